Context: an optimization exercise on an open-source flow, tuned for small area. The choices shown serve that exercise and are no tape-out recipe.
Where RTL was checked, it was by simulation tests only, not by an equivalence proof against the original.
Order is by start time. A run may have started before the one above it ended, and the first run may already hold edits.
The series may have gaps, and a smaller design here may also do less where the tests do not look.
Only the layout flow was run in run 1; the RTL was not checked for function there.
Power figures rest on the tool's default switching activity, not on a simulated workload.

### flow/run.sh
#!/bin/bash
# synth_recipe.tcl (not shown) runs the flow's synth.tcl, then flattens the netlist and writes it again
# the make line also repeats each setting of config.mk as NAME=value (left out here)
make -C /OpenROAD-flow-scripts/flow DESIGN_CONFIG=/design/flow/config.mk WORK_HOME=/design/flow/orfs CLKGATE_MAP_FILE= SYNTH_SCRIPT=/design/flow/synth_recipe.tcl finish
### flow/config.mk
export PLATFORM = sky130hd
export DESIGN_NAME = lx32_system
export DESIGN_NICKNAME = lx32_system
export VERILOG_FILES = /design/flow/design.v
export SDC_FILE = /design/flow/constraint.sdc
export NUM_CORES = 4
export LEC_CHECK = 0
export ABC_CLOCK_PERIOD_IN_PS = 11500
export CAP_MARGIN = 20
export CORE_MARGIN = 2
export CORE_UTILIZATION = 30
export PLACE_DENSITY = 0.4
export SETUP_SLACK_MARGIN = 0.2
export SLEW_MARGIN = 20
### flow/constraint.sdc
create_clock -name core_clock -period 13.0 [get_ports {clk}]
set_input_delay 2.6000 -clock core_clock [delete_from_list [all_inputs] [get_ports {clk}]]
set_output_delay 2.6000 -clock core_clock [all_outputs]
set_load 0.01 [all_outputs]
### flow/design.v
`timescale 1ns / 1ps
package lx32_arch_pkg;
  parameter int XLEN = 32;
  parameter int REG_COUNT = 32;
  localparam int REG_ADDR_WIDTH = $clog2(REG_COUNT);
  parameter int PC_WIDTH = 32;
  typedef logic [XLEN-1:0] instr_t;
  typedef logic [XLEN-1:0] data_t;
  typedef logic [REG_ADDR_WIDTH-1:0] reg_idx_t;
  typedef logic [PC_WIDTH-1:0] addr_t;
  typedef addr_t pc_t;
endpackage
`timescale 1ns / 1ps
package lx32_isa_pkg;
  typedef enum logic [6:0] {
    OP_LUI       = 7'b0110111,
    OP_AUIPC     = 7'b0010111,
    OP_JAL       = 7'b1101111,
    OP_JALR      = 7'b1100111,
    OP_BRANCH    = 7'b1100011,
    OP_LOAD      = 7'b0000011,
    OP_STORE     = 7'b0100011,
    OP_OP_IMM    = 7'b0010011,  
    OP_OP        = 7'b0110011,  
    OP_INVALID   = 7'b0000000
  } opcode_t;
endpackage
`timescale 1ns / 1ps
package lx32_alu_pkg;
  typedef enum logic [3:0] {
    ALU_ADD   = 4'd0,   
    ALU_SUB   = 4'd1,   
    ALU_SLL   = 4'd2,   
    ALU_SRL   = 4'd3,   
    ALU_SRA   = 4'd4,   
    ALU_SLT   = 4'd5,   
    ALU_SLTU  = 4'd6,   
    ALU_XOR   = 4'd7,
    ALU_OR    = 4'd8,
    ALU_AND   = 4'd9
  } alu_op_e;
endpackage
`timescale 1ns / 1ps
package lx32_branch_pkg;
  typedef enum logic [2:0] {
    BR_EQ   = 3'd0,   
    BR_NE   = 3'd1,   
    BR_LT   = 3'd2,   
    BR_GE   = 3'd3,   
    BR_LTU  = 3'd4,   
    BR_GEU  = 3'd5    
  } branch_op_e;
endpackage
`timescale 1ns / 1ps
package lx32_decode_pkg;
  localparam int INSTR_WIDTH = 32;
  localparam int SIGN_BIT    = INSTR_WIDTH - 1;
  localparam int I_IMM_BITS = 12;
  localparam int S_IMM_BITS = 12;
  localparam int B_IMM_BITS = 13; 
  localparam int U_IMM_BITS = 20;
  localparam int J_IMM_BITS = 21; 
  localparam int U_LOW_BITS = INSTR_WIDTH - U_IMM_BITS;
  function automatic logic [lx32_arch_pkg::XLEN-1:0] get_i_imm(lx32_arch_pkg::instr_t instr);
    get_i_imm = {
      {(lx32_arch_pkg::XLEN - I_IMM_BITS){instr[SIGN_BIT]}},
      instr[31:20]
    };
  endfunction
  function automatic logic [lx32_arch_pkg::XLEN-1:0] get_s_imm(lx32_arch_pkg::instr_t instr);
    get_s_imm = {
      {(lx32_arch_pkg::XLEN - S_IMM_BITS){instr[SIGN_BIT]}},
      instr[31:25],
      instr[11:7]
    };
  endfunction
  function automatic logic [lx32_arch_pkg::XLEN-1:0] get_b_imm(lx32_arch_pkg::instr_t instr);
    get_b_imm = {
      {(lx32_arch_pkg::XLEN - B_IMM_BITS){instr[SIGN_BIT]}},
      instr[31],
      instr[7],
      instr[30:25],
      instr[11:8],
      1'b0
    };
  endfunction
  /*verilator lint_off UNUSEDSIGNAL*/
  function automatic logic [lx32_arch_pkg::XLEN-1:0] get_u_imm(lx32_arch_pkg::instr_t instr);
    get_u_imm = {
      instr[31:12],
      {U_LOW_BITS{1'b0}}
    };
  endfunction
  /*verilator lint_on UNUSEDSIGNAL*/
  function automatic logic [lx32_arch_pkg::XLEN-1:0] get_j_imm(lx32_arch_pkg::instr_t instr);
    get_j_imm = {
      {(lx32_arch_pkg::XLEN - J_IMM_BITS){instr[SIGN_BIT]}},
      instr[31],
      instr[19:12],
      instr[20],
      instr[30:21],
      1'b0
    };
  endfunction
endpackage
module reg_generic #(
  parameter int WIDTH = 8
) (
  input  logic                   clk,
  input  logic                   rst,
  input  logic                   en,
  input  logic [WIDTH-1:0]       data_in,
  output logic [WIDTH-1:0]       data_out
);
  always_ff @(posedge clk or posedge rst) begin
    if (rst)
      data_out <= '0;
    else if (en)
      data_out <= data_in;
  end
endmodule
module register_file (
  input  logic        clk,
  input  logic        rst,
  input  logic [4:0]  addr_rs1,
  input  logic [4:0]  addr_rs2,
  input  logic [4:0]  addr_rd,
  input  logic [31:0] data_rd,
  input  logic        we,
  output logic [31:0] data_rs1,
  output logic [31:0] data_rs2
);
  logic [31:0] regs_out [31:0];
  assign regs_out[0] = 32'h0;
  /*verilator lint_off UNUSEDSIGNAL*/
  logic [31:0] write_en;
  /*verilator lint_on UNUSEDSIGNAL*/
  assign write_en = (we && (addr_rd != 5'd0)) ? (32'b1 << addr_rd) : 32'b0;
  genvar i;
  generate
    for (i = 1; i < 32; i++) begin : gen_registers
      reg_generic #(
        .WIDTH(32)
      ) reg_inst (
        .clk      (clk),
        .rst      (rst),
        .en       (write_en[i]),
        .data_in  (data_rd),
        .data_out (regs_out[i])
      );
    end
  endgenerate
  assign data_rs1 = regs_out[addr_rs1];
  assign data_rs2 = regs_out[addr_rs2];
endmodule
module alu #(
  parameter int WIDTH = 32
) (
  input  logic [WIDTH-1:0]              src_a,
  input  logic [WIDTH-1:0]              src_b,
  input  lx32_alu_pkg::alu_op_e         alu_control,
  output logic [WIDTH-1:0]              alu_result
);
  localparam int SHAMT_WIDTH = $clog2(WIDTH);
  logic [SHAMT_WIDTH-1:0] shamt;
  assign shamt = src_b[SHAMT_WIDTH-1:0];
  always_comb begin
    alu_result = '0;
    unique case (alu_control)
      lx32_alu_pkg::ALU_ADD  : alu_result = src_a + src_b;
      lx32_alu_pkg::ALU_SUB  : alu_result = src_a - src_b;
      lx32_alu_pkg::ALU_SLL  : alu_result = src_a << shamt;
      lx32_alu_pkg::ALU_SRL  : alu_result = src_a >> shamt;
      lx32_alu_pkg::ALU_SRA  : alu_result = $signed(src_a) >>> shamt;
      lx32_alu_pkg::ALU_SLT  : alu_result = {
                              {(WIDTH-1){1'b0}},
                              ($signed(src_a) < $signed(src_b))
                            };
      lx32_alu_pkg::ALU_SLTU : alu_result = {
                              {(WIDTH-1){1'b0}},
                              (src_a < src_b)
                            };
      lx32_alu_pkg::ALU_XOR  : alu_result = src_a ^ src_b;
      lx32_alu_pkg::ALU_OR   : alu_result = src_a | src_b;
      lx32_alu_pkg::ALU_AND  : alu_result = src_a & src_b;
    endcase
  end
endmodule
module branch_unit #(
  parameter int WIDTH = 32
) (
  input  logic [WIDTH-1:0]                src_a,
  input  logic [WIDTH-1:0]                src_b,
  input  logic                            is_branch,
  input  lx32_branch_pkg::branch_op_e     branch_op,
  output logic                            branch_taken
);
  logic compare_result;
  always_comb begin
    compare_result = 1'b0;
    case (branch_op)
      lx32_branch_pkg::BR_EQ  : compare_result = (src_a == src_b);
      lx32_branch_pkg::BR_NE  : compare_result = (src_a != src_b);
      lx32_branch_pkg::BR_LT  : compare_result = ($signed(src_a) <  $signed(src_b));
      lx32_branch_pkg::BR_GE  : compare_result = ($signed(src_a) >= $signed(src_b));
      lx32_branch_pkg::BR_LTU : compare_result = ($unsigned(src_a) <  $unsigned(src_b));
      lx32_branch_pkg::BR_GEU : compare_result = ($unsigned(src_a) >= $unsigned(src_b));
      default: compare_result = 1'b0;
    endcase
  end
  assign branch_taken = is_branch & compare_result;
endmodule
module control_unit (
    input lx32_isa_pkg::opcode_t       opcode,
    input logic                  [2:0] funct3,
    input logic                        funct7_5,
    output logic                              reg_write,
    output logic                              alu_src,
    output logic                              mem_write,
    output logic                        [1:0] result_src,
    output logic                              branch,
    output logic                              jump,
    output logic                              jalr,
    output logic                              src_a_pc,
    output lx32_branch_pkg::branch_op_e       branch_op,
    output lx32_alu_pkg::alu_op_e alu_control
);
  typedef enum logic [1:0] {
    ALU_MAIN_ADD  = 2'b00,   
    ALU_MAIN_SUB  = 2'b01,   
    ALU_MAIN_FUNC = 2'b10,   
    ALU_MAIN_RSVD = 2'b11    
  } alu_main_e;
  alu_main_e alu_op_main;
  always_comb begin
    reg_write   = 1'b0;
    alu_src     = 1'b0;
    mem_write   = 1'b0;
    result_src  = 2'b00;
    branch      = 1'b0;
    jump        = 1'b0;
    jalr        = 1'b0;
    src_a_pc    = 1'b0;
    branch_op   = lx32_branch_pkg::BR_EQ;
    alu_op_main = ALU_MAIN_ADD;
    case (opcode)
      lx32_isa_pkg::OP_LOAD: begin
        reg_write  = 1'b1;
        alu_src    = 1'b1;
        result_src = 2'b01;
      end
      lx32_isa_pkg::OP_STORE: begin
        alu_src   = 1'b1;
        mem_write = 1'b1;
      end
      lx32_isa_pkg::OP_LUI: begin
        reg_write  = 1'b1;
        alu_src    = 1'b1;
        result_src = 2'b11;  
      end
      lx32_isa_pkg::OP_AUIPC: begin
        reg_write   = 1'b1;
        alu_src     = 1'b1;
        src_a_pc    = 1'b1;
        alu_op_main = ALU_MAIN_ADD;
      end
      lx32_isa_pkg::OP_JAL: begin
        reg_write  = 1'b1;
        result_src = 2'b10;  
        jump       = 1'b1;
      end
      lx32_isa_pkg::OP_JALR: begin
        reg_write  = 1'b1;
        result_src = 2'b10;  
        jump       = 1'b1;
        jalr       = 1'b1;
        alu_src    = 1'b1;
      end
      lx32_isa_pkg::OP_OP: begin
        reg_write   = 1'b1;
        alu_op_main = ALU_MAIN_FUNC;
      end
      lx32_isa_pkg::OP_OP_IMM: begin
        reg_write   = 1'b1;
        alu_src     = 1'b1;
        alu_op_main = ALU_MAIN_FUNC;
      end
      lx32_isa_pkg::OP_BRANCH: begin
        branch      = 1'b1;
        alu_op_main = ALU_MAIN_SUB;
        case (funct3)
          3'b000:  branch_op = lx32_branch_pkg::BR_EQ;
          3'b001:  branch_op = lx32_branch_pkg::BR_NE;
          3'b100:  branch_op = lx32_branch_pkg::BR_LT;
          3'b101:  branch_op = lx32_branch_pkg::BR_GE;
          3'b110:  branch_op = lx32_branch_pkg::BR_LTU;
          3'b111:  branch_op = lx32_branch_pkg::BR_GEU;
          default: branch_op = lx32_branch_pkg::BR_EQ;
        endcase
      end
      default: ;
    endcase
  end
  always_comb begin
    alu_control = lx32_alu_pkg::ALU_ADD;
    case (alu_op_main)
      ALU_MAIN_ADD: alu_control = lx32_alu_pkg::ALU_ADD;
      ALU_MAIN_SUB: alu_control = lx32_alu_pkg::ALU_SUB;
      ALU_MAIN_FUNC: begin
        case (funct3)
          3'b000: alu_control = (opcode == lx32_isa_pkg::OP_OP && funct7_5) ? lx32_alu_pkg::ALU_SUB : lx32_alu_pkg::ALU_ADD;
          3'b001: alu_control = lx32_alu_pkg::ALU_SLL;
          3'b010: alu_control = lx32_alu_pkg::ALU_SLT;
          3'b011: alu_control = lx32_alu_pkg::ALU_SLTU;
          3'b100: alu_control = lx32_alu_pkg::ALU_XOR;
          3'b101: alu_control = funct7_5 ? lx32_alu_pkg::ALU_SRA : lx32_alu_pkg::ALU_SRL;
          3'b110: alu_control = lx32_alu_pkg::ALU_OR;
          3'b111: alu_control = lx32_alu_pkg::ALU_AND;
          default: alu_control = lx32_alu_pkg::ALU_ADD;
        endcase
      end
      default: alu_control = lx32_alu_pkg::ALU_ADD;
    endcase
  end
endmodule
module imm_gen (
  input  logic [31:0] instr,
  output logic [31:0] imm
);
  lx32_isa_pkg::opcode_t opcode;
  assign opcode = lx32_isa_pkg::opcode_t'(instr[6:0]);
  always_comb begin
    imm = 32'b0;
    case (opcode)
      lx32_isa_pkg::OP_OP_IMM,
      lx32_isa_pkg::OP_LOAD,
      lx32_isa_pkg::OP_JALR: begin
        imm = lx32_decode_pkg::get_i_imm(instr);
      end
      lx32_isa_pkg::OP_STORE: begin
        imm = lx32_decode_pkg::get_s_imm(instr);
      end
      lx32_isa_pkg::OP_BRANCH: begin
        imm = lx32_decode_pkg::get_b_imm(instr);
      end
      lx32_isa_pkg::OP_LUI,
      lx32_isa_pkg::OP_AUIPC: begin
        imm = lx32_decode_pkg::get_u_imm(instr);
      end
      lx32_isa_pkg::OP_JAL: begin
        imm = lx32_decode_pkg::get_j_imm(instr);
      end
      default: begin
        imm = 32'b0;
      end
    endcase
  end
endmodule
module lsu (
  input  logic [31:0] alu_result,    
  input  logic [31:0] write_data,    
  input  logic        mem_write,     
  output logic [31:0] mem_addr,      
  output logic [31:0] mem_wdata,     
  output logic        mem_we         
);
  assign mem_addr  = alu_result;
  assign mem_wdata = write_data;
  assign mem_we    = mem_write;
endmodule
module lx32_system (
  input  logic        clk,
  input  logic        rst,
  output logic [31:0] pc_out,
  input  logic [31:0] instr,
  output logic [31:0] mem_addr,
  output logic [31:0] mem_wdata,
  input  logic [31:0] mem_rdata,
  output logic        mem_we
);
  logic [31:0] pc, next_pc;
  logic [31:0] rs1_data, rs2_data, imm_ext;
  logic [31:0] alu_a, alu_b, alu_res, rd_data;
  logic        reg_write, alu_src, mem_write;
  logic        branch_en, branch_taken, jump, jalr, src_a_pc;
  logic [1:0]  result_src;
  lx32_alu_pkg::alu_op_e     alu_control;
  lx32_branch_pkg::branch_op_e  branch_op_ctrl;  
  /*verilator lint_off SYNCASYNCNET*/
  always_ff @(posedge clk or posedge rst) begin
    if (rst) pc <= 32'h0;
    else     pc <= next_pc;
  end
  /*verilator lint_on SYNCASYNCNET*/
  assign pc_out  = pc;
  assign next_pc = jump
                 ? (jalr ? ((rs1_data + imm_ext) & 32'hFFFF_FFFE) : (pc + imm_ext))
                 : ((branch_en && branch_taken) ? (pc + imm_ext) : (pc + 4));
  control_unit ctrl (
    .opcode      (lx32_isa_pkg::opcode_t'(instr[6:0])),
    .funct3      (instr[14:12]),
    .funct7_5    (instr[30]),
    .reg_write   (reg_write),
    .alu_src     (alu_src),
    .mem_write   (mem_write),
    .result_src  (result_src),
    .branch      (branch_en),
    .jump        (jump),
    .jalr        (jalr),
    .src_a_pc    (src_a_pc),
    .branch_op   (branch_op_ctrl),  
    .alu_control (alu_control)
  );
  register_file rf (
    .clk      (clk),
    .rst      (rst),
    .addr_rs1 (instr[19:15]),
    .addr_rs2 (instr[24:20]),
    .addr_rd  (instr[11:7]),
    .data_rd  (rd_data),
    .we       (reg_write),
    .data_rs1 (rs1_data),
    .data_rs2 (rs2_data)
  );
  imm_gen igen (
    .instr (instr),
    .imm   (imm_ext)
  );
  assign alu_a = src_a_pc ? pc : rs1_data;
  assign alu_b = alu_src ? imm_ext : rs2_data;
  alu core_alu (
    .src_a       (alu_a),
    .src_b       (alu_b),
    .alu_control (alu_control),
    .alu_result  (alu_res)
  );
  branch_unit core_branch_unit (
    .src_a        (rs1_data),        
    .src_b        (rs2_data),        
    .is_branch    (branch_en),
    .branch_op    (branch_op_ctrl),  
    .branch_taken (branch_taken)
  );
  lsu core_lsu (
    .alu_result (alu_res),
    .write_data (rs2_data),
    .mem_write  (mem_write),
    .mem_addr   (mem_addr),
    .mem_wdata  (mem_wdata),
    .mem_we     (mem_we)
  );
  always_comb begin
    case (result_src)
      2'b01:   rd_data = mem_rdata;  
      2'b10:   rd_data = pc + 32'd4;  
      2'b11:   rd_data = imm_ext;     
      default: rd_data = alu_res;    
    endcase
  end
endmodule
==> results of run 1 <==
==> worst max-delay path, stage by stage <==
cell and delay, ns:
sky130_fd_sc_hd__buf_2 0.38, sky130_fd_sc_hd__or3b_2 0.62, sky130_fd_sc_hd__nor2_4 0.81, sky130_fd_sc_hd__a22oi_1 0.22, sky130_fd_sc_hd__and4_1 0.25, sky130_fd_sc_hd__o2111ai_1 0.08, sky130_fd_sc_hd__or3_1 0.44, sky130_fd_sc_hd__a21oi_1 0.21
sky130_fd_sc_hd__ha_1 0.55, sky130_fd_sc_hd__and4_1 0.30, sky130_fd_sc_hd__o211ai_1 0.11, sky130_fd_sc_hd__a31oi_1 0.30, sky130_fd_sc_hd__buf_4 0.19, sky130_fd_sc_hd__o21ba_2 0.21, sky130_fd_sc_hd__o211ai_1 0.23, sky130_fd_sc_hd__a211oi_1 0.35
sky130_fd_sc_hd__nor2_1 0.15, sky130_fd_sc_hd__o21a_1 0.21, sky130_fd_sc_hd__o21ai_0 0.18, sky130_fd_sc_hd__mux2_2 0.37, sky130_fd_sc_hd__a2111o_1 0.44, sky130_fd_sc_hd__or2_2 0.33, sky130_fd_sc_hd__clkdlybuf4s50_1 0.50
==> per-layer routing <==
| layer | vias up | track usage, % | routed length, µm |
|---|---|---|---|
| li1 | 30731 | - | - |
| met1 | 37417 | 52.0 | 192000 |
| met2 | 5068 | 60.4 | 205000 |
| met3 | 1324 | 9.98 | 45200 |
| met4 | 12 | 25.8 | 36600 |
| met5 | - | 0 | 80 |
==> area by class of cell <==
class	instances	area (µm²)	share of cell area (%)
Sequential cell	1024	25600	32.2
Inverter	168	637	0.799
Tap cell	2992	3740	4.70
Multi-Input combinational cell	6324	39800	49.9
Clock buffer	188	3790	4.76
Antenna cell	23	57.6	0.0722
Clock inverter	46	671	0.842
Timing Repair Buffer	631	5380	6.76
==> synth_stat cells, types with 102 or more instances <==
| cell | number | area share [%] |
|---|---|---|
| sky130_fd_sc_hd__nand2_1 | 1219 | 6.7 |
| sky130_fd_sc_hd__dfrtp_1 | 1024 | 38 |
| sky130_fd_sc_hd__o21ai_0 | 877 | 6.5 |
| sky130_fd_sc_hd__clkbuf_1 | 639 | 3.5 |
| sky130_fd_sc_hd__a22oi_1 | 541 | 6.0 |
| sky130_fd_sc_hd__nor2_1 | 515 | 2.8 |
| sky130_fd_sc_hd__and3_1 | 387 | 3.6 |
| sky130_fd_sc_hd__a21oi_1 | 306 | 2.3 |
| sky130_fd_sc_hd__nand3_1 | 300 | 2.2 |
| sky130_fd_sc_hd__ha_1 | 193 | 3.6 |
| sky130_fd_sc_hd__inv_1 | 152 | 0.84 |
| sky130_fd_sc_hd__nand4_1 | 131 | 1.2 |
| sky130_fd_sc_hd__o211ai_1 | 105 | 1.2 |
| sky130_fd_sc_hd__nor3_1 | 102 | 0.75 |
==> worst max path at each step <==
stage | startpoint | cells past startpoint | end
after floorplan | rst | 1 | pc[0]
after global placement | instr[19] | 24 | mem_addr[31]
after detailed placement | instr[19] | 24 | mem_addr[31]
after CTS | instr[17] | 24 | mem_addr[31]
after global routing | instr[20] | 24 | mem_addr[31]
final | instr[22] | 23 | mem_addr[31]
==> power groups by stage <==
stage,clock [mW],combinational (mW),sequential (mW)
CTS,3.93,1.31,3.43
floorplan,0,0.658,3.42
detailed placement,0,1.30,3.49
global placement,0,1.30,3.49
finish,3.88,1.35,3.44
global route,4.05,1.40,3.44
==> cells by family (layout without fill, tap and decap cells) <==
kind of cell,count (synthesis),after routing,share of synthesized area (%)
multiplexers,185,185,3.19
XOR/XNOR,102,102,1.31
AO/OA/AOI/OAI,2786,2786,27.2
adder cells (fa/ha/maj),197,197,3.67
flip-flops,1024,1024,37.7
buffers and inverters,928,1033,5.40
other,0,23,0
AND/OR/NAND/NOR,3053,3054,21.5
==> repair_timing <==
item                                    in CTS  in global routing
pin swaps                                    0                  1
cloned                                       0                  1
endpoints found under the setup margin       5                 11
buffers inserted                             0                  6
resized for setup                            3                 16
==> sequential cells by signal, indices dropped and copies added (netlist names) <==
signal / count
rf.gen_registers.reg_inst.data_out: 992
pc: 32
==> per-stage QoR <==
| step | instances | worst slack [ns] | hold slack [ns] |
|---|---|---|---|
| after CTS | 11366 | 0.222 | 0.499 |
| final | 11396 | 0.293 | 0.500 |
| after floorplan | 8275 | -3.71 | 0.455 |
| after global routing | 11376 | 0.210 | 0.528 |
| after global placement | 11129 | -0.0940 | 0.478 |
| after detailed placement | 11132 | 0.0237 | 0.486 |
==> reports/summary.md, run 1 <==
The final layout contains routed wiring with a total length of 479000 µm. VDD sags by at most 156 µV. Count of nets left with antenna violations after detail routing: 0. The share of the clock period used by the worst path is 97.7%, and the final count of hold timing violations is 0.

Once the floorplan was initialized, standard cells occupied 30.2% of the core. Counting I/O delays and the setup requirement, the final critical path takes 12.71 ns. For the final-report setup violation count, the log shows 0. The run gives 0 as the total count of max-transition violations in the final report.

The worst clock skew is 0.0305 ns. The power per unit of standard cell area is 109 nW/µm², and the clock-pin slew on the worst setup and hold paths is 0.06 ns. In the layout the commonest cells are sky130_fd_sc_hd__nand2_1 (1186), sky130_fd_sc_hd__dfrtp_1 (1024), sky130_fd_sc_hd__o21ai_0 (869). For the net total in the final layout, the log shows 8543.

The timing-limited maximum frequency is 78.7 MHz, and the number of flops mapped to enable cells by yosys is 0. The path with the worst hold slack has its endpoint at rf.gen_registers[15].reg_inst.data_out[19]. The layout cell share with drive strength beyond 1 works out to 12.6%.

The relative contribution of sequential cells to total power was 39.7%; the Yosys warning count was 9. Leaving out fill and tap cells, the most frequent cell in the layout is sky130_fd_sc_hd__nand2_1. The measured slew at the worst slew-check pin is 1.25 ns, and the total cell area at the placement stage is 75000 µm². Measured against its own limit, the worst slew margin works out to 16.6%. Setup repair after global routing left no endpoint under its margin. Routability-driven placement finished with a final weighted congestion of 1.05. The quantity of hold-fixing buffers added after cts is 0. The power spent charging and discharging nets was 2.73 mW; the number of DRC violations after detailed routing was 0.

The most used flip-flop cell after synthesis is sky130_fd_sc_hd__dfrtp_1. The synthesized netlist occupies a cell area of 68000 µm². For the number of global-route vias before repair, the log shows 69819. The startpoint of the worst register-to-register path is rf.gen_registers[8].reg_inst.data_out[31]. The detailed router finished its first iteration with 10457 violations. The maximum root-to-sink buffer count is 3. The number of primary I/O pins is 163, and the cell area after layout is 79700 µm². The run gives 174 as the placement row count.

The worst setup path is launched from an input port. The sequential element share of the synthesized area is 37.7%, and the number of distinct library cell variants in the gate-level netlist after synthesis is 99. The run gives 4 as the H-tree depth.

The clock latency on the worst-skew pair is 0.83 ns, and the average cell area after synthesis is 8.22 µm². Layout filler cell count: 23440. The flop-to-flop setup slack was 5.26 ns.

In this run the horizontal extent of the chip is 480 µm. The critical path is of the in -> out type. Entering global routing, the biggest net connects 172 pins. The pre-antenna-repair detailed-routing pass consisted of 8 iterations.

The endpoint required time on the critical path is 10.40 ns, and the leakage dissipation is 35.5 nW. Switching share of power: 31.5%. In this run, synthesis produced a sequential element count of 1024. Input and output buffers added on the ports amount to 162. The hold path depth is 2, and the core area is 225000 µm².

The number of cell instances on the worst register-to-register path was 20. The cell count after synthesis came out at 8275. The first global-routing pass estimated 640000 µm of wire.

Relative to the synthesized area, the layout overhead comes to 17.2%. The tightest min-delay check is of the reg -> reg type. STA classifies the critical path endpoint as an output port.

The combinational power share was 15.5%; the height of the die was 480 µm. In this run, the clock network consumes 44.7% of the power. Total vias in the final route: 74552. Startpoint of the most critical hold path: rf.gen_registers[15].reg_inst.data_out[19]. After detailed routing, the average wire length per cell comes to 42.0 µm. The internal power of the cells totals 5.94 mW. Global routing used 40.4% of the available tracks.

The tools report the total power draw as 8.67 mW. The floorplan step defined a die boundary enclosing 230000 µm². The logs give 0 ns for the setup TNS and 35.4% for the utilization of the core after routing.

The max capacitance violation total came out at 0. After detailed routing, the number of vias per cell comes to 6.54. The CTS buffer count was 131; the async set or reset register ratio after synthesis was 100%. Global routing finished with a remaining overflow of 0. Number of clock sinks: 1024. TritonCTS built the clock tree.

STA puts the critical path data arrival time at 10.11 ns. The tools report the post-DP HPWL as 346000 µm. The initial antenna violation count was 40; the highest net fanout along the worst path was 23.

The reg-to-reg critical path endpoint was pc[30]. The tools report the cell chosen for the clock root as sky130_fd_sc_hd__clkbuf_16. The flow ran to the end and the layout has no timing, DRC or antenna violations.
==> inputs of run 2 (changes only) <==
==> flow/design.v (replaced) <==
module c_nand2 (input logic a, b, output logic y); assign y = ~(a & b); endmodule
module c_nand3 (input logic a, b, c, output logic y); assign y = ~(a & b & c); endmodule
module c_nand4 (input logic a, b, c, d, output logic y); assign y = ~(a & b & c & d); endmodule
module c_and4 (input logic a, b, c, d, output logic y); assign y = a & b & c & d; endmodule
module c_or3 (input logic a, b, c, output logic y); assign y = a | b | c; endmodule
module c_o21ai (input logic a1, a2, b1, output logic y); assign y = ~((a1 | a2) & b1); endmodule
module c_o22ai (input logic a1, a2, b1, b2, output logic y);
  assign y = ~((a1 | a2) & (b1 | b2));
endmodule
module c_a222oi (input logic a1, a2, b1, b2, c1, c2, output logic y);
  assign y = ~((a1 & a2) | (b1 & b2) | (c1 & c2));
endmodule
module rf_wbit (input logic q, we_n, wd_n, output logic d);
  logic h;
  c_nand2 u_h (.a(q), .b(we_n), .y(h));
  c_o21ai u_d (.a1(we_n), .a2(wd_n), .b1(h), .y(d));
endmodule
module rf_rbit (input logic [31:1] s, input logic [31:1] q, output logic y);
  logic [10:0] t;
  genvar k;
  generate
    for (k = 0; k < 10; k++) begin : g_t
      c_a222oi u (.a1(s[3*k+1]), .a2(q[3*k+1]), .b1(s[3*k+2]), .b2(q[3*k+2]),
                  .c1(s[3*k+3]), .c2(q[3*k+3]), .y(t[k]));
    end
  endgenerate
  c_nand2 u31 (.a(s[31]), .b(q[31]), .y(t[10]));
  logic p0, p1, p2;
  c_nand4 n0 (.a(t[0]), .b(t[1]), .c(t[2]), .d(t[3]), .y(p0));
  c_nand4 n1 (.a(t[4]), .b(t[5]), .c(t[6]), .d(t[7]), .y(p1));
  c_nand3 n2 (.a(t[8]), .b(t[9]), .c(t[10]), .y(p2));
  c_or3 o (.a(p0), .b(p1), .c(p2), .y(y));
endmodule
module rf_rbit_x (input logic [32:1] s, input logic [32:1] q, output logic y);
  logic [11:0] t;
  genvar k;
  generate
    for (k = 0; k < 10; k++) begin : g_t
      c_a222oi u (.a1(s[3*k+1]), .a2(q[3*k+1]), .b1(s[3*k+2]), .b2(q[3*k+2]),
                  .c1(s[3*k+3]), .c2(q[3*k+3]), .y(t[k]));
    end
  endgenerate
  c_nand2 u31 (.a(s[31]), .b(q[31]), .y(t[10]));
  c_nand2 u32 (.a(s[32]), .b(q[32]), .y(t[11]));
  logic p0, p1, p2;
  c_nand4 n0 (.a(t[0]), .b(t[1]), .c(t[2]), .d(t[3]), .y(p0));
  c_nand4 n1 (.a(t[4]), .b(t[5]), .c(t[6]), .d(t[7]), .y(p1));
  c_nand4 n2 (.a(t[8]), .b(t[9]), .c(t[10]), .d(t[11]), .y(p2));
  c_or3 o (.a(p0), .b(p1), .c(p2), .y(y));
endmodule
module add_sk #(parameter int W = 32) (
  input  logic [W-1:0] a, b,
  input  logic         ci,
  output logic [W-1:0] s, g, p,
  output logic         co
);
  logic [W-1:0] G [0:6];
  logic [W-1:0] P [0:6];
  always_comb begin
    g = a & b;
    p = a ^ b;
    G[0] = g; P[0] = p;
    G[0][0] = g[0] | (p[0] & ci);
    for (int l = 0; l < 6; l++) begin
      G[l+1] = G[l]; P[l+1] = P[l];
      for (int i = 0; i < W; i++) begin
        if (((i >> l) & 1) && (((i >> l) << l) - 1) < W) begin
          G[l+1][i] = G[l][i] | (P[l][i] & G[l][((i >> l) << l) - 1]);
          P[l+1][i] = P[l][i] & P[l][((i >> l) << l) - 1];
        end
      end
    end
  end
  assign s  = p ^ {G[6][W-2:0], ci};
  assign co = G[6][W-1];
endmodule
module inc #(parameter int W = 8) (input logic [W-1:0] a, output logic [W-1:0] s, output logic co);
  logic [W:0] c;
  assign c[0] = 1'b1;
  genvar i;
  generate
    for (i = 0; i < W; i++) begin : g_i
      assign s[i]   = a[i] ^ c[i];
      assign c[i+1] = a[i] & c[i];
    end
  endgenerate
  assign co = c[W];
endmodule
module dec #(parameter int W = 8) (input logic [W-1:0] a, output logic [W-1:0] s);
  logic [W:0] b;
  assign b[0] = 1'b1;
  genvar i;
  generate
    for (i = 0; i < W; i++) begin : g_i
      assign s[i]   = a[i] ^ b[i];
      assign b[i+1] = ~a[i] & b[i];
    end
  endgenerate
endmodule
module add_rc #(parameter int W = 8) (input logic [W-1:0] a, b, output logic [W-1:0] s, output logic co);
  logic [W:0] c;
  assign c[0] = 1'b0;
  genvar i;
  generate
    for (i = 0; i < W; i++) begin : g_i
      assign s[i]   = a[i] ^ b[i] ^ c[i];
      assign c[i+1] = (a[i] & b[i]) | (c[i] & (a[i] ^ b[i]));
    end
  endgenerate
  assign co = c[W];
endmodule
module shifter (
  input  logic [31:0] a,
  input  logic [4:0]  sh,
  input  logic        left,
  input  logic        fill,
  output logic [31:0] y
);
  logic [31:0] x [0:5];
  logic [4:0]  sh_n;
  logic        left_n, fill_n;
  assign sh_n   = ~sh;
  assign left_n = ~left;
  assign fill_n = ~fill;
  genvar i, k;
  generate
    for (i = 0; i < 32; i++) begin : g_rev
      c_o22ai u (.a1(left_n), .a2(a[31-i]), .b1(left), .b2(a[i]), .y(x[0][i]));
    end
    for (k = 0; k < 5; k++) begin : g_st
      for (i = 0; i < 32; i++) begin : g_b
        if (i + (1 << k) < 32) begin : g_in
          c_o22ai u (.a1(sh[k]), .a2(x[k][i]), .b1(sh_n[k]), .b2(x[k][i + (1 << k)]), .y(x[k+1][i]));
        end else begin : g_fill
          c_o22ai u (.a1(sh[k]), .a2(x[k][i]), .b1(sh_n[k]), .b2((k % 2 == 0) ? fill_n : fill), .y(x[k+1][i]));
        end
      end
    end
  endgenerate
  assign y = x[5];
endmodule
module lx32_system (
  input  logic        clk,
  input  logic        rst,
  output logic [31:0] pc_out,
  input  logic [31:0] instr,
  output logic [31:0] mem_addr,
  output logic [31:0] mem_wdata,
  input  logic [31:0] mem_rdata,
  output logic        mem_we
);
  logic [6:0] op;
  logic [4:0] rd, ra1, ra2;
  logic [2:0] f3;
  assign op  = instr[6:0];
  assign rd  = instr[11:7];
  assign f3  = instr[14:12];
  assign ra1 = instr[19:15];
  assign ra2 = instr[24:20];
  logic is_lui, is_auipc, is_jal, is_jalr, is_br, is_ld, is_st, is_opi, is_op, alu_op;
  assign is_lui   = (op == 7'b0110111);
  assign is_auipc = (op == 7'b0010111);
  assign is_jal   = (op == 7'b1101111);
  assign is_jalr  = (op == 7'b1100111);
  assign is_br    = (op == 7'b1100011);
  assign is_ld    = (op == 7'b0000011);
  assign is_st    = (op == 7'b0100011);
  assign is_opi   = (op == 7'b0010011);
  assign is_op    = (op == 7'b0110011);
  assign alu_op   = is_op | is_opi;
  logic is_u, sgn;
  logic [31:0] imm_a;
  assign is_u  = is_lui | is_auipc;
  assign sgn   = instr[31];
  assign imm_a[0]     = is_st ? instr[7] : ((is_u | is_jal) ? 1'b0 : instr[20]);
  assign imm_a[4:1]   = is_st ? instr[11:8] : (is_u ? 4'b0 : instr[24:21]);
  assign imm_a[10:5]  = is_u ? 6'b0 : instr[30:25];
  assign imm_a[11]    = is_u ? 1'b0 : (is_jal ? instr[20] : sgn);
  assign imm_a[19:12] = (is_u | is_jal) ? instr[19:12] : {8{sgn}};
  assign imm_a[31:20] = is_u ? instr[31:20] : {12{sgn}};
  logic [12:1] imm_b;
  assign imm_b = {instr[31], instr[7], instr[30:25], instr[11:8]};
  logic [31:1] pc;
  logic [31:1] next_pc;
  always_ff @(posedge clk or posedge rst) begin
    if (rst) pc <= '0;
    else     pc <= next_pc;
  end
  assign pc_out = {pc, 1'b0};
  logic [31:0] rf [1:31];
  logic [31:0] rf_d [1:31];
  logic [31:1] valid;
  logic [31:0] wd_n;
  logic        reg_write;
  logic [31:1] we_n;
  genvar gi, gb;
  generate
    for (gi = 1; gi < 32; gi++) begin : g_rf
      assign we_n[gi] = ~(reg_write & (rd == gi));
      for (gb = 0; gb < 32; gb++) begin : g_b
        rf_wbit u_w (.q(rf[gi][gb]), .we_n(we_n[gi]), .wd_n(wd_n[gb]), .d(rf_d[gi][gb]));
      end
      always_ff @(posedge clk) rf[gi] <= rf_d[gi];
      always_ff @(posedge clk or posedge rst) begin
        if (rst) valid[gi] <= 1'b0;
        else if (!we_n[gi]) valid[gi] <= 1'b1;
      end
    end
  endgenerate
  logic        a_pc;
  logic [32:1] s1;
  logic [31:1] s2;
  assign a_pc = is_auipc | is_jal;
  always_comb begin
    for (int i = 1; i < 32; i++) begin
      s1[i] = valid[i] & (ra1 == i) & ~(is_lui | a_pc);
      s2[i] = valid[i] & (ra2 == i);
    end
    s1[32] = a_pc;
  end
  logic [31:0] rs1, rs2;
  generate
    for (gb = 0; gb < 32; gb++) begin : g_rd
      logic [32:1] qc;
      for (gi = 1; gi < 32; gi++) begin : g_q
        assign qc[gi] = rf[gi][gb];
      end
      if (gb == 0) begin : g_pc0
        assign qc[32] = 1'b0;
        rf_rbit u_r1 (.s(s1[31:1]), .q(qc[31:1]), .y(rs1[gb]));
      end else begin : g_pcn
        assign qc[32] = pc[gb];
        rf_rbit_x u_r1 (.s(s1), .q(qc), .y(rs1[gb]));
      end
      rf_rbit u_r2 (.s(s2), .q(qc[31:1]), .y(rs2[gb]));
    end
  endgenerate
  logic        use_rs2, sub;
  logic [31:0] b, bx, sum, g, p;
  logic        cout;
  assign use_rs2 = is_op | is_br;
  assign sub     = is_br | (alu_op & (f3[2:1] == 2'b01)) | (is_op & (f3 == 3'b000) & instr[30]);
  assign b       = use_rs2 ? rs2 : imm_a;
  assign bx      = b ^ {32{sub}};
  add_sk #(.W(32)) u_add (.a(rs1), .b(bx), .ci(sub), .s(sum), .g(g), .p(p), .co(cout));
  logic lt_u, lt_s, eq;
  assign lt_u = ~cout;
  assign lt_s = p[31] ? lt_u : rs1[31];   
  assign eq   = &p;                       
  logic [31:0] sh;
  shifter u_sh (.a(rs1), .sh(b[4:0]), .left(~f3[2]), .fill(f3[2] & instr[30] & rs1[31]), .y(sh));
  logic [12:1] pc4_lo, bt_lo;
  logic [31:13] pc_hi, inc_hi, dec_hi;
  logic        c_lo, c_bt;
  assign pc_hi = pc[31:13];
  inc #(.W(11)) u_inc_lo (.a(pc[12:2]), .s(pc4_lo[12:2]), .co(c_lo));
  assign pc4_lo[1] = pc[1];
  inc #(.W(19)) u_inc_hi (.a(pc_hi), .s(inc_hi), .co());
  dec #(.W(19)) u_dec_hi (.a(pc_hi), .s(dec_hi));
  add_rc #(.W(12)) u_bt (.a(pc[12:1]), .b(imm_b), .s(bt_lo), .co(c_bt));
  logic cond, taken;
  assign cond  = f3[2] ? (f3[1] ? lt_u : lt_s) : eq;
  assign taken = cond ^ (f3[0] & (f3[2] | ~f3[1]));
  logic to_alu, to_bt, to_seq;
  assign to_alu = is_jalr | is_jal;
  assign to_bt  = is_br & taken;
  assign to_seq = ~to_alu & ~to_bt;
  logic hi_inc, hi_dec, hi_same;
  assign hi_inc  = (to_bt & c_bt & ~sgn) | (to_seq & c_lo);
  assign hi_dec  = to_bt & ~c_bt & sgn;
  assign hi_same = ~to_alu & ~hi_inc & ~hi_dec;
  always_comb begin
    next_pc[12:1]  = ({12{to_alu}} & sum[12:1]) | ({12{to_bt}} & bt_lo) | ({12{to_seq}} & pc4_lo);
    next_pc[31:13] = ({19{to_alu}} & sum[31:13]) | ({19{hi_inc}} & inc_hi)
                   | ({19{hi_dec}} & dec_hi) | ({19{hi_same}} & pc_hi);
  end
  logic sel_add, sel_p, sel_g, sel_sr, sel_sl, sel_lt, sel_ld, sel_link;
  assign reg_write = is_lui | is_auipc | is_jal | is_jalr | is_ld | alu_op;
  assign sel_add  = (alu_op & (f3 == 3'b000)) | is_lui | is_auipc;
  assign sel_p    = alu_op & (f3 == 3'b100 || f3 == 3'b110);
  assign sel_g    = alu_op & (f3 == 3'b111 || f3 == 3'b110);
  assign sel_sr   = alu_op & (f3 == 3'b101);
  assign sel_sl   = alu_op & (f3 == 3'b001);
  assign sel_lt   = alu_op & (f3[2:1] == 2'b01);
  assign sel_ld   = is_ld;
  assign sel_link = is_jal | is_jalr;
  logic sel_link_inc, sel_link_pc;
  assign sel_link_inc = sel_link & c_lo;
  assign sel_link_pc  = sel_link & ~c_lo;
  logic lt;
  assign lt = f3[0] ? lt_u : lt_s;
  generate
    for (gb = 0; gb < 32; gb++) begin : g_wd
      logic t1, t2, t3, t4;
      c_a222oi u_t1 (.a1(sel_add), .a2(sum[gb]), .b1(sel_p), .b2(p[gb]), .c1(sel_g), .c2(g[gb]), .y(t1));
      c_a222oi u_t2 (.a1(sel_sr), .a2(sh[gb]), .b1(sel_sl), .b2(sh[31-gb]), .c1(sel_ld), .c2(mem_rdata[gb]), .y(t2));
      if (gb == 0) begin : g_b0
        c_nand2 u_t3 (.a(sel_lt), .b(lt), .y(t3));
        assign t4 = 1'b1;
      end else if (gb < 13) begin : g_blo
        c_nand2 u_t3 (.a(sel_link), .b(pc4_lo[gb]), .y(t3));
        assign t4 = 1'b1;
      end else begin : g_bhi
        c_nand2 u_t3 (.a(sel_link_inc), .b(inc_hi[gb]), .y(t3));
        c_nand2 u_t4 (.a(sel_link_pc), .b(pc_hi[gb]), .y(t4));
      end
      c_and4 u_o (.a(t1), .b(t2), .c(t3), .d(t4), .y(wd_n[gb]));
    end
  endgenerate
  assign mem_addr  = sum;
  assign mem_wdata = rs2;
  assign mem_we    = is_st;
endmodule
==> flow/flow/run.sh (new file) <==
#!/bin/bash
# The standard layout (standard.sh: standard synthesis, then ORFS to
# finish), with one change: the port buffers are sky130_fd_sc_hd__buf_1
# instead of the flow's default pick. make's full output goes to
# standard_flow.log here; ORFS's own per-step logs are under orfs/logs/.
set -uo pipefail
export BUFFER_PORTS_ARGS="-buffer_cell sky130_fd_sc_hd__buf_1"
bash standard.sh > standard_flow.log 2>&1
==> flow/standard.sh (new file) <==
#!/bin/bash
# synth_recipe.tcl (not shown) runs the flow's synth.tcl, then flattens the netlist and writes it again
# the make line also repeats each setting of config.mk as NAME=value (left out here)
make -C /OpenROAD-flow-scripts/flow DESIGN_CONFIG=/design/flow/config.mk WORK_HOME=/design/flow/orfs CLKGATE_MAP_FILE= SYNTH_SCRIPT=/design/flow/synth_recipe.tcl "${@:-finish}"
--- a/flow/config.mk
+++ b/flow/config.mk
@@ -7,8 +7,11 @@
 export LEC_CHECK = 0
 export ABC_CLOCK_PERIOD_IN_PS = 11500
-export CAP_MARGIN = 20
+export CAP_MARGIN = 0
 export CORE_MARGIN = 2
-export CORE_UTILIZATION = 30
-export PLACE_DENSITY = 0.4
+export CORE_UTILIZATION = 50
+export CTS_CLUSTER_DIAMETER = 80
+export CTS_CLUSTER_SIZE = 30
+export PLACE_DENSITY = 0.55
 export SETUP_SLACK_MARGIN = 0.2
-export SLEW_MARGIN = 20
+export SLEW_MARGIN = 0
+export SYNTH_HIERARCHICAL = 1
removed: flow/run.sh
==> reports/summary.md, run 2 <==
The tools report the critical path arrival as 9.06 ns. Global placer's final weighted congestion: 1.06. The tools report the area of the mapped netlist as 46600 µm².

The category of the critical setup timing path was in -> out. The wire-length estimate of the detail-placed layout is 143000 µm. The cell sitting at the root of the clock tree is a sky130_fd_sc_hd__clkbuf_16.

The run gives 95600 µm² as the overall die area. Initial antenna violation count: 24. In this run the horizontal extent of the chip is 309 µm. Counting every instance in the synthesized netlist gives 5217.

The logs give 6.06 mW for the total power draw and 0 for the post-cts resize count. For the maximum root-to-sink buffer count, the log shows 3. Summed over all cells, the static leakage comes to 17.4 nW.

After synthesis, the cell types taking the most area are sky130_fd_sc_hd__dfxtp_1 (43%), sky130_fd_sc_hd__a222oi_1 (15%), sky130_fd_sc_hd__o21ai_1 (11%). The largest total area in the synthesized netlist belongs to sky130_fd_sc_hd__dfxtp_1. Final count of hold timing violations: 0. Once the floorplan was initialized, standard cells occupied 50.7% of the core.

The count of nets left with antenna violations after detail routing is 0. The logs give 1054 for the number of clock sinks and 66 for the largest net degree at the start of global routing. After detailed routing, the number of remaining DRC violations is 0.

The total of buffers placed on input and output ports came out at 161. Between clock sinks in the finished design, the worst skew comes to 0.0460 ns. VDD sags by at most 139 µV. 163 I/O pins were placed. The power per unit of standard cell area is 119 nW/µm², and the highest net fanout along the worst path is 32. Area fraction of the dominant cell type after synthesis: 42.6%. The number of flops mapped to enable cells by yosys is 0. STA classifies the critical path startpoint as an input port. Max-cap violations in this run came to 0.

Global routing used 43.6% of the available tracks. The post-detailed-route wirelength per cell works out to 32.1 µm. The run gives 0 as the count of buffers added by post-CTS timing repair for setup.

The register with the most flip-flops in the layout has 992 of them. The flip-flop cell with the highest count after synthesis was sky130_fd_sc_hd__dfxtp_1. The first routing iteration left 10773 violations.

The internal power is 4.32 mW. In this run the worst hold path is classified as reg -> reg. The worst path needs 11.66 ns of the cycle, external delays included. In the final design database the tool counted 5637 nets.

For the detailed-routing iteration count for the pre-antenna-repair pass, the log shows 15. Sequential cells account for 58.1% of the total power. Data on the critical path is required at its endpoint by 10.40 ns. The tools report the setup slack of the critical path after layout as 1.34 ns. The commonest non-fill, non-tap cell in the layout was sky130_fd_sc_hd__nand2_1. The logs give 77 for the number of distinct library cell variants in the gate-level netlist after synthesis and 91900 µm² for the core area. For the quantity of hold-fixing buffers added after cts, the log shows 0.

Of the available clock period, the critical path in the final layout requires 89.7%. The tools report the H-tree depth as 2. The total count of max-transition violations in the final report was 0. Setup repair after global routing left no endpoint under its margin.

Area added between synthesis and finish: 9.60%. Dividing the detail-routed via count by the number of cells gives 7.20. The run gives 0 as the final-report setup violation count. The library cells used most frequently in the layout, excluding fill and tap cells, are sky130_fd_sc_hd__nand2_1 (1173), sky130_fd_sc_hd__o21ai_1 (994), sky130_fd_sc_hd__dfxtp_1 (992). The timing-limited maximum frequency came out at 85.8 MHz. The tools report the power spent charging and discharging nets as 1.74 mW. For the total wire length, the log shows 217000 µm. The async set or reset register ratio after synthesis came out at 5.88%. rf holds more flip-flops than any other register.

Once placement finished, the instance area stood at 49500 µm². The setup TNS is 0 ns. The capturing element type of the critical path is an output port. The part of the power in the clock network was 31.4%; the layout cell share with drive strength beyond 1 was 5.74%.

The global-route wire length before repair is 306000 µm, and the Yosys warning count is 15. The flow ran to the end and the layout has no timing, DRC or antenna violations. At the later pin of the worst-skew pair, clock insertion delay measures 0.72 ns.

TritonCTS built the clock tree. After synthesis, the most frequently instantiated cells are sky130_fd_sc_hd__nand2_1 (1202), sky130_fd_sc_hd__o21ai_1 (994), sky130_fd_sc_hd__dfxtp_1 (992), sky130_fd_sc_hd__a222oi_1 (704), sky130_fd_sc_hd__o22ai_1 (192). By instance count, the leading cell after synthesis is sky130_fd_sc_hd__nand2_1. Total vias in the final route: 48665. The switching share of power is 28.7%. In this run, the combinational gates consume 10.5% of the power.

The CTS buffer count is 46, and the post-placement worst setup slack is 1.66 ns. The initialized floorplan defines 111 standard-cell rows. Summing the sequential cell areas from Yosys gives 46.0% of the chip area. Measured against its own limit, the worst slew margin works out to 16.8%.

In the final layout, the registers with the most flip-flops are rf (992), pc (31), valid (31). For the cell area after layout, the log shows 51100 µm². Global routing finished with a remaining overflow of 0. The number of global-route vias before repair was 42507. At the pin with the least slew margin, the transition time is 1.24 ns.

The height of the die is 309 µm. Clock-pin slew was measured on the worst setup and hold paths at 0.11 ns. The number of flip-flops and latches in the synthesized netlist is 1054. Each instance of the synthesized netlist takes up on average 8.93 µm².
[run 2: kinds of logic after synthesis]
family | Yosys count | synth area share [%]
adder cells (fa/ha/maj) | 95 | 2.83
flip-flops | 1054 | 46.0
multiplexers | 5 | 0.107
AND/OR/NAND/NOR | 1754 | 16.9
AO/OA/AOI/OAI | 2084 | 31.5
XOR/XNOR | 52 | 0.978
other | 2 | 0.0161
buffers and inverters | 171 | 1.74
[run 2: layout make-up]
| cell class | count | area [µm²] |
|---|---|---|
| well taps | 1243 | 1560 |
| diodes | 12 | 30.0 |
| clock inverters | 19 | 254 |
| clock buffers | 59 | 1270 |
| flip-flops and latches | 1054 | 21400 |
| repair buffers | 272 | 1440 |
| inverters | 98 | 368 |
| multi-input cells | 4004 | 24700 |
| fillers | 8883 | 40900 |
[run 2: through the flow]
step	cells	util [%]	hold slack [ns]
2_1_floorplan	5229	-	0.440
3_3_place_gp	6671	53.8	0.458
3_5_place_dp	6671	53.8	0.462
4_1_cts	6749	55.5	0.480
5_1_grt	6753	55.5	0.496
6_report	6761	55.5	0.482
[run 2: power by group through the flow]
stage                     Sequential [mW]  Combinational (mW)  Clock, mW
final                                3.52               0.637       1.90
after detailed placement             3.58               0.611          0
after CTS                            3.50               0.614       1.91
after floorplan                      3.50               0.441          0
after global routing                 3.53               0.690       2.03
after global placement               3.57               0.603          0
[run 2: per-layer routing]
layer | vias up | global-route usage (%) | routed length, µm
li1 | 21526 | - | -
met1 | 22909 | 57.6 | 81600
met2 | 3596 | 62.3 | 88400
met3 | 618 | 14.1 | 32500
met4 | 16 | 25.0 | 14600
met5 | - | 0 | 102
[run 2: modules after synthesis, one instance, submodules excluded, a selection]
module       cells  flip-flops and latches  copies in the design  area, µm²
c_or3            1                       0                    64       6.26
c_o21ai          1                       0                   992       5.00
c_nand2          1                       0                  1138       3.75
c_nand4          1                       0                   159       6.26
shifter          7                       0                     1       26.3
c_nand3          1                       0                    33       5.00
c_o22ai          1                       0                   192       6.26
c_and4           1                       0                    32       8.76
lx32_system   1599                    1054                     1      24800
c_a222oi         1                       0                   704       10.0
[run 2: worst max-delay path: stages]
cell and delay (ns):
sky130_fd_sc_hd__buf_1 0.34, sky130_fd_sc_hd__and2b_1 0.28, sky130_fd_sc_hd__nand4_1 0.16, sky130_fd_sc_hd__clkinv_1 0.17, sky130_fd_sc_hd__nand2_1 0.19, sky130_fd_sc_hd__nand2_1 0.30
sky130_fd_sc_hd__nor4_1 0.48, sky130_fd_sc_hd__and3_2 1.00, sky130_fd_sc_hd__a222oi_1 0.28, sky130_fd_sc_hd__nand4_1 0.23, sky130_fd_sc_hd__or3_1 0.28, sky130_fd_sc_hd__inv_1 0.10
sky130_fd_sc_hd__fa_1 0.43, sky130_fd_sc_hd__inv_1 0.08, sky130_fd_sc_hd__fa_1 0.21, sky130_fd_sc_hd__a211o_1 0.17, sky130_fd_sc_hd__nand3_1 0.15, sky130_fd_sc_hd__a31oi_2 0.36
sky130_fd_sc_hd__o21ai_2 0.15, sky130_fd_sc_hd__a21boi_2 0.22, sky130_fd_sc_hd__nor2_1 0.10, sky130_fd_sc_hd__o311ai_1 0.51, sky130_fd_sc_hd__buf_1 0.22
[run 2: worst paths after layout]
kind	from	to	slack, ns	depth (start not counted)
max	instr[4]	mem_addr[23]	1.34	23
min	rf[8][28]	rf[8][28]	0.48	2
max reg2reg	valid[30]	pc[16]	4.82	24
min reg2reg	rf[8][28]	rf[8][28]	0.48	2
max in group asynchronous	rst	valid[8]	10.08	3
min in group asynchronous	rst	pc[31]	1.77	2
==> inputs of run 3 (changes only) <==
==> flow/run.sh (new file) <==
#!/bin/bash
# synth_recipe.tcl (not shown) runs the flow's synth.tcl, then flattens the netlist and writes it again
# the make line also repeats each setting of config.mk as NAME=value (left out here)
make -C /OpenROAD-flow-scripts/flow DESIGN_CONFIG=/design/flow/config.mk WORK_HOME=/design/flow/orfs CLKGATE_MAP_FILE= SYNTH_SCRIPT=/design/flow/synth_recipe.tcl finish
--- a/flow/config.mk
+++ b/flow/config.mk
@@ -11,5 +11,5 @@
 export CORE_UTILIZATION = 50
 export CTS_CLUSTER_DIAMETER = 80
-export CTS_CLUSTER_SIZE = 30
+export CTS_CLUSTER_SIZE = 25
 export PLACE_DENSITY = 0.55
 export SETUP_SLACK_MARGIN = 0.2
removed: flow/flow/run.sh
removed: flow/standard.sh
==> reports/summary.md, run 3 <==
After layout, the worst path uses 98.6% of the clock period. The largest register by flop count was rf. The run finished with no timing, DRC or antenna violations. The clock latency on the worst-skew pair was 0.73 ns. The run gives 32 as the initial antenna violation count.

Startpoint of the most critical hold path: rf[29][26]. In the final layout, the registers with the most flip-flops are rf (992), pc (31), valid (31). The post-DP HPWL came out at 148000 µm. Clock-pin slew on the worst setup and hold paths: 0.10 ns. The run gives 46.0% as the sequential element share of the synthesized area. For the max capacitance violation total, the log shows 0. The most numerous cell on the critical path is sky130_fd_sc_hd__nand4_1.

Counting instances in the post-synthesis netlist gives the leading cell types as sky130_fd_sc_hd__nand2_1 (1202), sky130_fd_sc_hd__o21ai_1 (994), sky130_fd_sc_hd__dfxtp_1 (992), sky130_fd_sc_hd__a222oi_1 (704), sky130_fd_sc_hd__o22ai_1 (192). The quantity of hold-fixing buffers added after cts came out at 0. After detailed routing, the number of vias per cell comes to 7.32.

The library cell used most frequently in the layout, excluding fill and tap cells, is sky130_fd_sc_hd__nand2_1. The tools report the source of the critical timing path as instr[5]. The tools report the leakage dissipation as 18.0 nW.

Post-CTS timing repair inserted 0 buffers for setup. In this run the horizontal extent of the chip is 309 µm. The final count of hold timing violations is 0, and the power per unit of standard cell area is 117 nW/µm². The H-tree was split into 2 levels. Buffers placed on the I/O ports in this run total 161.

The number of DRC violations after detailed routing was 0; the largest net degree at the start of global routing was 66. For the total count of max-transition violations in the final report, the log shows 0. The longest clock path from root to sink contains 3 buffers. The cell chosen for the clock root was sky130_fd_sc_hd__clkbuf_16. Most frequently used cell type in the post-synthesis netlist: sky130_fd_sc_hd__nand2_1. The core area is 91900 µm².

Clock tree synthesis inserted a total of 51 buffers. sky130_fd_sc_hd__dfxtp_1 takes more of the synthesized area than any other cell. In this run, synthesis produced a sequential element count of 1054. Endpoint of the most critical setup path: mem_addr[23]. The number of clock sinks is 1054. The cell at the slowest stage of the critical path was sky130_fd_sc_hd__a222oi_1.

Sorting the synthesized cells by area gives the leading types as sky130_fd_sc_hd__dfxtp_1 (43%), sky130_fd_sc_hd__a222oi_1 (15%), sky130_fd_sc_hd__o21ai_1 (11%). The top cell type by area accounts for 42.6% of the synthesized area. The die covers 95600 µm². The run gives 43460 as the number of global-route vias before repair.

In this run the mean area of a mapped cell was 8.93 µm². In the layout the commonest cells are sky130_fd_sc_hd__nand2_1 (1173), sky130_fd_sc_hd__o21ai_1 (994), sky130_fd_sc_hd__dfxtp_1 (992). The timing-limited maximum frequency was 78.0 MHz; the post-detailed-route wirelength per cell was 32.6 µm. The placement row count came out at 111. Clock skew on the completed layout was measured at 0.0502 ns.

After layout, the minimum clock period comes to 12.82 ns. The tools report the reg-to-reg critical path endpoint as pc[16]. Counting every instance in the synthesized netlist gives 5217.

The post-cts resize count is 0. Measured against its own limit, the worst slew margin works out to 17.0%. The global placer's final weighted congestion came out at 1.06. For the number of distinct library cell variants in the gate-level netlist after synthesis, the log shows 77.

The synthesized netlist occupies a cell area of 46600 µm². The logs give 312000 µm for the global-route wire length before repair and 5683 for the net total in the final layout. TritonCTS built the clock tree. STA classifies the critical path startpoint as an input port. The measured slew at the worst slew-check pin was 1.24 ns; the highest net fanout along the worst path was 9.

Setup violations remaining at the end of the flow were counted as 0. Startpoint of the worst register-to-register path: valid[6]. Setup repair after global routing left no endpoint under its margin.

In this run the vertical extent of the chip is 309 µm. For the total global routing overflow, the log shows 0. STA puts the critical path data arrival time at 10.22 ns. The register with the most flip-flops in the layout has 992 of them. VDD sags by at most 118 µV. Power comes to 6.16 mW.

The number of cell instances on the worst register-to-register path was 25; the number of violations reported at the end of detailed-routing iteration 0 was 12175. The total vias in the final route was 49765. The layout has 8725 filler cells. Once the floorplan was initialized, standard cells occupied 50.7% of the core.

Adding up every negative setup slack in the final design gives 0 ns. The total wire length came out at 222000 µm. The setup path with the least slack is of type in -> out. The capturing element type of the critical path is an output port.

For the detailed-routing iteration count for the pre-antenna-repair pass, the log shows 14. Counting flops with a built-in enable in the synthesized netlist gives 0. Cells with a size suffix above 1 make up 6.44% of the layout. The count of nets left with antenna violations after detail routing was 0; the endpoint required time on the critical path was 10.40 ns. Traced cell by cell, the critical path runs through clkdlybuf4s50_1 > and2b_1 > nand4_1 > clkinv_1 > nand2_1 > nand2_1 > nor3_1 > and3_2 > a222oi_1 > nand4_1 > or3_1 > ha_1 > and4_1 > nand4_1 > a31oi_2 > o21ai_2 > a21boi_2 > nor2_1 > o311ai_1 > clkdlybuf4s50_1.

The number of primary I/O pins came out at 163. The tools report the Yosys warning count as 15. Across every metal layer, demand over resource in global routing totals 44.5%.

The setup check on the worst reg-to-reg path leaves a slack of 5.01 ns. The async set or reset register ratio after synthesis works out to 5.88%. The flip-flop cell with the highest count after synthesis is sky130_fd_sc_hd__dfxtp_1. The path class of the tightest hold or removal check is reg -> reg.

The area added between synthesis and finish was 12.6%; the delay of the slowest cell on the worst path was 0.99 ns.
==> run 3: cell counts after synthesis <==
No cell type changed its count.
==> run 3: report_power, final <==
group          switching, mW  internal, mW
logic                  0.418         0.290
registers              0.176          3.35
clock network           1.13         0.801
==> run 3: area by class of cell <==
| cell class | instances | area, µm² | area share (%) |
|---|---|---|---|
| Multi-Input combinational cell | 4004 | 24700 | 47.2 |
| Sequential cell | 1054 | 21400 | 40.8 |
| Timing Repair Buffer | 313 | 2780 | 5.30 |
| Tap cell | 1243 | 1560 | 2.97 |
| Clock buffer | 61 | 1370 | 2.60 |
| Inverter | 98 | 368 | 0.701 |
| Clock inverter | 11 | 178 | 0.339 |
| Antenna cell | 19 | 47.5 | 0.0906 |
==> run 3: per-module statistics from Yosys (local to each module, per instance), a selection <==
module       cells inside  times used  flip-flops and latches  cell area [µm²]
shifter                 7           1                       0             26.3
c_a222oi                1         704                       0             10.0
c_and4                  1          32                       0             8.76
c_o22ai                 1         192                       0             6.26
lx32_system          1599           1                    1054            24800
c_nand4                 1         159                       0             6.26
c_or3                   1          64                       0             6.26
c_nand3                 1          33                       0             5.00
c_o21ai                 1         992                       0             5.00
c_nand2                 1        1138                       0             3.75
==> run 3: through the flow <==
stage | instances | hold slack, ns | utilization (%) | cell area, µm² | setup slack, ns
2_1_floorplan | 5229 | 0.440 | - | 46600 | 0.261
3_3_place_gp | 6712 | 0.458 | 55.3 | 50900 | 0.970
3_5_place_dp | 6712 | 0.464 | 55.3 | 50900 | 0.809
4_1_cts | 6784 | 0.478 | 57.0 | 52400 | 0.793
5_1_grt | 6787 | 0.491 | 57.0 | 52400 | 0.252
6_report | 6803 | 0.478 | 57.0 | 52500 | 0.182
==> run 3: logic make-up after synthesis <==
family	share of synthesized area, %
muxes	0.107
xor gates and xnor gates	0.978
buffers and inverters	1.74
AOI/OAI and AO/OA	31.5
other	0.0161
DFF	46.0
and+or+nand+nor	16.9
adders and majority gates	2.83
==> run 3: metal layers <==
| metal | global-route usage, % | wire [µm] | up-vias |
|---|---|---|---|
| li1 | - | - | 21599 |
| met1 | 60.2 | 83400 | 23331 |
| met2 | 62.0 | 87700 | 4094 |
| met3 | 13.4 | 34400 | 719 |
| met4 | 27.3 | 16400 | 22 |
| met5 | 0.354 | 179 | - |
==> run 3: worst min-delay path by stage <==
stage	end	slack, ns	cells past startpoint
after floorplan	valid[11]	0.44	1
after global placement	rf[2][31]	0.46	2
after detailed placement	rf[26][15]	0.46	2
after CTS	rf[26][15]	0.48	2
after global routing	rf[28][13]	0.49	2
final	rf[29][26]	0.48	2
==> run 3: critical path: cells and delay by family <==
family | cells | cell delay, ns
buffers and inverters | 3 | 1.56
adders and majority gates | 1 | 0.43
AOI/OAI and AO/OA | 5 | 2.40
and+or+nand+nor | 11 | 3.23
==> inputs of run 4 (changes only) <==
==> flow/flow/run.sh (new file) <==
#!/bin/bash
# The standard layout (standard.sh: standard synthesis, then ORFS to
# finish), with one change: the port buffers are sky130_fd_sc_hd__buf_1
# instead of the flow's default pick. make's full output goes to
# standard_flow.log here; ORFS's own per-step logs are under orfs/logs/.
set -uo pipefail
export BUFFER_PORTS_ARGS="-buffer_cell sky130_fd_sc_hd__buf_1"
bash standard.sh > standard_flow.log 2>&1
==> flow/standard.sh (new file) <==
#!/bin/bash
# synth_recipe.tcl (not shown) runs the flow's synth.tcl, then flattens the netlist and writes it again
# the make line also repeats each setting of config.mk as NAME=value (left out here)
make -C /OpenROAD-flow-scripts/flow DESIGN_CONFIG=/design/flow/config.mk WORK_HOME=/design/flow/orfs CLKGATE_MAP_FILE= SYNTH_SCRIPT=/design/flow/synth_recipe.tcl "${@:-finish}"
--- a/flow/config.mk
+++ b/flow/config.mk
@@ -10,6 +10,6 @@
 export CORE_MARGIN = 2
 export CORE_UTILIZATION = 50
-export CTS_CLUSTER_DIAMETER = 80
-export CTS_CLUSTER_SIZE = 25
+export CTS_CLUSTER_DIAMETER = 100
+export CTS_CLUSTER_SIZE = 20
 export PLACE_DENSITY = 0.55
 export SETUP_SLACK_MARGIN = 0.2
removed: flow/run.sh
==> reports/summary.md, run 4 <==
The tools report the number of global-route vias before repair as 42727. Path class of the lowest-slack min-delay path: reg -> reg. The clock network burns 31.9% of the power.

In the final routed layout, each cell accounts on average for 32.1 µm. On the final layout, the worst hold slack is 0.477 ns. In this run the number of cells on the critical path is 23. During I/O placement, the number of pins put on the boundary was 163.

The number of flip-flops and latches in the synthesized netlist was 1054. The global placer's final weighted congestion was 1.06. The post-cts resize count came out at 0.

The library cell used most frequently in the layout, excluding fill and tap cells, is sky130_fd_sc_hd__nand2_1. The logs give 2 for the H-tree depth and 217000 µm for the total wire length. The run gives 3 as the maximum root-to-sink buffer count. The run gives 43.6% as the overall routing resource usage. The layout cell share with drive strength beyond 1 works out to 5.69%. STA classifies the critical path startpoint as an input port. Entering global routing, the biggest net connects 66 pins. Hold repair after CTS inserted 0 buffers. The net count of the finished layout is 5650. In this run the worst path has a maximum fanout of 32. The final non-filler cell total was 6757.

The total global routing overflow is 0, and the count of buffers added by post-CTS timing repair for setup is 0. The critical path arrival is 9.06 ns, and the async set or reset register ratio after synthesis is 5.88%. After layout, the minimum clock period comes to 11.66 ns. The worst register-to-register path begins at valid[30]. Layout filler cell count: 8874. In the synthesized netlist the dominant register cell turns out to be sky130_fd_sc_hd__dfxtp_1.

Based on the critical path, the design can be clocked at up to 85.7 MHz. Area added between synthesis and finish: 9.75%. The final count of hold timing violations is 0, and the flop-to-flop setup slack is 4.92 ns.

The initial antenna violation count is 20, and the switching share of power is 27.9%. The fraction of synthesized area in multiplexers is 0.107%, and the setup TNS is 0 ns. The cell at the slowest stage of the critical path is sky130_fd_sc_hd__and3_2. The register with the most flip-flops in the layout has 992 of them. TritonCTS built the clock tree. Together, buffers and inverters on the worst path number 5.

The overall die area was 95600 µm²; the global-route wire length before repair was 306000 µm. The flow ran to the end and the layout has no timing, DRC or antenna violations. For this block, the initial DRC count from the detailed router was 10378. The sequential element share of the synthesized area was 46.0%; the area fraction in compound gates after synthesis was 31.5%. The measured slew at the worst slew-check pin was 1.22 ns. After synthesis, the cell types taking the most area are sky130_fd_sc_hd__dfxtp_1 (43%), sky130_fd_sc_hd__a222oi_1 (15%), sky130_fd_sc_hd__o21ai_1 (11%). Summing the areas of all fa, ha and maj instances in the mapped netlist gives 2.83% of the synthesized area.

The run gives 77 as the number of distinct library cell variants in the gate-level netlist after synthesis. For this configuration, the core starts out at a cell density of 50.7%. Of the available clock period, the critical path in the final layout requires 89.7%. For this design the ratio of total power to cell area is 119 nW/µm². Of the total synthesized cell area, the portion taken by XOR and XNOR cells is 0.978%. Sorting the synthesized cells by how often they occur yields sky130_fd_sc_hd__nand2_1 (1202), sky130_fd_sc_hd__o21ai_1 (994), sky130_fd_sc_hd__dfxtp_1 (992), sky130_fd_sc_hd__a222oi_1 (704), sky130_fd_sc_hd__o22ai_1 (192). Timing analysis after detailed placement gives a worst setup slack of 1.66 ns.

Cell internal power was estimated by the tool at 4.40 mW. CTS saw 1054 sinks. Summed over all cells, the static leakage comes to 17.4 nW. Across all setup checks in the final design, the least slack found is 1.34 ns. The critical path is of the in -> out type. The number of cell instances on the worst register-to-register path was 24. By area, the combinational part of the netlist is dominated by compound AO/OA/AOI/OAI gates. The floorplan step set the die width to 309 µm.

Tracing the worst setup path back leads to its startpoint at instr[4]. The tools report the capturing element type of the critical path as an output port. For the total count of max-transition violations in the final report, the log shows 0.

The worst register-to-register path ends at pc[17]. The wire-length estimate of the detail-placed layout is 143000 µm. The tree is rooted in a sky130_fd_sc_hd__clkbuf_16.

The register with the most flip-flops in the final layout is rf. The largest registers in the layout are rf (992), pc (31), valid (31). sky130_fd_sc_hd__dfxtp_1 takes more of the synthesized area than any other cell.

Before antenna repair, the detailed router went through 14 iterations. Counting the buffers created by CTS gives 59. The tools report the clock latency on the worst-skew pair as 0.72 ns.

The area fraction of the dominant cell type after synthesis is 42.6%. The max capacitance violation total was 0; the total of buffers placed on input and output ports was 161. For the worst clock skew, the log shows 0.0357 ns. The critical path goes through buf_1 > and2b_1 > nand4_1 > clkinv_1 > nand2_1 > nand2_1 > nor3_1 > and3_2 > a222oi_1 > nand4_1 > or3_1 > inv_1 > fa_1 > inv_1 > fa_1 > a211o_1 > nand3_1 > a31oi_2 > o21ai_2 > a21boi_2 > nor2_1 > o311ai_1 > buf_1. Setup repair after global routing left no endpoint under its margin. The mapped netlist covers 46600 µm². Across the VDD grid, the largest voltage drop is 120 µV.

The placement row count was 111. The clock-pin slew on the worst setup and hold paths was 0.08 ns; the average cell area after synthesis was 8.93 µm². The count of nets left with antenna violations once routing finished came out at 0. The worst hold path passes through 2 cells.

The run gives 15 as the Yosys warning count. Headroom to the max-slew limit came out at 18.3%. In this run the power spent charging and discharging nets is 1.70 mW. Following the worst setup path forward leads to its endpoint at mem_addr[23]. The number of placed instances, taps included, is 6671. Leaving out fill and tap cells, the most frequent cells in the layout are sky130_fd_sc_hd__nand2_1 (1173), sky130_fd_sc_hd__o21ai_1 (994), sky130_fd_sc_hd__dfxtp_1 (992). In the routed layout, each cell is associated on average with a via count of 7.23.

The synthesized netlist cell count is 5217, and the simple logic cell fraction of the synthesized area is 16.9%. Combinational cells account for 10.4% of the total power. The delay of the slowest cell on the worst path was 0.99 ns. Height of the die: 309 µm. Most frequently used cell type in the post-synthesis netlist: sky130_fd_sc_hd__nand2_1. The run gives 0 as the final-report setup violation count. The floorplan step defined a core boundary enclosing 91900 µm². The detailed router placed 48825 vias in this run. After detailed routing, the number of remaining DRC violations is 0. The cell family contributing the most delay on the critical path is simple AND/OR/NAND/NOR gates. The number of flops mapped to enable cells by yosys was 0; the endpoint required time on the critical path was 10.40 ns. Of the total power, registers draw 57.6%.
## run 4: cell count changes in the layout (fill, tap and decap cells not counted), moves of 2 or more
cell                              before  now
sky130_fd_sc_hd__clkbuf_16            52   59
sky130_fd_sc_hd__diode_2              19   12
sky130_fd_sc_hd__inv_12                3    0
sky130_fd_sc_hd__clkdlybuf4s50_1     161    0
sky130_fd_sc_hd__clkbuf_8              3    1
sky130_fd_sc_hd__buf_1                 0  161
sky130_fd_sc_hd__inv_6                 0    2
sky130_fd_sc_hd__and4_2               13    9
sky130_fd_sc_hd__buf_12                2    0
sky130_fd_sc_hd__bufinv_16             2    0
sky130_fd_sc_hd__buf_4               150  111
sky130_fd_sc_hd__and4_1               24   28
## run 4: worst min-delay path by stage
stage / start / endpoint
2_1_floorplan: valid[11] / valid[11]
3_3_place_gp: rf[29][17] / rf[29][17]
3_5_place_dp: valid[11] / valid[11]
4_1_cts: rf[14][30] / rf[14][30]
5_1_grt: rf[10][7] / rf[10][7]
6_report: rf[8][30] / rf[8][30]
## run 4: cells by family (layout without fill, tap and decap cells)
kind of cell / Yosys count / after routing
AND/OR/NAND/NOR: 1754 / 1754
flip-flops: 1054 / 1054
AO/OA/AOI/OAI: 2084 / 2084
other: 2 / 26
adder cells (fa/ha/maj): 95 / 95
multiplexers: 5 / 5
XOR/XNOR: 52 / 52
buffers and inverters: 171 / 444
## run 4: worst min-delay path, delay by kind of cell (launching register included)
| kind | cells | cell delay, ns |
|---|---|---|
| compound gates | 1 | 0.05 |
| flops | 1 | 0.33 |
| simple gates | 1 | 0.06 |
## run 4: final cells by class
cell class / instances / area (µm²) / share of cell area (%)
diodes: 12 / 30.0 / 0.0587
clock buffers: 67 / 1520 / 2.97
clock inverters: 7 / 78.8 / 0.154
inverters: 98 / 368 / 0.719
multi-input cells: 4004 / 24700 / 48.4
flip-flops and latches: 1054 / 21400 / 41.9
well taps: 1243 / 1560 / 3.04
repair buffers: 272 / 1440 / 2.81
## run 4: modules after synthesis (local to each module, per instance), excerpt
| module | flip-flops and latches | cells inside | area [µm²] | copies in the design |
|---|---|---|---|---|
| c_nand2 | 0 | 1 | 3.75 | 1138 |
| shifter | 0 | 7 | 26.3 | 1 |
| c_a222oi | 0 | 1 | 10.0 | 704 |
| c_o21ai | 0 | 1 | 5.00 | 992 |
| lx32_system | 1054 | 1599 | 24800 | 1 |
| c_and4 | 0 | 1 | 8.76 | 32 |
| c_or3 | 0 | 1 | 6.26 | 64 |
| c_nand3 | 0 | 1 | 5.00 | 33 |
| c_nand4 | 0 | 1 | 6.26 | 159 |
| c_o22ai | 0 | 1 | 6.26 | 192 |
## run 4: per-stage QoR
stage	area (µm²)	total power, mW	util (%)
final	51100	6.10	55.6
after global placement	49500	4.18	53.8
after CTS	51100	6.09	55.6
after floorplan	46600	3.95	-
after global routing	51100	6.29	55.6
after detailed placement	49500	4.19	53.8
## run 4: layer usage
| metal | track usage, % | vias to the layer above | routed length [µm] |
|---|---|---|---|
| met5 | 0 | - | 88 |
| met3 | 14.3 | 625 | 32900 |
| met1 | 57.4 | 22942 | 81300 |
| met4 | 25.3 | 14 | 14700 |
| li1 | - | 21570 | - |
| met2 | 62.4 | 3674 | 88000 |
## run 4: power by group through the flow
stage / clock network [mW] / logic [mW] / registers, mW
global route: 2.08 / 0.689 / 3.52
CTS: 1.97 / 0.613 / 3.50
detailed placement: 0 / 0.611 / 3.58
finish: 1.95 / 0.637 / 3.51
global placement: 0 / 0.603 / 3.57
floorplan: 0 / 0.441 / 3.50
==> inputs of run 5 (changes only) <==
--- a/flow/design.v
+++ b/flow/design.v
@@ -2,4 +2,5 @@
 module c_nand3 (input logic a, b, c, output logic y); assign y = ~(a & b & c); endmodule
 module c_nand4 (input logic a, b, c, d, output logic y); assign y = ~(a & b & c & d); endmodule
+module c_and3 (input logic a, b, c, output logic y); assign y = a & b & c; endmodule
 module c_and4 (input logic a, b, c, d, output logic y); assign y = a & b & c & d; endmodule
 module c_or3 (input logic a, b, c, output logic y); assign y = a | b | c; endmodule
@@ -181,11 +182,10 @@
   logic [12:1] imm_b;
   assign imm_b = {instr[31], instr[7], instr[30:25], instr[11:8]};
-  logic [31:1] pc;
   logic [31:1] next_pc;
   always_ff @(posedge clk or posedge rst) begin
-    if (rst) pc <= '0;
-    else     pc <= next_pc;
+    if (rst) pc_out[31:1] <= '0;
+    else     pc_out[31:1] <= next_pc;
   end
-  assign pc_out = {pc, 1'b0};
+  assign pc_out[0] = 1'b0;
   logic [31:0] rf [1:31];
   logic [31:0] rf_d [1:31];
@@ -230,5 +230,5 @@
         rf_rbit u_r1 (.s(s1[31:1]), .q(qc[31:1]), .y(rs1[gb]));
       end else begin : g_pcn
-        assign qc[32] = pc[gb];
+        assign qc[32] = pc_out[gb];
         rf_rbit_x u_r1 (.s(s1), .q(qc), .y(rs1[gb]));
       end
@@ -251,12 +251,11 @@
   shifter u_sh (.a(rs1), .sh(b[4:0]), .left(~f3[2]), .fill(f3[2] & instr[30] & rs1[31]), .y(sh));
   logic [12:1] pc4_lo, bt_lo;
-  logic [31:13] pc_hi, inc_hi, dec_hi;
+  logic [31:13] inc_hi, dec_hi;
   logic        c_lo, c_bt;
-  assign pc_hi = pc[31:13];
-  inc #(.W(11)) u_inc_lo (.a(pc[12:2]), .s(pc4_lo[12:2]), .co(c_lo));
-  assign pc4_lo[1] = pc[1];
-  inc #(.W(19)) u_inc_hi (.a(pc_hi), .s(inc_hi), .co());
-  dec #(.W(19)) u_dec_hi (.a(pc_hi), .s(dec_hi));
-  add_rc #(.W(12)) u_bt (.a(pc[12:1]), .b(imm_b), .s(bt_lo), .co(c_bt));
+  inc #(.W(11)) u_inc_lo (.a(pc_out[12:2]), .s(pc4_lo[12:2]), .co(c_lo));
+  assign pc4_lo[1] = pc_out[1];
+  inc #(.W(19)) u_inc_hi (.a(pc_out[31:13]), .s(inc_hi), .co());
+  dec #(.W(19)) u_dec_hi (.a(pc_out[31:13]), .s(dec_hi));
+  add_rc #(.W(12)) u_bt (.a(pc_out[12:1]), .b(imm_b), .s(bt_lo), .co(c_bt));
   logic cond, taken;
   assign cond  = f3[2] ? (f3[1] ? lt_u : lt_s) : eq;
@@ -273,5 +272,5 @@
     next_pc[12:1]  = ({12{to_alu}} & sum[12:1]) | ({12{to_bt}} & bt_lo) | ({12{to_seq}} & pc4_lo);
     next_pc[31:13] = ({19{to_alu}} & sum[31:13]) | ({19{hi_inc}} & inc_hi)
-                   | ({19{hi_dec}} & dec_hi) | ({19{hi_same}} & pc_hi);
+                   | ({19{hi_dec}} & dec_hi) | ({19{hi_same}} & pc_out[31:13]);
   end
   logic sel_add, sel_p, sel_g, sel_sr, sel_sl, sel_lt, sel_ld, sel_link;
@@ -297,13 +296,13 @@
       if (gb == 0) begin : g_b0
         c_nand2 u_t3 (.a(sel_lt), .b(lt), .y(t3));
-        assign t4 = 1'b1;
+        c_and3 u_o (.a(t1), .b(t2), .c(t3), .y(wd_n[gb]));
       end else if (gb < 13) begin : g_blo
         c_nand2 u_t3 (.a(sel_link), .b(pc4_lo[gb]), .y(t3));
-        assign t4 = 1'b1;
+        c_and3 u_o (.a(t1), .b(t2), .c(t3), .y(wd_n[gb]));
       end else begin : g_bhi
         c_nand2 u_t3 (.a(sel_link_inc), .b(inc_hi[gb]), .y(t3));
-        c_nand2 u_t4 (.a(sel_link_pc), .b(pc_hi[gb]), .y(t4));
+        c_nand2 u_t4 (.a(sel_link_pc), .b(pc_out[gb]), .y(t4));
+        c_and4 u_o (.a(t1), .b(t2), .c(t3), .d(t4), .y(wd_n[gb]));
       end
-      c_and4 u_o (.a(t1), .b(t2), .c(t3), .d(t4), .y(wd_n[gb]));
     end
   endgenerate
--- a/flow/config.mk
+++ b/flow/config.mk
@@ -11,5 +11,5 @@
 export CORE_UTILIZATION = 50
 export CTS_CLUSTER_DIAMETER = 100
-export CTS_CLUSTER_SIZE = 20
+export CTS_CLUSTER_SIZE = 25
 export PLACE_DENSITY = 0.55
 export SETUP_SLACK_MARGIN = 0.2
==> reports/summary.md, run 5 <==
The worst setup path is launched from an input port. Flip-flop cell with the highest count after synthesis: sky130_fd_sc_hd__dfxtp_1. For this design, the slowest cell found on the critical path is sky130_fd_sc_hd__and3_2. In this run, post-CTS repair resized a total of 0 instances.

Counting every sink on the clock net gives 1054. For this block, the initial DRC count from the detailed router was 11816. The run gives 59.5% as the global-route met2 utilization. The die outline width works out to 309 µm. Data on the critical path arrives at its endpoint at 9.66 ns. The tools report the global routing usage on met3 as 13.3%. Largest register by flop count: rf.

Reg-to-reg critical path endpoint: pc_out[20]. The final critical path takes up 94.3% of the cycle. The total overflow left after global routing is 0.

After synthesis, the most frequently instantiated cells are sky130_fd_sc_hd__nand2_1 (1202), sky130_fd_sc_hd__o21ai_1 (994), sky130_fd_sc_hd__dfxtp_1 (992), sky130_fd_sc_hd__a222oi_1 (704), sky130_fd_sc_hd__o22ai_1 (192). The placement row count is 111. No sink is reached through more buffers than the 3 on the longest clock path.

TritonCTS built the clock tree. The run finished with no timing, DRC or antenna violations. The cell count after synthesis came out at 5216. Clock-pin slew was measured on the worst setup and hold paths at 0.10 ns.

The startpoint of the worst register-to-register path is valid[23]. The path class of the lowest-slack min-delay path was reg -> reg. For the detailed-routing iteration count for the pre-antenna-repair pass, the log shows 12.

Entering global routing, the biggest net connects 66 pins. For met1 alone, demand over resource in global routing was 58.4%. The category of the critical setup timing path is in -> out.

For this run, design rule violations remaining after detail routing come to 0. The largest registers in the layout are rf (992), pc_out (31), valid (31). Total of buffers placed on input and output ports: 161. The hold path depth was 2. The leakage dissipation is 16.8 nW. The endpoint required time on the critical path is 10.40 ns. The CTS buffer count is 49, and the number of primary I/O pins is 163. The cell taking the most area after synthesis is sky130_fd_sc_hd__dfxtp_1. Buffers added to address setup during post-CTS repair amount to 0.

The overall die area came out at 95600 µm². The first global-routing pass estimated 304000 µm of wire. The worst hold path terminates at rf[23][19]. In the layout the commonest cells are sky130_fd_sc_hd__nand2_1 (1173), sky130_fd_sc_hd__o21ai_1 (994), sky130_fd_sc_hd__dfxtp_1 (992).

In this design, the stage delay of the slowest critical-path cell is 0.89 ns. Counting distinct cell types in the post-synthesis netlist gives 77. Timing-limited maximum frequency: 81.6 MHz. Setup repair after global routing left no endpoint under its margin. In the post-synthesis netlist, the cell with the most instances is sky130_fd_sc_hd__nand2_1. The tools report the core area as 91900 µm².

The count of nets left with antenna violations once routing finished came out at 0. The signal on the critical path passes through buf_1 > and2b_1 > nand4_1 > clkinv_1 > a21oi_2 > nand2_1 > nor3_1 > and3_2 > a222oi_1 > nand4_1 > or3_1 > inv_1 > fa_1 > inv_1 > fa_1 > a211o_1 > nand3_1 > a31oi_2 > o21ai_2 > a21oi_1 > o211ai_1 > a211oi_1 > buf_1. The post-detailed-route wirelength per cell is 31.9 µm, and the utilization of the core after routing is 55.4%. Summed over all failing endpoints, the final setup total negative slack is 0 ns. The worst path in the final design needs a cycle of 12.26 ns, including I/O delays and setup. Capturing element type of the critical path: an output port.

The H-tree depth came out at 2. Between clock sinks in the finished design, the worst skew comes to 0.0531 ns. The final layout contains 5636 nets.

The number of global-route vias before repair came out at 42339. The final count of hold timing violations came out at 0. Highest net fanout along the worst path: 32. The initial antenna violation count was 26; the measured slew at the worst slew-check pin was 1.41 ns.

Measured along the y axis, the die boundary spans 309 µm. Across all register-to-register paths, the minimum setup slack is 5.04 ns. Clock latency on the worst-skew pair, taken at its later pin, is 0.71 ns.

The layout cell share with drive strength beyond 1 is 5.48%, and the average cell area after synthesis is 8.93 µm². For this run, the number of Yosys warnings is 17. At the end of routability-driven placement, the weighted congestion stood at 1.03. Relative to the synthesized area, the layout overhead comes to 9.35%. The startpoint of the most critical hold path was rf[23][19].

Power per unit of standard cell area: 113 nW/µm². The run gives 43.2% as the overall routing resource usage. The number of cell instances on the worst register-to-register path was 25; the worst ir drop on vdd was 124 µV. In this run the most used layer during global routing was met2. The design draws 5.76 mW. By area the synthesized netlist is led by sky130_fd_sc_hd__dfxtp_1 (43%), sky130_fd_sc_hd__a222oi_1 (15%), sky130_fd_sc_hd__o21ai_1 (11%). The run gives 0 as the quantity of hold-fixing buffers added after cts. The cell sitting at the root of the clock tree is a sky130_fd_sc_hd__clkbuf_16.

Headroom to the max-slew limit came out at 5.75%. The final-report setup violation count is 0, and the number of flip-flops under the largest register name is 992. Commonest non-fill, non-tap cell in the layout: sky130_fd_sc_hd__nand2_1.

The wire-length estimate of the detail-placed layout is 142000 µm. The logs give 0 for the max capacitance violation total and 0 for the total count of max-transition violations in the final report. The logs give 215000 µm for the total wire length and 46600 µm² for the area of the mapped netlist. The initial utilization of the core area, before any placement, comes to 50.6%. The total vias in the final route is 48875. After detailed routing, the number of vias per cell comes to 7.24. In this run, synthesis inferred 0 flip-flops with an integrated enable. For this run, asynchronously set or reset flops after synthesis account for 5.88%. The number of flip-flops and latches in the synthesized netlist works out to 1054. The sequential element share of the synthesized area is 46.0%, and the area fraction of the dominant cell type after synthesis is 42.7%.
-- run 5: cell families after synthesis --
logic type / Yosys count / share of synthesized area, %
AO/OA/AOI/OAI: 2084 / 31.5
adder cells (fa/ha/maj): 95 / 2.83
AND/OR/NAND/NOR: 1754 / 16.9
XOR/XNOR: 52 / 0.978
other: 1 / 0.00806
buffers and inverters: 171 / 1.74
multiplexers: 5 / 0.108
flip-flops: 1054 / 46.0
-- run 5: how the worst max path moves through the flow --
stage / start / to / slack [ns] / depth (start not counted)
finish: instr[4] / mem_addr[30] / 0.74 / 23
global route: instr[4] / mem_addr[23] / 0.62 / 23
CTS: instr[4] / mem_addr[23] / 1.17 / 23
detailed placement: instr[4] / mem_addr[23] / 1.21 / 23
global placement: instr[4] / mem_addr[30] / 1.32 / 23
floorplan: instr[24] / mem_addr[26] / 0.26 / 21
-- run 5: metrics by stage --
step                      worst slack (ns)  std cells  area, µm²  hold slack (ns)
after global placement                1.32       6667      49500            0.458
after global routing                 0.618       6736      50900            0.495
after CTS                             1.17       6731      50900            0.478
after floorplan                      0.261       5216      46600            0.440
final                                0.738       6748      50900            0.477
after detailed placement              1.21       6667      49500            0.463
-- run 5: layer usage --
metal	wire [µm]	share of wire [%]	vias to the layer above
met2	84400	39	3663
met5	79	0.037	-
met4	16600	7.7	12
li1	-	-	21530
met3	31400	15	605
met1	82700	38	23065
-- run 5: cell type report --
cell class	count	area (µm²)
diodes	17	42.5
inverters	98	368
multi-input cells	3991	24600
flip-flops and latches	1054	21400
clock inverters	7	130
well taps	1243	1560
repair buffers	281	1510
fillers	8721	41000
clock buffers	57	1260
-- run 5: report_power, final --
part	total, mW	switching (mW)	internal, mW
clock network	1.82	1.10	0.722
logic	0.541	0.356	0.184
registers	3.39	0.109	3.28
-- run 5: critical path: cells and delay by family --
| family | cells | cell delay, ns |
|---|---|---|
| buffers and inverters | 5 | 1.03 |
| AND/OR/NAND/NOR | 8 | 2.89 |
| AO/OA/AOI/OAI | 8 | 2.47 |
| adder cells (fa/ha/maj) | 2 | 0.64 |
-- run 5: Yosys stat by module (local to each module, per instance), a selection --
module,cells inside,flip-flops and latches,times used
c_a222oi,1,0,704
c_and4,1,0,19
c_nand2,1,0,1138
c_nand4,1,0,159
c_o22ai,1,0,192
c_or3,1,0,64
lx32_system,1598,1054,1
==> inputs of run 6 (changes only) <==
--- a/flow/design.v
+++ b/flow/design.v
@@ -5,4 +5,8 @@
 module c_and4 (input logic a, b, c, d, output logic y); assign y = a & b & c & d; endmodule
 module c_or3 (input logic a, b, c, output logic y); assign y = a | b | c; endmodule
+module c_nor2 (input logic a, b, output logic y); assign y = ~(a | b); endmodule
+module c_nand2b (input logic a_n, b, output logic y); assign y = a_n | ~b; endmodule
+module c_xor2 (input logic a, b, output logic y); assign y = a ^ b; endmodule
+module c_xnor2 (input logic a, b, output logic y); assign y = ~(a ^ b); endmodule
 module c_o21ai (input logic a1, a2, b1, output logic y); assign y = ~((a1 | a2) & b1); endmodule
 module c_o22ai (input logic a1, a2, b1, b2, output logic y);
@@ -89,11 +93,19 @@
 endmodule
 module dec #(parameter int W = 8) (input logic [W-1:0] a, output logic [W-1:0] s);
-  logic [W:0] b;
-  assign b[0] = 1'b1;
+  logic [W:0] b, nb;
+  assign b[0]  = 1'b1;
+  assign s[0]  = ~a[0];
   genvar i;
   generate
     for (i = 0; i < W; i++) begin : g_i
-      assign s[i]   = a[i] ^ b[i];
-      assign b[i+1] = ~a[i] & b[i];
+      if (i == 0) begin : g_0
+        assign b[1] = ~a[0];
+      end else if (i % 2 == 0) begin : g_e
+        c_nor2 u_c (.a(a[i]), .b(nb[i]), .y(b[i+1]));
+        c_xnor2 u_s (.a(a[i]), .b(nb[i]), .y(s[i]));
+      end else begin : g_o
+        c_nand2b u_c (.a_n(a[i]), .b(b[i]), .y(nb[i+1]));
+        c_xor2 u_s (.a(a[i]), .b(b[i]), .y(s[i]));
+      end
     end
   endgenerate
==> flow/flow/run.sh (replaced) <==
#!/bin/bash
set -uo pipefail
export BUFFER_PORTS_ARGS="-buffer_cell sky130_fd_sc_hd__buf_1"
export CTS_ARGS="-sink_clustering_enable -repair_clock_nets -sink_clustering_size 25 -sink_clustering_max_diameter 100 -dont_use_dummy_load"
bash standard.sh > standard_flow.log 2>&1
==> reports/summary.md, run 6 <==
Ranked by instance count, the synthesized netlist is headed by sky130_fd_sc_hd__nand2_1 (1202), sky130_fd_sc_hd__o21ai_1 (994), sky130_fd_sc_hd__dfxtp_1 (992), sky130_fd_sc_hd__a222oi_1 (704), sky130_fd_sc_hd__o22ai_1 (192). The die covers 95400 µm². The HPWL after detailed placement is 145000 µm. Derived from the worst setup path, the maximum achievable clock frequency is 84.1 MHz. The flip-flop cell with the highest count after synthesis is sky130_fd_sc_hd__dfxtp_1. Wires add up to 217000 µm.

The total count of max-transition violations in the final report was 0; the number of distinct library cell variants in the gate-level netlist after synthesis was 77. The pre-antenna-repair detailed-routing pass consisted of 13 iterations. Global routing used 43.7% of the available tracks. Power comes to 5.69 mW. The average cell area after synthesis is 8.93 µm². In this run, synthesis inferred 0 flip-flops with an integrated enable. After synthesis the cells add up to 46500 µm². The setup TNS was 0 ns. STA classifies the critical path endpoint as an output port.

The area growth from synthesis to layout is 9.35%. The initial core utilization came out at 50.5%. Dividing the final minimum period by the clock period gives 91.4%. Summing over every cut layer, the via total after detailed routing is 48877.

Counting flops and latches in the post-synthesis netlist gives 1054. The register with the most flip-flops in the layout has 992 of them. After clock tree synthesis, the repair step resized 0 gates. The run finished with no timing, DRC or antenna violations. Measured against its own limit, the worst slew margin works out to 2.21%.

The number of hold buffers added after CTS was 0. The largest net degree at the start of global routing was 66. sky130_fd_sc_hd__dfxtp_1 takes more of the synthesized area than any other cell. The number of clock sinks is 1054. Cell chosen for the clock root: sky130_fd_sc_hd__clkbuf_16. The worst setup path is launched from an input port. The longest clock path from root to sink contains 3 buffers.

In this run the remaining antenna-violating nets after routing total 0. Sequential cells were found to cover 46.1% of the synthesized design area. With fillers left out, the area of the finished cells amounts to 50800 µm². For the number of global-route vias before repair, the log shows 42825.

The tools report the H-tree depth as 2. The tools report the initial antenna violation count as 22. The CTS buffer count was 50; the layout cell share with drive strength beyond 1 was 5.81%. The clock latency on the worst-skew pair is 0.72 ns. The placement row count was 111.

After detailed routing, the average wire length per cell comes to 32.2 µm. The height of the die came out at 309 µm. The worst setup path is of the in -> out kind. The final non-filler cell total was 6731. After synthesis, the cell types taking the most area are sky130_fd_sc_hd__dfxtp_1 (43%), sky130_fd_sc_hd__a222oi_1 (15%), sky130_fd_sc_hd__o21ai_1 (11%). The measured slew at the worst slew-check pin came out at 1.47 ns. The net total in the final layout is 5621, and the area fraction of the dominant cell type after synthesis is 42.7%.

The most frequently used cell type in the post-synthesis netlist is sky130_fd_sc_hd__nand2_1. In this run the static leakage power is 16.6 nW. The min-delay analysis places its worst path in the category reg -> reg. The worst-case IR drop observed on VDD is 106 µV. In the routed design, unresolved DRC markers number 0. Counting tap cells, the placed design contains a total of 6668 instances.

The commonest non-fill, non-tap cell in the layout is sky130_fd_sc_hd__nand2_1. After global routing the overflow that remains totals 0. Cells fill 55.3% of the core in the end. Setup repair after global routing left no endpoint under its margin.

Setup violations remaining at the end of the flow were counted as 0. The global placer's final weighted congestion is 1.05, and the clock-pin slew on the worst setup and hold paths is 0.04 ns. In the layout the commonest cells are sky130_fd_sc_hd__nand2_1 (1173), sky130_fd_sc_hd__o21ai_1 (994), sky130_fd_sc_hd__dfxtp_1 (992). From left edge to right edge, the die measures 309 µm. The total of buffers placed on input and output ports came out at 161.

Largest register by flop count: rf. The placed instances occupy a cell area of 49500 µm². The flop-to-flop setup slack is 5.38 ns, and the number of vias per cell is 7.26.

In the synthesized netlist the async set-or-reset flop fraction comes to 5.88%. Post-CTS timing repair inserted 0 buffers for setup. The clock arrives with 0.112 ns of skew.

Along the worst path, the maximum fanout reaches 32. In the synthesized netlist, the number of instances is 5200. The first global-routing pass estimated 308000 µm of wire.

For the worst setup path, the data arrival time is 9.28 ns. The final count of hold timing violations came out at 0. The largest registers in the layout are rf (992), pc_out (31), valid (31). The power per unit of standard cell area was 112 nW/µm²; the max capacitance violation total was 0. The detailed router finished its first iteration with 11609 violations. The core area is 91900 µm². TritonCTS built the clock tree. The number of primary I/O pins is 163. For the endpoint required time on the critical path, the log shows 10.40 ns. The minimum clock period after layout was 11.88 ns. Yosys printed 17 warnings.
run 6: final cells by class:
cell class              instances  area, µm²
repair buffers                299       1640
clock buffers                  50       1250
flip-flops and latches       1054      21400
diodes                         13       32.5
fillers                      8880      41100
multi-input cells            4008      24700
inverters                      64        240
well taps                    1243       1560
run 6: kinds of logic after synthesis:
kind of cell             synth area share, %
AND/OR/NAND/NOR                         17.1
adder cells (fa/ha/maj)                 2.38
other                                0.00807
multiplexers                           0.108
flip-flops                              46.1
AO/OA/AOI/OAI                           31.6
XOR/XNOR                                1.30
buffers and inverters                   1.48
run 6: power breakdown:
group | internal, mW | leakage [nW] | switching, mW
combinational | 0.189 | 7.20 | 0.361
clock | 0.687 | 0.616 | 1.05
sequential | 3.28 | 8.78 | 0.113
total | 4.16 | 16.6 | 1.53
run 6: routing by layer:
metal / track usage (%) / routed length (µm)
met1: 58.9 / 82100
met2: 61.5 / 87100
met3: 12.1 / 31900
met4: 27.6 / 15400
met5: 0 / 68
run 6: final timing paths:
check,start,endpoint,depth (start not counted)
min in group asynchronous,rst,valid[9],2
setup reg to reg,valid[14],pc_out[18],25
hold reg to reg,rf[21][21],rf[21][21],2
setup / recovery,instr[4],mem_addr[23],23
max in group asynchronous,rst,pc_out[12],3
hold / removal,rf[21][21],rf[21][21],2
run 6: critical path, stage by stage:
cell	delay, ns
sky130_fd_sc_hd__buf_1	0.38
sky130_fd_sc_hd__and2b_1	0.28
sky130_fd_sc_hd__nand4_1	0.16
sky130_fd_sc_hd__inv_1	0.11
sky130_fd_sc_hd__nand2_1	0.13
sky130_fd_sc_hd__nand2_1	0.41
sky130_fd_sc_hd__nor3_1	0.64
sky130_fd_sc_hd__and3_2	0.97
sky130_fd_sc_hd__a222oi_1	0.23
sky130_fd_sc_hd__nand4_1	0.22
sky130_fd_sc_hd__or3_1	0.30
sky130_fd_sc_hd__inv_1	0.11
sky130_fd_sc_hd__fa_1	0.43
sky130_fd_sc_hd__inv_1	0.08
sky130_fd_sc_hd__fa_1	0.23
sky130_fd_sc_hd__a211o_1	0.20
sky130_fd_sc_hd__nand3_1	0.14
sky130_fd_sc_hd__a31oi_2	0.36
sky130_fd_sc_hd__o21ai_2	0.15
sky130_fd_sc_hd__a21boi_2	0.23
sky130_fd_sc_hd__nor2_1	0.11
sky130_fd_sc_hd__o311ai_1	0.56
sky130_fd_sc_hd__buf_1	0.21
run 6: modules after synthesis (local to each module, per instance), a selection:
module,copies in the design,flops+latches
shifter,1,0
c_nand2b,9,0
c_a222oi,704,0
c_xor2,9,0
c_nand3,33,0
lx32_system,1,1054
c_nand2,1138,0
c_o21ai,992,0
c_o22ai,192,0
c_and4,19,0
c_and3,13,0
c_nor2,8,0
c_nand4,159,0
run 6: metrics by stage:
| step | setup slack, ns | hold slack (ns) |
|---|---|---|
| 2_1_floorplan | 0.261 | 0.440 |
| 3_3_place_gp | 1.40 | 0.458 |
| 4_1_cts | 1.31 | 0.477 |
| 3_5_place_dp | 1.30 | 0.463 |
| 5_1_grt | 0.825 | 0.495 |
| 6_report | 1.12 | 0.479 |

[afterwards: timing with drivers on the ports]
In the flow no input, the clock included, has a driving cell. The finished layouts below were timed again as built, in two steps.
Step 1 sets driving cells, clkbuf_16 on the clock port and buf_2 on the other inputs (assumed; they add their load-dependent delay and slew).
Step 2 moves the port delays by t, midway between the first and last clock arrival at a register: inputs arrive t later, outputs are due t later. That takes back most of the time a late clock gives input paths.
a / b / c = ideal / step 1 / step 2; a / b = the first two.
run	t (ns)	slack for setup (ns)	worst setup path at the end	pins driven straight from the clock port
run 1	0.907	0.293 / 0.260 / 0.260	input to output	1
run 2	0.771	1.344 / 1.317 / 1.317	input to output	1
run 3	0.782	0.182 / 0.154 / 0.154	input to output	1
run 4	0.780	1.336 / 1.309 / 1.309	input to output	1
run 5	0.760	0.738 / 0.659 / 0.659	input to output	1
run 6	0.736	1.116 / 1.087 / 1.087	input to output	1
After both steps setup and hold are still met in every run listed. The setup slack of run 5, which loses most, moves by -0.079 ns with the drivers and by -0.079 ns with both steps.
